This is an optimization exercise on Yosys and OpenROAD, whose aim is small area and a short achievable clock period, not a production implementation.
At most, simulation tests tie the RTL to the original design; equivalence was not proved.
Order is by start time. A run may have started before the one above it ended, and the first run may already hold edits.
The series may have gaps, and a smaller design here may also do less where the tests do not look.
Function not checked in runs 2 to 6 and 9: the RTL went through the layout flow alone.

==> design.v <==
module fifo (
    clk      ,  
    rst      ,  
    data_in  ,  
    rd_en    ,  
    wr_en    ,  
    data_out ,  
    empty    ,  
    full        
);
parameter DATA_WIDTH = 8;
parameter ADDR_WIDTH = 8;
parameter FIFO_DEPTH = (1 << ADDR_WIDTH);
input clk;
input rst;
input rd_en;
input wr_en;
input [DATA_WIDTH-1:0] data_in;
output full;
output empty;
output [DATA_WIDTH-1:0] data_out;
reg [DATA_WIDTH-1:0] mem [0:FIFO_DEPTH-1];
reg [ADDR_WIDTH-1:0] wr_pointer;
reg [ADDR_WIDTH-1:0] rd_pointer;
reg [ADDR_WIDTH:0] status_cnt;
reg [DATA_WIDTH-1:0] data_out;
assign full = (status_cnt == FIFO_DEPTH);
assign empty = (status_cnt == 0);
always @ (posedge clk)
begin : WRITE_POINTER
  if (rst) begin
    wr_pointer <= 0;
  end
  else if (wr_en & ~full) begin
    mem[wr_pointer] <= data_in;
    wr_pointer <= wr_pointer + 1;
  end
end
always @ (posedge clk)
begin : READ_POINTER
  if (rst) begin
    data_out <= 0;
    rd_pointer <= 0;
  end
  else if (rd_en & ~empty) begin
    data_out <= mem[rd_pointer];
    rd_pointer <= rd_pointer + 1;
  end
end
always @ (posedge clk)
begin : STATUS_COUNTER
  if (rst)
    status_cnt <= 0;
  else if (rd_en && !(wr_en && ~full) && (status_cnt != 0))
    status_cnt <= status_cnt - 1;
  else if (wr_en && !(rd_en && !empty) && (status_cnt != FIFO_DEPTH))
    status_cnt <= status_cnt + 1;
end
endmodule
==> run.sh <==
#!/bin/bash
# synth_recipe.tcl (not shown) runs the flow's synth.tcl, then flattens the netlist and writes it again
# the make line also repeats each setting of config.mk as NAME=value (left out here)
make -C /OpenROAD-flow-scripts/flow DESIGN_CONFIG=/design/flow/config.mk WORK_HOME=/design/flow/orfs CLKGATE_MAP_FILE= SYNTH_SCRIPT=/design/flow/synth_recipe.tcl finish
==> config.mk <==
export PLATFORM = sky130hd
export DESIGN_NAME = fifo
export DESIGN_NICKNAME = fifo
export VERILOG_FILES = /design/flow/design.v
export SDC_FILE = /design/flow/constraint.sdc
export NUM_CORES = 4
export LEC_CHECK = 0
export CAP_MARGIN = 20
export CORE_MARGIN = 2
export CORE_UTILIZATION = 50
export PLACE_DENSITY = 0.6
export SLEW_MARGIN = 20
==> constraint.sdc <==
create_clock -name core_clock -period 5.0 [get_ports {clk}]
set_input_delay 1.0000 -clock core_clock [delete_from_list [all_inputs] [get_ports {clk}]]
set_output_delay 1.0000 -clock core_clock [all_outputs]
set_load 0.01 [all_outputs]
==> results of run 1 <==
-- critical path: cells and delay by family, from the launching register on --
kind / cells / cell delay [ns]
simple gates: 1 / 0.12
buf+inv: 1 / 0.50
mux: 2 / 0.91
flops: 1 / 0.76
compound gates: 4 / 1.38
-- registers in the layout, summed over array words and instances (netlist names) --
register / count
data_out: 8
status_cnt: 9
mem: 2048
rd_pointer: 8
wr_pointer: 8
-- cells in the mapped netlist (4+ instances only) --
library cell / number / area [sq um]
xnor2_1: 12 / 105
a211o_1: 10 / 87.6
nand2b_1: 8 / 50.1
buf_6: 38 / 428
a22oi_1: 31 / 233
nor3_1: 16 / 80.1
a211oi_1: 13 / 97.6
ha_1: 12 / 150
o211ai_1: 5 / 37.5
mux2_2: 8 / 90.1
o22ai_1: 30 / 188
buf_2: 56 / 280
a221o_1: 4 / 40.0
mux2i_1: 149 / 1490
dfxtp_1: 33 / 661
inv_1: 10 / 37.5
nor2_1: 319 / 1200
o21ai_1: 10 / 50.1
nor2b_1: 19 / 119
and2_1: 7 / 43.8
a221oi_1: 28 / 245
a21oi_1: 56 / 280
buf_8: 4 / 60.1
edfxtp_1: 2048 / 61500
o2111ai_1: 4 / 35.0
a222oi_1: 5 / 50.1
a2111oi_0: 8 / 70.1
nand2_1: 73 / 274
nor4_1: 5 / 31.3
buf_1: 7 / 26.3
xor2_1: 8 / 70.1
and3_1: 4 / 25.0
a31oi_1: 8 / 50.1
nand3_1: 21 / 105
o21ai_0: 28 / 140
clkbuf_1: 91 / 342
o221ai_1: 13 / 114
mux4_2: 516 / 11600
a22o_1: 10 / 87.6
a21o_1: 8 / 60.1
buf_4: 28 / 210
-- path summary, 6_finish.rpt --
| path | endpoint | slack [ns] | from |
|---|---|---|---|
| hold reg to reg | status_cnt[5] | 0.50 | status_cnt[5] |
| setup / recovery | data_out[7] | 1.08 | rd_pointer[0] |
| setup reg to reg | data_out[7] | 1.08 | rd_pointer[0] |
| hold / removal | status_cnt[5] | 0.50 | status_cnt[5] |
-- stage by stage --
stage	area, sq um	setup slack, ns	cells	hold slack [ns]
after floorplan	81300	1.42	3805	0.456
after global placement	84200	-1.55	5890	0.482
after detailed placement	84200	0.429	5892	0.498
after CTS	91100	1.06	6277	0.505
after global routing	91100	0.886	6280	0.519
final	91100	1.08	6283	0.501
-- cell type report --
cell class | instances | area, sq um
clock buffer | 241 | 5290
clock inverter | 144 | 1530
timing repair buffer | 155 | 1600
tap | 2160 | 2700
sequential | 2081 | 62200
antenna | 4 | 10.0
inverter | 11 | 41.3
multi-input combinational | 1487 | 17800
fill | 11800 | 69800
-- cell usage in the layout (no fill, tap or decap), types with 16 or more instances in the layout --
cell type and count:
clkbuf_1 35, clkinv_2 41, mux4_2 516, clkinv_1 49
a221oi_1 28, dfxtp_1 28, nor3_1 16, buf_12 25
mux2i_1 149, a22oi_1 31, nand3_1 17, clkbuf_16 206
nand2_1 61, edfxtp_1 2048, o22ai_1 30, buf_4 106
o21ai_0 28, a21oi_1 56, bufinv_16 21, nor2b_1 16
nor2_1 317
-- cells by family after synthesis --
logic type      after synthesis
compound gates              291
xor+xnor                     20
fa+ha+maj                    13
buf+inv                     237
flops                      2081
mux                         673
simple gates                490
-- layer usage --
metal	track usage	share of wire	vias up
li1	-	-	16200
met1	0.385	0.42	21200
met2	0.381	0.46	1944
met3	0.0604	0.095	355
met4	0.0807	0.030	8
met5	0	0.00023	-
==> impl_metrics.yaml, run 1 <==
worst_setup_path:
  cp_slowest_stage_delay_ns: 0.76
  rr_worst_depth: 8
  arrival_ns: 4.64
  cp_max_fo: 67
  startpoint_type: "flip-flop"
  cp_slowest_cell: "dfxtp_4"
  path_cells: "buf_12 -> mux4_2 -> mux2i_1 -> o22ai_1 -> a31oi_1 -> nand2_1 -> a221oi_1 -> o311ai_1"
  worstSetupEndpointType: "flip-flop"
  critPathRequiredTime_ns: 5.72
  crit_type: "flip-flop to flip-flop"
global_route:
  grt_pass1_vias: 39600
  grt_util_all_layers: 0.258
  grt_max_degree: 142
  grt_pass1_wl_um: 304000
  gr-total-overflow: 0
  antenna_found_initial: 9
finish:
  fin_nets: 3967
  utilization: 0.566
  drive_above_1_share: 0.244
  areaGrowthSynthToFinish_pct: 12.1
clocking:
  ctsHoldBuffers: 0
  cts_buffer_depth: 3
  cts_tree: "yes"
  clk_pin_slew_ns: 0.06
  cts_made_buffers: 206
  htree_levels: 4
  cts_setup_buffers: 0
  clk_latency_ns: 0.87
  clockRootBuffer: "clkbuf_16"
  cts.sinks: 2081
  ctsResizeCount: 0
synth:
  synth_edf_count: 2048
  postSynthCellCount: 3805
  yosys.area_share.simple: 0.0255
  synth_flop_cell: "edfxtp_1"
  synthesis.nets: 3830
  synth_fa_ha_area_frac: 0.00209
  synth_compound_area_frac: 0.0253
  muxShareOfSynthArea: 0.162
  synth_top_family_by_area: "multiplexers"
  async_reset_ff_frac: 0
  syn_area_per_cell_sq_um: 21.4
  synthesis.area_sq_mm: 0.0813
  ys_warn_count: 1
  yosysSeqAreaShare: 0.765
  ys_seq_elements: 2081
  ys_types: 70
  synth-xor-area-share: 0.00216
timing:
  tightest_slew_ns: 1.11
  tns_ns: 0
  clock_skew_ns: 0.0459
  fmax_mhz: 255
  hold_viol: 0
  rsz0062_at_grt: "false"
  slew_violations: 0
  period_needed_ns: 3.92
  post-route-period-util: 0.784
  slew_headroom: 0.254
  finalSetupViolCount: 0
detailed_routing:
  wire_per_inst_um: 33.9
  drt.antenna.violating_nets: 0
  viasPerCell: 6.32
  drt_iter0_drc: 5656
  route.vias.total: 39700
  wl_um: 213000
  drc_errors: 0
  first_pass_iters: 6
floorplanning:
  ios: 22
  die_x_um: 407
  start_util: 0.505
  placementRows: 147
  die_h_um: 407
  core_area_sq_mm: 0.161
  die_area_sq_mm: 0.166
placement:
  io_buffers: 21
  gp_congestion: 0.930
  hpwlAfterDp_um: 129000
min_path:
  whs_path_depth: 2
  hp-class: "flip-flop to flip-flop"
job:
  max-cap-violations: 0
outcome:
  status: "finished clean"
Power of run 1 is not shown: the default activity estimate is doubtful for this run.
==> run 2: changes to the inputs <==
==> design.v (replaced) <==
module fifo (
    clk      ,  
    rst      ,  
    data_in  ,  
    rd_en    ,  
    wr_en    ,  
    data_out ,  
    empty    ,  
    full        
);
input clk;
input rst;
input rd_en;
input wr_en;
input [7:0] data_in;
output full;
output empty;
output [7:0] data_out;
reg [7:0] data_out;
reg       full;
reg       empty;
reg [7:0] wr_ptr;
reg [7:0] rd_ptr;
reg       phase;
reg [7:0] q [0:255];
wire wr_acc = wr_en & ~full & ~rst;
wire rd_acc = rd_en & ~empty;
wire [7:0] wr_ptr_p1 = wr_ptr + 8'd1;
wire [7:0] rd_ptr_p1 = rd_ptr + 8'd1;
wire almost_full  = (wr_ptr_p1 == rd_ptr);    
wire almost_empty = (rd_ptr_p1 == wr_ptr);    
wire sel_cur  = ~full | rd_en;
wire sel_next = wr_acc & (~almost_full | rd_en);
wire [7:0] col_even = (wr_acc & ~wr_ptr[0]) ? (data_in ^ {8{phase}}) : 8'hff;
wire [7:0] col_odd  = (wr_acc &  wr_ptr[0]) ? (data_in ^ {8{phase}}) : 8'hff;
wire [15:0] wr_hi = 16'd1 << wr_ptr[7:4];
wire [15:0] wr_lo = 16'd1 << wr_ptr[3:0];
wire [15:0] wn_hi = 16'd1 << wr_ptr_p1[7:4];
wire [15:0] wn_lo = 16'd1 << wr_ptr_p1[3:0];
genvar k;
generate
  for (k = 0; k < 256; k = k + 1) begin : row
    wire r = (wr_hi[k >> 4] & wr_lo[k & 15] & sel_cur) |
             (wn_hi[k >> 4] & wn_lo[k & 15] & sel_next) |
             ((k == 0) & rst);
    wire [7:0] c = (k & 1) ? col_odd : col_even;
    always @(posedge clk)
      q[k] <= ~(({8{r}} & c) | q[k]);
  end
endgenerate
wire [15:0] rd_hi = 16'd1 << rd_ptr[7:4];
wire [15:0] rd_lo = 16'd1 << rd_ptr[3:0];
reg  [7:0] rd_data;
integer i;
always @* begin
  rd_data = 8'd0;
  for (i = 0; i < 256; i = i + 1)
    rd_data = rd_data | ({8{rd_hi[i >> 4] & rd_lo[i & 15]}} & q[i]);
end
always @(posedge clk) begin
  phase <= ~phase & ~rst;
  if (rst) begin
    wr_ptr   <= 8'd0;
    rd_ptr   <= 8'd0;
    data_out <= 8'd0;
    full     <= 1'b0;
    empty    <= 1'b1;
  end else begin
    if (wr_acc) wr_ptr <= wr_ptr_p1;
    if (rd_acc) begin
      rd_ptr   <= rd_ptr_p1;
      data_out <= rd_data ^ {8{phase}};
    end
    if (full)  full  <= ~rd_en;
    else       full  <= wr_acc & ~rd_acc & almost_full;
    if (empty) empty <= ~wr_en;
    else       empty <= rd_acc & ~wr_acc & almost_empty;
  end
end
endmodule
--- a/config.mk
+++ b/config.mk
@@ -8,5 +8,6 @@
 export CAP_MARGIN = 20
 export CORE_MARGIN = 2
-export CORE_UTILIZATION = 50
-export PLACE_DENSITY = 0.6
+export CORE_UTILIZATION = 60
+export PLACE_DENSITY = 0.7
+export SETUP_SLACK_MARGIN = 2.6
 export SLEW_MARGIN = 20
==> run 2 against run 1 <==
Effect of this change:
- the run now fails in global routing
- synthesized cell count is 94% higher
- area after synthesis down 11%
==> impl_metrics.yaml, run 2 <==
placement:
  hpwlAfterDp_um: 314000
  gp_congestion: 1.33
  placed_area_sq_mm: 0.0794
  io_buffers: 21
synth:
  synth_compound_area_frac: 0.286
  synth_edf_count: 0
  yosysSeqAreaShare: 0.575
  yosys-top-cells-area: "dfxtp_1, a21oi_1, a22oi_1, nand3_1, clkbuf_1"
  synth-xor-area-share: 0.00532
  yosys.area_share.simple: 0.0883
  synthesis.area_sq_mm: 0.0723
  synth_fa_ha_area_frac: 0.00225
  syn_area_per_cell_sq_um: 9.78
  synth_top_area_frac: 0.575
  muxShareOfSynthArea: 0.00532
  synthesis.nets: 7410
  ys_top_cells_by_count: "a21oi_1, dfxtp_1, clkbuf_1, a22oi_1, nand3_1"
  synth.most_common_cell: "a21oi_1"
  ys_seq_elements: 2075
  ys_warn_count: 2
  synth_flop_cell: "dfxtp_1"
  yosysTopAreaCell: "dfxtp_1"
  ys_types: 87
  async_reset_ff_frac: 0
  synth_top_family_by_area: "compound AO/OA/AOI/OAI gates"
  postSynthCellCount: 7385
global_route:
  grt_pass1_vias: 96900
  gr-total-overflow: 6082
  grt_util_all_layers: 0.989
  grt_max_degree: 129
  grt_pass1_wl_um: 856000
floorplanning:
  die_x_um: 351
  die_h_um: 351
  start_util: 0.604
  placementRows: 127
  ios: 22
clocking:
  cts.sinks: 2075
  htree_levels: 4
  ctsHoldBuffers: 0
  cts_made_buffers: 197
  cts_buffer_depth: 3
  clockRootBuffer: "clkbuf_16"
outcome:
  status: "stopped before the end"
  failing_step: "global routing"
  error_line: "[ERROR GRT-0116] Global routing finished with congestion. Check the congestion regions in the DRC Viewer."
run 2: cell count changes after synthesis, moves of 125 or more:
| cell | before | now |
|---|---|---|
| a21oi_1 | 56 | 2172 |
| edfxtp_1 | 2048 | 0 |
| dfxtp_1 | 33 | 2075 |
| mux4_2 | 516 | 0 |
| a22oi_1 | 31 | 439 |
| nand3_1 | 21 | 420 |
| clkbuf_1 | 91 | 467 |
| o22ai_1 | 30 | 275 |
| nor2_1 | 319 | 117 |
| nand4_1 | 3 | 147 |
| mux2i_1 | 149 | 20 |
| a32oi_1 | 0 | 125 |
run 2: layer usage:
layer / track usage / GRT overflow
met5: 0.810 / 66
met4: 1.01 / 1328
met3: 0.908 / 668
met2: 1.10 / 3252
met1: 0.953 / 768
run 2: logic make-up after synthesis:
family                     Yosys count
adders and majority gates           13
DFF                               2075
muxes                               36
and+or+nand+nor                   1155
xor gates and xnor gates            39
AOI/OAI and AO/OA                 3403
buffers and inverters              664
run 2: how the worst max path moves through the flow:
stage | slack, ns | endpoint | start
after floorplan | 1.73 | data_out[5] | rd_ptr[2]
after global placement | 0.20 | data_out[0] | rd_ptr[7]
after detailed placement | 0.24 | data_out[0] | rd_ptr[7]
after CTS | 1.46 | data_out[5] | rd_ptr[5]
run 2: stage by stage:
step / util / instances / hold WS (ns) / setup slack (ns)
CTS: 0.872 / 9800 / 0.402 / 1.46
detailed placement: 0.663 / 8792 / 0.390 / 0.239
global placement: 0.663 / 8792 / 0.389 / 0.203
floorplan: - / 7385 / 0.380 / 1.73
run 2: what timing repair did:
action,CTS
gates resized for setup,2293
buffers inserted,601
setup endpoints to repair,2068
gates cloned,50
pin swaps,398
==> run 3: changes to the inputs <==
--- a/design.v
+++ b/design.v
@@ -17,10 +17,12 @@
 output empty;
 output [7:0] data_out;
-reg [7:0] data_out;
-reg       full;
-reg       empty;
-reg [7:0] wr_ptr;
-reg [7:0] rd_ptr;
-reg       phase;
+reg [7:0]  data_out;
+reg        full;
+reg        empty;
+reg [7:0]  wr_ptr;
+reg [7:0]  rd_ptr;
+reg [15:0] rd_hi_n;    
+reg [15:0] rd_lo_n;    
+reg        phase;
 reg [7:0] q [0:255];
 wire wr_acc = wr_en & ~full & ~rst;
@@ -36,26 +38,56 @@
 wire [15:0] wr_hi = 16'd1 << wr_ptr[7:4];
 wire [15:0] wr_lo = 16'd1 << wr_ptr[3:0];
-wire [15:0] wn_hi = 16'd1 << wr_ptr_p1[7:4];
-wire [15:0] wn_lo = 16'd1 << wr_ptr_p1[3:0];
-genvar k;
+wire [15:0] z_cur  = wr_lo & {16{sel_cur}};
+wire [15:0] z_next = {wr_lo[14:0], 1'b0} & {16{sel_next}};
+wire        z_wrap = wr_lo[15] & sel_next;
+wire [15:0] z = z_cur | z_next;
+genvar k, b, j;
 generate
   for (k = 0; k < 256; k = k + 1) begin : row
-    wire r = (wr_hi[k >> 4] & wr_lo[k & 15] & sel_cur) |
-             (wn_hi[k >> 4] & wn_lo[k & 15] & sel_next) |
-             ((k == 0) & rst);
+    wire r;
+    if ((k & 15) != 0) begin : mid
+      g_and2 u_r (.a(wr_hi[k >> 4]), .b(z[k & 15]), .y(r));
+    end else begin : first
+      assign r = (wr_hi[k >> 4] & z[0]) |
+                 (wr_hi[((k >> 4) + 15) & 15] & z_wrap) |
+                 ((k == 0) & rst);
+    end
     wire [7:0] c = (k & 1) ? col_odd : col_even;
+    wire [7:0] d;
+    for (b = 0; b < 8; b = b + 1) begin : cb
+      g_a21oi u_c (.a1(r), .a2(c[b]), .b1(q[k][b]), .y(d[b]));
+    end
     always @(posedge clk)
-      q[k] <= ~(({8{r}} & c) | q[k]);
+      q[k] <= d;
   end
 endgenerate
-wire [15:0] rd_hi = 16'd1 << rd_ptr[7:4];
-wire [15:0] rd_lo = 16'd1 << rd_ptr[3:0];
-reg  [7:0] rd_data;
-integer i;
-always @* begin
-  rd_data = 8'd0;
-  for (i = 0; i < 256; i = i + 1)
-    rd_data = rd_data | ({8{rd_hi[i >> 4] & rd_lo[i & 15]}} & q[i]);
-end
+wire [255:0] rsel;
+generate
+  for (k = 0; k < 256; k = k + 1) begin : rs
+    g_nor2 u_s (.a(rd_hi_n[k >> 4]), .b(rd_lo_n[k & 15]), .y(rsel[k]));
+  end
+endgenerate
+wire [7:0] rd_data;
+generate
+  for (b = 0; b < 8; b = b + 1) begin : rt
+    wire [127:0] l1;   
+    wire [31:0]  l2;   
+    wire [7:0]   l3;   
+    wire [1:0]   l4;   
+    for (j = 0; j < 128; j = j + 1) begin : a
+      g_a22oi u (.a1(rsel[2*j]), .a2(q[2*j][b]), .b1(rsel[2*j+1]), .b2(q[2*j+1][b]), .y(l1[j]));
+    end
+    for (j = 0; j < 32; j = j + 1) begin : n2
+      g_nand4 u (.a(l1[4*j]), .b(l1[4*j+1]), .c(l1[4*j+2]), .d(l1[4*j+3]), .y(l2[j]));
+    end
+    for (j = 0; j < 8; j = j + 1) begin : n3
+      g_nor4 u (.a(l2[4*j]), .b(l2[4*j+1]), .c(l2[4*j+2]), .d(l2[4*j+3]), .y(l3[j]));
+    end
+    for (j = 0; j < 2; j = j + 1) begin : n4
+      g_nand4 u (.a(l3[4*j]), .b(l3[4*j+1]), .c(l3[4*j+2]), .d(l3[4*j+3]), .y(l4[j]));
+    end
+    assign rd_data[b] = l4[0] | l4[1];
+  end
+endgenerate
 always @(posedge clk) begin
   phase <= ~phase & ~rst;
@@ -63,4 +95,6 @@
     wr_ptr   <= 8'd0;
     rd_ptr   <= 8'd0;
+    rd_hi_n  <= 16'hfffe;
+    rd_lo_n  <= 16'hfffe;
     data_out <= 8'd0;
     full     <= 1'b0;
@@ -70,4 +104,6 @@
     if (rd_acc) begin
       rd_ptr   <= rd_ptr_p1;
+      rd_lo_n  <= {rd_lo_n[14:0], rd_lo_n[15]};
+      if (~rd_lo_n[15]) rd_hi_n <= {rd_hi_n[14:0], rd_hi_n[15]};
       data_out <= rd_data ^ {8{phase}};
     end
@@ -79,2 +115,20 @@
 end
 endmodule
+module g_and2 (input a, input b, output y);
+  assign y = a & b;
+endmodule
+module g_nor2 (input a, input b, output y);
+  assign y = ~(a | b);
+endmodule
+module g_a21oi (input a1, input a2, input b1, output y);
+  assign y = ~((a1 & a2) | b1);
+endmodule
+module g_a22oi (input a1, input a2, input b1, input b2, output y);
+  assign y = ~((a1 & a2) | (b1 & b2));
+endmodule
+module g_nand4 (input a, input b, input c, input d, output y);
+  assign y = ~(a & b & c & d);
+endmodule
+module g_nor4 (input a, input b, input c, input d, output y);
+  assign y = ~(a | b | c | d);
+endmodule
==> flow/run.sh (new file) <==
#!/bin/bash
# Standard flow, with one step added after synthesis: the single-gate cells
# that synthesis mapped to drive strength 2 are set back to drive strength 1
# (timing repair later upsizes the ones that need it).
set -euo pipefail
R=orfs/results/sky130hd/fifo/base
bash standard.sh synth > log_synth.txt 2>&1
cat > downsize.tcl <<TCL
read_db $R/1_synth.odb
set db [ord::get_db]
set block [ord::get_db_block]
set n 0
foreach pair {{a21oi_2 a21oi_1} {a22oi_2 a22oi_1}} {
  set from sky130_fd_sc_hd__[lindex \$pair 0]
  set to [\$db findMaster sky130_fd_sc_hd__[lindex \$pair 1]]
  foreach inst [\$block getInsts] {
    if {[[\$inst getMaster] getName] eq \$from} {
      \$inst swapMaster \$to
      incr n
    }
  }
}
puts "downsized \$n instances"
write_db $R/1_synth.odb
TCL
openroad -no_init -exit downsize.tcl > log_downsize.txt 2>&1
touch $R/1_synth.sdc
bash standard.sh finish > log_finish.txt 2>&1
==> standard.sh (new file) <==
#!/bin/bash
# synth_recipe.tcl (not shown) runs the flow's synth.tcl, then flattens the netlist and writes it again
# the make line also repeats each setting of config.mk as NAME=value (left out here)
make -C /OpenROAD-flow-scripts/flow DESIGN_CONFIG=/design/flow/config.mk WORK_HOME=/design/flow/orfs CLKGATE_MAP_FILE= SYNTH_SCRIPT=/design/flow/synth_recipe.tcl "${@:-finish}"
--- a/config.mk
+++ b/config.mk
@@ -8,6 +8,7 @@
 export CAP_MARGIN = 20
 export CORE_MARGIN = 2
-export CORE_UTILIZATION = 60
-export PLACE_DENSITY = 0.7
-export SETUP_SLACK_MARGIN = 2.6
+export CORE_UTILIZATION = 50
+export PLACE_DENSITY = 0.6
 export SLEW_MARGIN = 20
+export SYNTH_HIERARCHICAL = 1
+export SYNTH_MINIMUM_KEEP_SIZE = 0
removed: run.sh
==> run 3 against run 2 <==
Effect of this change:
- now clean on timing, DRC and antenna
- area after synthesis decreased by 6.7%
- synthesized cell count decreased by 13%
==> impl_metrics.yaml, run 3 <==
min_path:
  hold_path.startpoint: "q[218][1]"
  hp-class: "flip-flop to flip-flop"
  whs_path_depth: 1
detailed_routing:
  drt.antenna.violating_nets: 0
  wire_per_inst_um: 29.6
  route.vias.total: 58200
  viasPerCell: 6.68
  first_pass_iters: 8
  drc_errors: 0
  wl_um: 258000
  drt_iter0_drc: 8335
synth:
  ys_warn_count: 9
  synthesis.area_sq_mm: 0.0674
  synthesis.nets: 6454
  postSynthCellCount: 6435
  syn_area_per_cell_sq_um: 10.5
timing:
  tns_ns: 0
  slew_headroom: 0.178
  tightest_slew_ns: 1.23
  fin_ws_ns: 0.616
  slew_violations: 0
  rsz0062_at_grt: "false"
  clock_skew_ns: 0.0309
  period_needed_ns: 4.38
  post-route-period-util: 0.877
  hold_viol: 0
  fmax_mhz: 228
  finalSetupViolCount: 0
floorplanning:
  start_util: 0.504
  placementRows: 134
  ios: 22
  die_x_um: 371
  die_area_sq_mm: 0.138
  core_area_sq_mm: 0.134
  die_h_um: 371
clocking:
  clk_pin_slew_ns: 0.06
  ctsResizeCount: 0
  htree_levels: 4
  cts.sinks: 2107
  cts_buffer_depth: 3
  cts_setup_buffers: 0
  cts_tree: "yes"
  clockRootBuffer: "clkbuf_16"
  ctsHoldBuffers: 0
  cts_made_buffers: 203
  clk_latency_ns: 0.85
finish:
  regMostFlops: "q"
  multi_input_area_sq_mm: 0.0255
  fin_nets: 6785
  nFillCells: 11400
  areaGrowthSynthToFinish_pct: 16.5
  final_cell_mix: "dfxtp_1, a21oi_1, a22oi_1"
  regArea_sq_mm: 0.0422
  final_cells: 8707
  drive_above_1_share: 0.0864
  top_regs: "q x2048, rd_hi_n x16, rd_lo_n x16"
  fin_area_sq_mm: 0.0785
  final_common_cell: "dfxtp_1"
  largest_reg_flops: 2048
placement:
  placed_area_sq_mm: 0.0717
  hpwlAfterDp_um: 160000
  gp_congestion: 0.935
  io_buffers: 21
  pre_cts_ws_ns: 0.555
  placedCellCount: 8329
worst_setup_path:
  worstSetupEndpointType: "flip-flop"
  cp_slowest_stage_delay_ns: 0.97
  startpoint: "rd_hi_n[14]"
  cp_max_fo: 18
  rr_worst_depth: 9
  arrival_ns: 5.16
  critPathRequiredTime_ns: 5.78
  path_buf_inv: 0
  path_cells: "nor2_1 -> a22oi_1 -> nand4_1 -> nor4_2 -> nand4_1 -> nor2_1 -> xnor2_1 -> nand2_1 -> a21oi_1"
  cp.depth: 9
  startpoint_type: "flip-flop"
  crit_family: "simple AND/OR/NAND/NOR gates"
  crit-reg2reg-launch: "rd_hi_n[14]"
  cp_slowest_cell: "dfxtp_1"
  crit_type: "flip-flop to flip-flop"
outcome:
  status: "finished clean"
global_route:
  grt_max_degree: 69
  grt_util_all_layers: 0.362
  gr-total-overflow: 0
  grt_pass1_wl_um: 369000
  antenna_found_initial: 13
  grt_pass1_vias: 54000
job:
  max-cap-violations: 0
-- run 3: final cells by class --
| cell class | instances | area share |
|---|---|---|
| repair buffers | 165 | 0.0231 |
| flip-flops and latches | 2107 | 0.537 |
| multi-input cells | 4284 | 0.324 |
| clock buffers | 303 | 0.0772 |
| clock inverters | 67 | 0.00956 |
| well taps | 1768 | 0.0282 |
| inverters | 5 | 0.000239 |
| diodes | 8 | 0.000255 |
-- run 3: final timing paths --
| path | end | slack (ns) |
|---|---|---|
| min | q[218][1] | 0.41 |
| min reg2reg | q[218][1] | 0.41 |
| max reg2reg | data_out[1] | 0.62 |
| max | data_out[1] | 0.62 |
-- run 3: through the flow --
stage	hold WS, ns	util
4_1_cts	0.407	0.588
3_5_place_dp	0.399	0.537
2_1_floorplan	0.389	-
3_3_place_gp	0.396	0.537
6_report	0.405	0.588
5_1_grt	0.414	0.588
-- run 3: metal layers --
layer	GRT usage	vias up	wire, um	share of wire
met5	0	-	15	0.000058
met4	0.147	2	10900	0.042
met3	0.0781	579	27600	0.11
met2	0.527	3566	109000	0.42
met1	0.519	28600	110000	0.43
li1	-	25400	-	-
Power of run 3 is not shown: the default activity estimate is doubtful for this run.
==> run 4: changes to the inputs <==
==> run.sh (new file) <==
#!/bin/bash
# synth_recipe.tcl (not shown) runs the flow's synth.tcl, then flattens the netlist and writes it again
# the make line also repeats each setting of config.mk as NAME=value (left out here)
make -C /OpenROAD-flow-scripts/flow DESIGN_CONFIG=/design/flow/config.mk WORK_HOME=/design/flow/orfs CLKGATE_MAP_FILE= SYNTH_SCRIPT=/design/flow/synth_recipe.tcl finish
removed: flow/run.sh
removed: standard.sh
==> run 4 against run 3 <==
Effect of this change:
- wire length is 9.6% higher
- count of clock-buffer cells in the layout is 26 higher
- cell count is 4.2% higher
- largest cell class unchanged
- non-clock buffer count is 40 higher
- register-to-register slack better by 0.42 ns
- critical endpoint is now data_out[6]
==> impl_metrics.yaml, run 4 <==
clocking:
  ctsResizeCount: 0
  ctsHoldBuffers: 0
  clk_latency_ns: 0.87
  cts_buffer_depth: 3
  htree_levels: 4
  clockRootBuffer: "clkbuf_16"
  cts_tree: "yes"
  clk_pin_slew_ns: 0.06
  cts_made_buffers: 213
  cts.sinks: 2107
  cts_setup_buffers: 0
finish:
  final_common_cell: "dfxtp_1"
  drive_above_1_share: 0.534
  largest_reg_flops: 2048
  fin_nets: 6835
  final_cell_mix: "dfxtp_1, a21oi_2, a22oi_2"
  top_regs: "q x2048, rd_hi_n x16, rd_lo_n x16"
  areaGrowthSynthToFinish_pct: 15.5
  final_cells: 9077
  regMostFlops: "q"
timing:
  slew_violations: 0
  finalSetupViolCount: 0
  rsz0062_at_grt: "false"
  clock_skew_ns: 0.0278
  fmax_mhz: 252
  period_needed_ns: 3.97
  slew_headroom: 0.246
  tightest_slew_ns: 1.13
  post-route-period-util: 0.793
  hold_viol: 0
synth:
  synth_flop_cell: "dfxtp_1"
  synth.most_common_cell: "dfxtp_1"
  ys_top_cells_by_count: "dfxtp_1, a21oi_2, a22oi_2, nor2_1, nand4_1"
  synthesis.nets: 6454
  postSynthCellCount: 6435
  ys_warn_count: 9
  async_reset_ff_frac: 0
  ys_seq_elements: 2107
  yosysTopAreaCell: "dfxtp_1"
  yosys-top-cells-area: "dfxtp_1, a21oi_2, a22oi_2, nand4_1, and2_1"
  syn_area_per_cell_sq_um: 12.5
  yosysSeqAreaShare: 0.526
  synth_edf_count: 0
  synthesis.area_sq_mm: 0.0802
  synth_top_area_frac: 0.526
  ys_types: 44
worst_setup_path:
  startpoint_type: "flip-flop"
  cp-endpoint: "data_out[6]"
  critPathRequiredTime_ns: 5.79
  worstSetupEndpointType: "flip-flop"
  arrival_ns: 4.76
  regToRegSetupSlack_ns: 1.03
  cp_max_fo: 11
  rr_worst_depth: 11
  crit_family: "simple AND/OR/NAND/NOR gates"
  startpoint: "rd_lo_n[10]"
  cp_slowest_stage_delay_ns: 1.03
  path_buf_inv: 2
  crit_type: "flip-flop to flip-flop"
  r2r-end: "data_out[6]"
  path_cells: "buf_4 -> nor2_1 -> a22oi_2 -> nand4_1 -> nor4_2 -> nand4_1 -> buf_4 -> nor2_1 -> xnor2_1 -> nand2_1 -> a21oi_1"
  crit-reg2reg-launch: "rd_lo_n[10]"
  cp.depth: 11
  cp_slowest_cell: "dfxtp_2"
global_route:
  grt_util_all_layers: 0.339
  gr-total-overflow: 0
  grt_pass1_vias: 56400
  grt_max_degree: 75
  antenna_found_initial: 24
  grt_pass1_wl_um: 407000
detailed_routing:
  viasPerCell: 6.35
  drt.antenna.violating_nets: 0
  first_pass_iters: 6
  wire_per_inst_um: 31.1
  drc_errors: 0
  drt_iter0_drc: 4890
  route.vias.total: 57700
  wl_um: 283000
floorplanning:
  ios: 22
  die_area_sq_mm: 0.164
  placementRows: 146
  die_h_um: 405
  core_area_sq_mm: 0.159
  die_x_um: 405
  start_util: 0.505
job:
  max-cap-violations: 0
placement:
  placedCellCount: 8673
  hpwlAfterDp_um: 182000
  io_buffers: 21
  gp_congestion: 0.889
outcome:
  status: "finished clean"
min_path:
  hold_path.startpoint: "q[14][6]"
  hp-class: "flip-flop to flip-flop"
run 4: metal layers:
layer / GRT usage / vias to the layer above / routed length, um
met4: 0.117 / 8 / 9650
met3: 0.0509 / 466 / 17100
met1: 0.472 / 29800 / 127000
met5: 0 / - / 47
met2: 0.535 / 1945 / 128000
li1: - / 25500 / -
run 4: final cells by class:
class                      instances  area (sq um)
antenna                            6          15.0
clock buffer                     329          6490
clock inverter                    69           788
fill                           13200         66300
inverter                           5          18.8
multi-input combinational       4284         38300
sequential                      2107         42200
tap                             2072          2590
timing repair buffer             205          2220
run 4: cells by family after synthesis:
family          Yosys count  share of synthesized area
flops                  2107                      0.526
buf+inv                  44                    0.00211
fa+ha+maj                 7                    0.00109
compound gates         3152                      0.390
simple gates           1086                     0.0771
mux                       2                   0.000250
xor+xnor                 37                    0.00404
run 4: how the worst min path moves through the flow:
stage                     to  slack, ns  cells past startpoint
detailed placement  q[24][2]       0.43                      1
CTS                 q[83][1]       0.43                      1
global route         q[4][7]       0.44                      1
floorplan            q[0][0]       0.42                      1
finish              q[14][6]       0.43                      1
global placement    q[62][0]       0.42                      1
run 4: per-module statistics from Yosys (local to each module, per instance):
module   cells  cell area [sq um]  times used
g_and2       1               6.26         240
g_a21oi      1               8.76        2048
g_nor4       1               12.5          64
g_nor2       1               3.75         256
fifo      2531              44500           1
g_nand4      1               6.26         272
g_a22oi      1               12.5        1024
run 4: metrics by stage:
stage	area [sq um]	TNS (ns)	setup slack (ns)	utilization	hold slack (ns)
floorplan	80200	-1114.73	-0.555	-	0.416
global placement	85300	0	0.462	0.537	0.421
detailed placement	85300	0	0.418	0.537	0.425
CTS	92600	0	1.24	0.583	0.434
global route	92600	0	1.11	0.583	0.438
finish	92600	0	1.03	0.583	0.431
Power of run 4 is not shown: the default activity estimate is doubtful for this run.
==> run 5: changes to the inputs <==
==> flow/run.sh (new file) <==
#!/bin/bash
# Standard flow, with one step added after synthesis: the single-gate cells
# that synthesis mapped to drive strength 2 are set back to drive strength 1
# (timing repair later upsizes the ones that need it).
set -euo pipefail
R=orfs/results/sky130hd/fifo/base
bash standard.sh synth > log_synth.txt 2>&1
cat > downsize.tcl <<TCL
read_db $R/1_synth.odb
set db [ord::get_db]
set block [ord::get_db_block]
set n 0
foreach pair {{a21oi_2 a21oi_1} {a22oi_2 a22oi_1}} {
  set from sky130_fd_sc_hd__[lindex \$pair 0]
  set to [\$db findMaster sky130_fd_sc_hd__[lindex \$pair 1]]
  foreach inst [\$block getInsts] {
    if {[[\$inst getMaster] getName] eq \$from} {
      \$inst swapMaster \$to
      incr n
    }
  }
}
puts "downsized \$n instances"
write_db $R/1_synth.odb
TCL
openroad -no_init -exit downsize.tcl > log_downsize.txt 2>&1
touch $R/1_synth.sdc
bash standard.sh finish > log_finish.txt 2>&1
==> standard.sh (new file) <==
#!/bin/bash
# synth_recipe.tcl (not shown) runs the flow's synth.tcl, then flattens the netlist and writes it again
# the make line also repeats each setting of config.mk as NAME=value (left out here)
make -C /OpenROAD-flow-scripts/flow DESIGN_CONFIG=/design/flow/config.mk WORK_HOME=/design/flow/orfs CLKGATE_MAP_FILE= SYNTH_SCRIPT=/design/flow/synth_recipe.tcl "${@:-finish}"
--- a/config.mk
+++ b/config.mk
@@ -8,6 +8,9 @@
 export CAP_MARGIN = 20
 export CORE_MARGIN = 2
-export CORE_UTILIZATION = 50
-export PLACE_DENSITY = 0.6
+export CORE_UTILIZATION = 55
+export CTS_BUF_LIST = sky130_fd_sc_hd__clkbuf_8
+export CTS_CLUSTER_SIZE = 30
+export PLACE_DENSITY = 0.65
+export SETUP_SLACK_MARGIN = 2.6
 export SLEW_MARGIN = 20
 export SYNTH_HIERARCHICAL = 1
removed: run.sh
==> run 5 against run 4 <==
Effect of this change:
- still clean
- utilization grew 17 points
- synthesized cell count is the same
- clock skew grew 0.027 ns
- critical path type unchanged
- critical endpoint is now data_out[5]
- largest cell class unchanged
- highest routed layer unchanged
==> impl_metrics.yaml, run 5 <==
outcome:
  status: "finished clean"
timing:
  hold_viol: 0
  period_needed_ns: 3.32
  slew_headroom: 0.172
  post-route-period-util: 0.665
  tightest_slew_ns: 1.24
  finalSetupViolCount: 0
  clock_skew_ns: 0.0544
  fmax_mhz: 301
  slew_violations: 0
  rsz0062_at_grt: "true"
  tns_ns: 0
finish:
  nFillCells: 8201
  areaGrowthSynthToFinish_pct: 35.7
  regMostFlops: "q"
  final_cell_mix: "dfxtp_1, a21oi_2, a22oi_1"
  largest_reg_flops: 2048
  top_regs: "q x2048, rd_hi_n x16, rd_lo_n x16"
  fin_nets: 7110
  final_common_cell: "dfxtp_1"
  drive_above_1_share: 0.477
synth:
  ys_warn_count: 9
  postSynthCellCount: 6435
  synthesis.area_sq_mm: 0.0674
  syn_area_per_cell_sq_um: 10.5
  synthesis.nets: 6454
detailed_routing:
  m1WireLength_um: 108000
  first_pass_iters: 9
  dr.max_layer_used: "met5"
  drt_iter0_drc: 8426
  route.vias.total: 61900
  viasPerCell: 6.92
  drc_errors: 0
  wire_per_inst_um: 31.8
  wl_met2_um: 121000
  dr_wl_met3_um: 33800
  drt.antenna.violating_nets: 0
  wl_um: 284000
floorplanning:
  die_area_sq_mm: 0.125
  start_util: 0.554
  ios: 22
  die_x_um: 354
  die_h_um: 354
  placementRows: 128
  core_area_sq_mm: 0.122
clocking:
  cts.sinks: 2107
  cts_buffer_depth: 4
  clk_latency_ns: 1.04
  htree_levels: 5
  clockRootBuffer: "clkbuf_8"
  ctsHoldBuffers: 0
  cts_made_buffers: 337
  cts_tree: "yes"
  clk_pin_slew_ns: 0.06
global_route:
  grt_max_degree: 81
  grt_pass1_vias: 60100
  grt_pass1_wl_um: 403000
  gr-total-overflow: 0
  grt_util_all_layers: 0.432
  antenna_found_initial: 7
min_path:
  hp-class: "flip-flop to flip-flop"
worst_setup_path:
  startpoint_type: "flip-flop"
  crit_type: "flip-flop to flip-flop"
  cp_max_fo: 8
  critPathRequiredTime_ns: 5.93
  worstSetupEndpointType: "flip-flop"
  arrival_ns: 4.25
placement:
  hpwlAfterDp_um: 156000
  io_buffers: 21
  gp_congestion: 0.901
job:
  max-cap-violations: 0
## run 5: what timing repair did
item | CTS | global route
setup buffers | 141 | 44
pin swaps | 1890 | 418
cloned | 25 | 2
endpoints found under the setup margin | 2067 | 2066
resized for setup | 2631 | 401
## run 5: critical path, stage by stage, from the launching register on
cell and delay [ns]:
dfxtp_4 0.47, buf_6 0.15, nor2_4 0.07, a22oi_1 0.26, nand4_1 0.28, nor4_4 0.61
nand4_1 0.65, nor2_2 0.29, xnor2_1 0.14, nand2_1 0.11, a21oi_1 0.18
## run 5: final cells by class
cell class	instances	area, sq um	share of cell area
Antenna cell	8	20.0	0.000219
Sequential cell	2107	42300	0.463
Multi-Input combinational cell	4297	35800	0.391
Inverter	5	33.8	0.000369
Timing Repair Buffer	343	4660	0.0510
Tap cell	1625	2030	0.0222
Clock buffer	421	5790	0.0634
Clock inverter	139	793	0.00867
## run 5: worst paths after layout
check	endpoint	cells past startpoint	slack [ns]	start
worst max-delay path	data_out[5]	10	1.68	rd_hi_n[10]
worst min register to register	q[145][4]	1	0.41	q[145][4]
worst min-delay path	q[145][4]	1	0.41	q[145][4]
worst max register to register	data_out[5]	10	1.68	rd_hi_n[10]
## run 5: per-stage QoR
step	hold slack [ns]	cell area [sq um]	std cells	util	setup WS, ns
floorplan	0.389	68300	6435	-	2.11
global placement	0.396	71700	8157	0.589	0.549
detailed placement	0.399	71900	8165	0.591	0.602
CTS	0.408	89400	8891	0.735	2.14
global route	0.422	91400	8940	0.751	1.86
finish	0.414	91400	8945	0.751	1.68
## run 5: metal layers
| layer | vias to the layer above | GRT usage |
|---|---|---|
| li1 | 26100 | - |
| met1 | 30300 | 0.552 |
| met2 | 4299 | 0.631 |
| met3 | 1245 | 0.125 |
| met4 | 14 | 0.300 |
| met5 | - | 0.00226 |
Power of run 5 is not shown: the default activity estimate is doubtful for this run.
==> run 6: changes to the inputs <==
--- a/design.v
+++ b/design.v
@@ -20,22 +20,28 @@
 reg        full;
 reg        empty;
-reg [7:0]  wr_ptr;
+reg [7:0]  wr_ptr;     
+reg [7:0]  arr_ptr;    
 reg [7:0]  rd_ptr;
 reg [15:0] rd_hi_n;    
 reg [15:0] rd_lo_n;    
 reg        phase;
+reg        pend_v;
+reg [7:0]  pend_d;
 reg [7:0] q [0:255];
-wire wr_acc = wr_en & ~full & ~rst;
+wire wr_acc = wr_en & ~full;
 wire rd_acc = rd_en & ~empty;
-wire [7:0] wr_ptr_p1 = wr_ptr + 8'd1;
-wire [7:0] rd_ptr_p1 = rd_ptr + 8'd1;
+wire [7:0] wr_ptr_p1  = wr_ptr + 8'd1;
+wire [7:0] rd_ptr_p1  = rd_ptr + 8'd1;
+wire [7:0] arr_ptr_p1 = arr_ptr + 8'd1;
 wire almost_full  = (wr_ptr_p1 == rd_ptr);    
 wire almost_empty = (rd_ptr_p1 == wr_ptr);    
-wire sel_cur  = ~full | rd_en;
-wire sel_next = wr_acc & (~almost_full | rd_en);
-wire [7:0] col_even = (wr_acc & ~wr_ptr[0]) ? (data_in ^ {8{phase}}) : 8'hff;
-wire [7:0] col_odd  = (wr_acc &  wr_ptr[0]) ? (data_in ^ {8{phase}}) : 8'hff;
-wire [15:0] wr_hi = 16'd1 << wr_ptr[7:4];
-wire [15:0] wr_lo = 16'd1 << wr_ptr[3:0];
+wire rd_pend      = pend_v & (arr_ptr == rd_ptr);
+wire sel_cur  = pend_v | ~full;
+wire sel_next = pend_v & ~full;
+wire [7:0] col_data = pend_d ^ {8{phase}};
+wire [7:0] col_even = (pend_v & ~arr_ptr[0]) ? col_data : 8'hff;
+wire [7:0] col_odd  = (pend_v &  arr_ptr[0]) ? col_data : 8'hff;
+wire [15:0] wr_hi = 16'd1 << arr_ptr[7:4];
+wire [15:0] wr_lo = 16'd1 << arr_ptr[3:0];
 wire [15:0] z_cur  = wr_lo & {16{sel_cur}};
 wire [15:0] z_next = {wr_lo[14:0], 1'b0} & {16{sel_next}};
@@ -50,6 +56,5 @@
     end else begin : first
       assign r = (wr_hi[k >> 4] & z[0]) |
-                 (wr_hi[((k >> 4) + 15) & 15] & z_wrap) |
-                 ((k == 0) & rst);
+                 (wr_hi[((k >> 4) + 15) & 15] & z_wrap);
     end
     wire [7:0] c = (k & 1) ? col_odd : col_even;
@@ -90,8 +95,10 @@
   end
 endgenerate
+wire [7:0] rd_val = rd_pend ? pend_d : (rd_data ^ {8{phase}});
 always @(posedge clk) begin
   phase <= ~phase & ~rst;
   if (rst) begin
     wr_ptr   <= 8'd0;
+    arr_ptr  <= 8'd0;
     rd_ptr   <= 8'd0;
     rd_hi_n  <= 16'hfffe;
@@ -100,11 +107,17 @@
     full     <= 1'b0;
     empty    <= 1'b1;
+    pend_v   <= 1'b0;
   end else begin
-    if (wr_acc) wr_ptr <= wr_ptr_p1;
+    pend_v <= wr_acc;
+    if (wr_acc) begin
+      pend_d <= data_in;
+      wr_ptr <= wr_ptr_p1;
+    end
+    if (pend_v) arr_ptr <= arr_ptr_p1;
     if (rd_acc) begin
       rd_ptr   <= rd_ptr_p1;
       rd_lo_n  <= {rd_lo_n[14:0], rd_lo_n[15]};
       if (~rd_lo_n[15]) rd_hi_n <= {rd_hi_n[14:0], rd_hi_n[15]};
-      data_out <= rd_data ^ {8{phase}};
+      data_out <= rd_val;
     end
     if (full)  full  <= ~rd_en;
--- a/config.mk
+++ b/config.mk
@@ -8,8 +8,6 @@
 export CAP_MARGIN = 20
 export CORE_MARGIN = 2
-export CORE_UTILIZATION = 55
-export CTS_BUF_LIST = sky130_fd_sc_hd__clkbuf_8
-export CTS_CLUSTER_SIZE = 30
-export PLACE_DENSITY = 0.65
+export CORE_UTILIZATION = 50
+export PLACE_DENSITY = 0.6
 export SETUP_SLACK_MARGIN = 2.6
 export SLEW_MARGIN = 20
==> run 6 against run 5 <==
Effect of this change:
- critical path depth unchanged
- via count down 4.6%
- still clean
- sequential cell count up 17
- worst hold slack worse by 0.010 ns
- area after synthesis up 1.2%
- worst setup slack better by 0.31 ns
- cell count down 1.4%
- cell area down 11%
==> impl_metrics.yaml, run 6 <==
floorplanning:
  die_x_um: 373
  placementRows: 135
  ios: 22
  start_util: 0.504
  die_area_sq_mm: 0.139
  core_area_sq_mm: 0.135
  die_h_um: 373
synth:
  synthesis.area_sq_mm: 0.0682
  postSynthCellCount: 6474
  synthesis.nets: 6494
  ys_warn_count: 9
  syn_area_per_cell_sq_um: 10.5
detailed_routing:
  drt_iter0_drc: 8069
  first_pass_iters: 7
  route.vias.total: 59100
  viasPerCell: 6.70
  drt.antenna.violating_nets: 0
  wire_per_inst_um: 30.0
  drc_errors: 0
  wl_um: 264000
worst_setup_path:
  cp_slowest_cell: "nor4_4"
  cp_slowest_stage_delay_ns: 0.50
  path_buf_inv: 1
  worstSetupEndpointType: "flip-flop"
  arrival_ns: 3.74
  startpoint_type: "flip-flop"
  path_cells: "buf_12 -> nor2_1 -> a22oi_1 -> nand4_1 -> nor4_4 -> nand4_1 -> nor2_2 -> xnor2_1 -> mux2i_1 -> a211oi_1"
  crit_top_cell: "nand4_1"
  cp_max_fo: 8
  crit_family: "simple AND/OR/NAND/NOR gates"
  critPathRequiredTime_ns: 5.73
  crit_type: "flip-flop to flip-flop"
global_route:
  grt_max_degree: 99
  grt_pass1_wl_um: 380000
  grt_util_all_layers: 0.363
  gr-total-overflow: 0
  antenna_found_initial: 17
  grt_pass1_vias: 55700
min_path:
  hp-class: "flip-flop to flip-flop"
timing:
  slew_headroom: 0.302
  slew_violations: 0
  rsz0062_at_grt: "true"
  holdWs_ns: 0.404
  fmax_mhz: 332
  tightest_slew_ns: 1.05
  clock_skew_ns: 0.0327
  period_needed_ns: 3.01
  post-route-period-util: 0.602
  finalSetupViolCount: 0
  hold_viol: 0
  tns_ns: 0
placement:
  io_buffers: 21
  hpwlAfterDp_um: 157000
  gp_congestion: 0.935
  placedCellCount: 8306
  placed_area_sq_mm: 0.0714
clocking:
  htree_levels: 4
  clockRootBuffer: "clkbuf_16"
  ctsHoldBuffers: 0
  cts_tree: "yes"
  cts_made_buffers: 204
  clk_pin_slew_ns: 0.07
  cts.sinks: 2124
  cts_buffer_depth: 3
  clk_latency_ns: 0.84
finish:
  regMostFlops: "q"
  final_cells: 8816
  largest_reg_flops: 2048
  fin_area_sq_mm: 0.0814
  top_regs: "q x2048, rd_hi_n x16, rd_lo_n x16"
  final_common_cell: "dfxtp_1"
  fin_nets: 6878
  areaGrowthSynthToFinish_pct: 19.4
  final_cell_mix: "dfxtp_1, a21oi_1, a22oi_1"
  drive_above_1_share: 0.141
job:
  max-cap-violations: 0
outcome:
  status: "finished clean"
[run 6: final timing paths]
kind                             startpoint          end  slack, ns  cells past startpoint
worst min register to register     q[41][2]     q[41][2]       0.40                      1
worst max register to register  rd_lo_n[12]  data_out[7]       1.99                     10
worst max-delay path            rd_lo_n[12]  data_out[7]       1.99                     10
worst min-delay path               q[41][2]     q[41][2]       0.40                      1
[run 6: layer usage]
layer / up-vias / part of all wire / GRT usage / wire (um)
met3: 803 / 0.097 / 0.0679 / 25600
met2: 3551 / 0.44 / 0.555 / 116000
met4: 20 / 0.054 / 0.179 / 14400
met1: 29000 / 0.41 / 0.493 / 109000
met5: - / 0.00048 / 0 / 127
li1: 25700 / - / - / -
[run 6: layout make-up]
type                       instances  area [sq um]
fill                           11300         54000
sequential                      2124         42800
multi-input combinational       4289         26900
clock buffer                     302          6020
timing repair buffer             216          2660
tap                             1781          2230
clock inverter                    62           637
inverter                          23           135
antenna                           19          47.5
[run 6: timing repair]
action | CTS | global route
resized for setup | 440 | 133
endpoints found under the setup margin | 2066 | 1885
buffers inserted | 122 | 0
endpoints found under the hold margin | 0 | 0
pin swaps | 160 | 38
gates cloned | 4 | 1
[run 6: worst reg2reg max path: stages, from the launching register on]
cell and delay [ns]:
dfxtp_4 0.41, buf_12 0.17, nor2_1 0.18, a22oi_1 0.24, nand4_1 0.37, nor4_4 0.50
nand4_1 0.33, nor2_2 0.23, xnor2_1 0.14, mux2i_1 0.09, a211oi_1 0.24
[run 6: through the flow]
stage | utilization | setup slack [ns]
2_1_floorplan | - | 1.95
4_1_cts | 0.598 | 2.16
3_3_place_gp | 0.527 | 1.04
3_5_place_dp | 0.527 | 1.04
5_1_grt | 0.601 | 2.03
6_report | 0.601 | 1.99
Power of run 6 is not shown: the default activity estimate is doubtful for this run.
==> run 7: changes to the inputs <==
--- a/design.v
+++ b/design.v
@@ -78,6 +78,7 @@
     wire [127:0] l1;   
     wire [31:0]  l2;   
-    wire [7:0]   l3;   
-    wire [1:0]   l4;   
+    wire [15:0]  l3;   
+    wire [3:0]   l4;   
+    wire [1:0]   l5;   
     for (j = 0; j < 128; j = j + 1) begin : a
       g_a22oi u (.a1(rsel[2*j]), .a2(q[2*j][b]), .b1(rsel[2*j+1]), .b2(q[2*j+1][b]), .y(l1[j]));
@@ -86,11 +87,14 @@
       g_nand4 u (.a(l1[4*j]), .b(l1[4*j+1]), .c(l1[4*j+2]), .d(l1[4*j+3]), .y(l2[j]));
     end
-    for (j = 0; j < 8; j = j + 1) begin : n3
-      g_nor4 u (.a(l2[4*j]), .b(l2[4*j+1]), .c(l2[4*j+2]), .d(l2[4*j+3]), .y(l3[j]));
+    for (j = 0; j < 16; j = j + 1) begin : n3
+      g_nor2 u (.a(l2[2*j]), .b(l2[2*j+1]), .y(l3[j]));
     end
-    for (j = 0; j < 2; j = j + 1) begin : n4
+    for (j = 0; j < 4; j = j + 1) begin : n4
       g_nand4 u (.a(l3[4*j]), .b(l3[4*j+1]), .c(l3[4*j+2]), .d(l3[4*j+3]), .y(l4[j]));
     end
-    assign rd_data[b] = l4[0] | l4[1];
+    for (j = 0; j < 2; j = j + 1) begin : n5
+      g_nor2 u (.a(l4[2*j]), .b(l4[2*j+1]), .y(l5[j]));
+    end
+    g_nand2 u6 (.a(l5[0]), .b(l5[1]), .y(rd_data[b]));
   end
 endgenerate
@@ -143,5 +147,5 @@
   assign y = ~(a & b & c & d);
 endmodule
-module g_nor4 (input a, input b, input c, input d, output y);
-  assign y = ~(a | b | c | d);
+module g_nand2 (input a, input b, output y);
+  assign y = ~(a & b);
 endmodule
==> run 7 against run 6 <==
Effect of this change:
- still clean
- cell count rose by 1.7%
- worst hold slack gained 0.0017 ns
- utilization increased by 0.85 points
- non-clock buffer count rose by 18
- maximum frequency increased by 3.2%
- worst setup slack better by 0.093 ns
- count of clock-buffer cells in the layout is 6 higher
- wire length up 6.5%
- critical path type unchanged
==> impl_metrics.yaml, run 7 <==
outcome:
  status: "finished clean"
floorplanning:
  placementRows: 135
  ios: 22
  core_area_sq_mm: 0.135
  die_area_sq_mm: 0.139
  die_x_um: 373
  start_util: 0.503
  die_h_um: 373
timing:
  tns_ns: 0
  post-route-period-util: 0.584
  slew_violations: 0
  clock_skew_ns: 0.0265
  hold_viol: 0
  rsz0062_at_grt: "true"
  finalSetupViolCount: 0
  holdWs_ns: 0.406
  fin_ws_ns: 2.08
  period_needed_ns: 2.92
  tightest_slew_ns: 1.13
  slew_headroom: 0.249
  fmax_mhz: 343
worst_setup_path:
  startpoint: "rd_lo_n[14]"
  crit-reg2reg-launch: "rd_lo_n[14]"
  crit_type: "flip-flop to flip-flop"
  critPathRequiredTime_ns: 5.72
  startpoint_type: "flip-flop"
  arrival_ns: 3.64
  cp_max_fo: 8
  worstSetupEndpointType: "flip-flop"
synth:
  ys_warn_count: 9
  synthesis.nets: 6593
  postSynthCellCount: 6573
  syn_area_per_cell_sq_um: 10.3
  synthesis.area_sq_mm: 0.0680
finish:
  top_regs: "q x2048, rd_hi_n x16, rd_lo_n x16"
  fin_nets: 7006
  regMostFlops: "q"
  nFillCells: 11200
  multi_input_area_sq_mm: 0.0273
  final_common_cell: "dfxtp_1"
  final_cell_mix: "dfxtp_1, a21oi_1, a22oi_1"
  final_cells: 8962
  regArea_sq_mm: 0.0428
  areaGrowthSynthToFinish_pct: 21.2
  largest_reg_flops: 2048
  drive_above_1_share: 0.153
placement:
  io_buffers: 21
  hpwlAfterDp_um: 160000
  gp_congestion: 0.926
  pre_cts_ws_ns: 1.17
  placedCellCount: 8410
clocking:
  clk_pin_slew_ns: 0.06
  clockRootBuffer: "clkbuf_16"
  clk_latency_ns: 0.85
  cts_tree: "yes"
  htree_levels: 4
  cts_made_buffers: 205
  cts_buffer_depth: 3
  ctsHoldBuffers: 0
  cts.sinks: 2124
detailed_routing:
  route.vias.total: 60200
  viasPerCell: 6.72
  drt.antenna.violating_nets: 0
  wl_um: 282000
  drc_errors: 0
  first_pass_iters: 6
  wire_per_inst_um: 31.4
  drt_iter0_drc: 8287
min_path:
  hold_path.startpoint: "q[70][2]"
  hp-class: "flip-flop to flip-flop"
global_route:
  gr-total-overflow: 0
  grt_max_degree: 91
  antenna_found_initial: 23
  grt_pass1_vias: 56000
  grt_pass1_wl_um: 397000
  grt_util_all_layers: 0.386
job:
  max-cap-violations: 0
run 7: metal layers:
metal	part of all wire	up-vias	track usage
li1	-	26000	-
met1	0.40	29400	0.519
met2	0.43	3918	0.580
met3	0.11	819	0.0842
met4	0.062	12	0.213
met5	0.00028	-	0
run 7: metrics by stage:
step	area, sq um	utilization
CTS	81700	0.604
global route	82300	0.609
detailed placement	71300	0.528
floorplan	68000	-
global placement	71300	0.528
finish	82400	0.610
run 7: path summary, 6_finish.rpt:
path,end,slack [ns],cells after the start
setup reg to reg,data_out[2],2.08,11
hold / removal,q[70][2],0.41,1
setup / recovery,data_out[2],2.08,11
hold reg to reg,q[70][2],0.41,1
run 7: cell type report:
type,count,share of cell area
Sequential cell,2124,0.519
Multi-Input combinational cell,4397,0.331
Clock buffer,308,0.0749
Timing Repair Buffer,234,0.0345
Tap cell,1781,0.0271
Clock inverter,67,0.0104
Inverter,23,0.00169
Antenna cell,27,0.000820
Timing Repair inverter,1,0.0000608
run 7: timing repair:
item / 4_1_cts / 5_1_grt
buffers inserted: 125 / 8
endpoints found under the setup margin: 2066 / 1821
cloned: 13 / 4
pin swaps: 158 / 88
gates resized for setup: 550 / 159
run 7: worst max-delay path, cell delays in order, from the launching register on:
cell	delay [ns]
dfxtp_4	0.41
buf_12	0.18
nor2_1	0.14
a22oi_1	0.28
nand4_1	0.23
nor2_2	0.23
nand4_1	0.44
nor2_1	0.25
nand2_1	0.12
xnor2_2	0.15
nor3_1	0.06
a211o_1	0.28
Power of run 7 is not shown: the default activity estimate is doubtful for this run.
==> run 8: changes to the inputs <==
--- a/design.v
+++ b/design.v
@@ -67,4 +67,8 @@
   end
 endgenerate
+wire       take_arr = rd_acc & ~rst & ~rd_pend;
+wire [7:0] d_early  = take_arr ? {8{phase}} :
+                      rst      ? 8'd0 :
+                      rd_acc   ? pend_d : data_out;
 wire [255:0] rsel;
 generate
@@ -73,5 +77,6 @@
   end
 endgenerate
-wire [7:0] rd_data;
+wire [7:0] rd_hit;
+wire [7:0] data_out_d;
 generate
   for (b = 0; b < 8; b = b + 1) begin : rt
@@ -96,8 +101,10 @@
       g_nor2 u (.a(l4[2*j]), .b(l4[2*j+1]), .y(l5[j]));
     end
-    g_nand2 u6 (.a(l5[0]), .b(l5[1]), .y(rd_data[b]));
+    g_a21oi u6 (.a1(l5[0]), .a2(l5[1]), .b1(~take_arr), .y(rd_hit[b]));
+    g_xor2 u7 (.a(rd_hit[b]), .b(d_early[b]), .y(data_out_d[b]));
   end
 endgenerate
-wire [7:0] rd_val = rd_pend ? pend_d : (rd_data ^ {8{phase}});
+always @(posedge clk)
+  data_out <= data_out_d;
 always @(posedge clk) begin
   phase <= ~phase & ~rst;
@@ -108,5 +115,4 @@
     rd_hi_n  <= 16'hfffe;
     rd_lo_n  <= 16'hfffe;
-    data_out <= 8'd0;
     full     <= 1'b0;
     empty    <= 1'b1;
@@ -123,5 +129,4 @@
       rd_lo_n  <= {rd_lo_n[14:0], rd_lo_n[15]};
       if (~rd_lo_n[15]) rd_hi_n <= {rd_hi_n[14:0], rd_hi_n[15]};
-      data_out <= rd_val;
     end
     if (full)  full  <= ~rd_en;
@@ -150,2 +155,5 @@
   assign y = ~(a & b);
 endmodule
+module g_xor2 (input a, input b, output y);
+  assign y = a ^ b;
+endmodule
--- a/flow/run.sh
+++ b/flow/run.sh
@@ -26,3 +26,5 @@
 openroad -no_init -exit downsize.tcl > log_downsize.txt 2>&1
 touch $R/1_synth.sdc
+# input and output ports get a buf_4 rather than the smallest buffer
+export BUFFER_PORTS_ARGS="-buffer_cell sky130_fd_sc_hd__buf_4"
 bash standard.sh finish > log_finish.txt 2>&1
==> run 8 against run 7 <==
Effect of this change:
- still clean
- register-to-register slack improved by 0.24 ns
- critical path depth fell by 1
- sequential cell count did not move
- clock skew rose by 0.0081 ns
- critical endpoint is now data_out[0]
==> impl_metrics.yaml, run 8 <==
clocking:
  cts_buffer_depth: 3
  clk_pin_slew_ns: 0.06
  clk_latency_ns: 0.85
  clockRootBuffer: "clkbuf_16"
  cts.sinks: 2124
  htree_levels: 4
  cts_made_buffers: 208
  cts_tree: "yes"
  ctsHoldBuffers: 0
worst_setup_path:
  cp_max_fo: 8
  crit-reg2reg-launch: "rd_hi_n[2]"
  worstSetupEndpointType: "flip-flop"
  critPathRequiredTime_ns: 5.71
  regToRegSetupSlack_ns: 2.32
  crit_top_cell: "nor2_4"
  cp_slowest_cell: "nand4_1"
  rr_worst_depth: 10
  crit_type: "flip-flop to flip-flop"
  r2r-end: "data_out[0]"
  arrival_ns: 3.39
  cp_slowest_stage_delay_ns: 0.46
  startpoint_type: "flip-flop"
  path_cells: "buf_12 -> buf_16 -> nor2_4 -> a22oi_1 -> nand4_1 -> nor2_4 -> nand4_1 -> nor2_4 -> a21oi_1 -> xor2_1"
  startpoint: "rd_hi_n[2]"
detailed_routing:
  wire_per_inst_um: 30.8
  drt_iter0_drc: 8739
  wl_um: 275000
  drc_errors: 0
  first_pass_iters: 6
  drt.antenna.violating_nets: 0
  viasPerCell: 6.72
  route.vias.total: 60100
finish:
  nFillCells: 11100
  largest_reg_flops: 2048
  drive_above_1_share: 0.158
  top_regs: "q x2048, rd_hi_n x16, rd_lo_n x16"
  areaGrowthSynthToFinish_pct: 21.1
  final_common_cell: "dfxtp_1"
  regMostFlops: "q"
  fin_nets: 6995
  final_cell_mix: "dfxtp_1, a21oi_1, a22oi_1"
job:
  max-cap-violations: 0
min_path:
  whs_path_depth: 1
  whs_endpoint: "pend_d[2]"
  hp-class: "input pin to flip-flop"
  hold_path.startpoint: "data_in[2]"
timing:
  slew_violations: 0
  slew_headroom: 0.422
  rsz0062_at_grt: "true"
  clock_skew_ns: 0.0346
  tightest_slew_ns: 0.863
  period_needed_ns: 2.68
  tns_ns: 0
  post-route-period-util: 0.536
  hold_viol: 0
  fmax_mhz: 373
  finalSetupViolCount: 0
synth:
  synthesis.nets: 6604
  synthesis.area_sq_mm: 0.0679
  ys_warn_count: 9
  postSynthCellCount: 6584
  syn_area_per_cell_sq_um: 10.3
global_route:
  grt_util_met1: 0.509
  use_met2: 0.550
  grt_max_degree: 97
  grt_pass1_wl_um: 384000
  gr-total-overflow: 0
  busiest_layer: "met2"
  grt_pass1_vias: 56200
  grtUsageMet3: 0.0958
  antenna_found_initial: 16
  grt_util_all_layers: 0.374
floorplanning:
  core_area_sq_mm: 0.135
  start_util: 0.503
  die_area_sq_mm: 0.139
  placementRows: 135
  ios: 22
  die_h_um: 373
  die_x_um: 373
placement:
  gp_congestion: 0.950
  hpwlAfterDp_um: 155000
  io_buffers: 21
outcome:
  status: "finished clean"
[run 8: worst max path at each step]
stage / slack, ns / cells after the start / to
5_1_grt: 2.37 / 10 / data_out[4]
6_report: 2.32 / 10 / data_out[0]
2_1_floorplan: 1.86 / 4 / q[0][0]
4_1_cts: 2.36 / 4 / q[190][1]
3_5_place_dp: 1.30 / 9 / data_out[0]
3_3_place_gp: 1.26 / 9 / data_out[7]
[run 8: layer usage]
metal | wire length (um) | up-vias | part of all wire
met5 | 29 | - | 0.00011
met2 | 116000 | 3891 | 0.42
met3 | 31700 | 875 | 0.12
li1 | - | 26000 | -
met1 | 112000 | 29400 | 0.41
met4 | 15100 | 4 | 0.055
[run 8: stage by stage]
| step | area [sq um] | setup WS (ns) | util | hold slack (ns) | cells |
|---|---|---|---|---|---|
| after floorplan | 67900 | 1.86 | - | 0.389 | 6584 |
| after global placement | 71100 | 1.26 | 0.526 | 0.396 | 8418 |
| after detailed placement | 71100 | 1.30 | 0.526 | 0.399 | 8418 |
| after CTS | 81300 | 2.36 | 0.601 | 0.310 | 8900 |
| after global routing | 82200 | 2.37 | 0.608 | 0.331 | 8931 |
| final | 82200 | 2.32 | 0.608 | 0.345 | 8947 |
[run 8: area by class of cell]
type / instances / area [sq um] / area share
Sequential cell: 2124 / 42700 / 0.520
Multi-Input combinational cell: 4403 / 27300 / 0.332
Clock buffer: 301 / 6130 / 0.0746
Timing Repair Buffer: 213 / 2750 / 0.0335
Tap cell: 1781 / 2230 / 0.0271
Clock inverter: 80 / 903 / 0.0110
Inverter: 24 / 143 / 0.00174
Antenna cell: 20 / 50.0 / 0.000609
Timing Repair inverter: 1 / 5.00 / 0.0000609
[run 8: timing repair]
item                                    in CTS  in global routing
setup buffers                               92                 16
pin swaps                                  161                 65
resized for setup                          547                193
endpoints found under the setup margin    2008               1874
gates cloned                                 9                 11
[run 8: worst max-delay path, delay by kind of cell (launching register included)]
| family | cells | cell delay [ns] |
|---|---|---|
| flops | 1 | 0.37 |
| xor+xnor | 1 | 0.16 |
| compound gates | 2 | 0.42 |
| buf+inv | 2 | 0.35 |
| simple gates | 5 | 1.22 |
Power of run 8 is not shown: the default activity estimate is doubtful for this run.
==> run 9: changes to the inputs <==
--- a/design.v
+++ b/design.v
@@ -48,4 +48,6 @@
 wire        z_wrap = wr_lo[15] & sel_next;
 wire [15:0] z = z_cur | z_next;
+wire [15:0] z_n = ~z;
+wire [15:0] wr_hi_n = ~wr_hi;
 genvar k, b, j;
 generate
@@ -53,5 +55,5 @@
     wire r;
     if ((k & 15) != 0) begin : mid
-      g_and2 u_r (.a(wr_hi[k >> 4]), .b(z[k & 15]), .y(r));
+      g_nor2 u_r (.a(wr_hi_n[k >> 4]), .b(z_n[k & 15]), .y(r));
     end else begin : first
       assign r = (wr_hi[k >> 4] & z[0]) |
@@ -137,7 +139,4 @@
 end
 endmodule
-module g_and2 (input a, input b, output y);
-  assign y = a & b;
-endmodule
 module g_nor2 (input a, input b, output y);
   assign y = ~(a | b);
@@ -152,7 +151,4 @@
   assign y = ~(a & b & c & d);
 endmodule
-module g_nand2 (input a, input b, output y);
-  assign y = ~(a & b);
-endmodule
 module g_xor2 (input a, input b, output y);
   assign y = a ^ b;
--- a/flow/run.sh
+++ b/flow/run.sh
@@ -1,6 +1,8 @@
 #!/bin/bash
-# Standard flow, with one step added after synthesis: the single-gate cells
-# that synthesis mapped to drive strength 2 are set back to drive strength 1
-# (timing repair later upsizes the ones that need it).
+# Standard flow, with one step added after synthesis:
+# - the single-gate cells that synthesis mapped to drive strength 2 are set
+#   back to drive strength 1 (timing repair later upsizes the ones that need it);
+# - the last two levels of the read tree, which drive long wires, are given
+#   stronger cells (upsize_tree.tcl).
 set -euo pipefail
 R=orfs/results/sky130hd/fifo/base
@@ -25,4 +27,5 @@
 TCL
 openroad -no_init -exit downsize.tcl > log_downsize.txt 2>&1
+ODB_IN=$R/1_synth.odb L5=nor2_4 L4=nand4_2 openroad -no_init -exit flow/upsize_tree.tcl > log_upsize.txt 2>&1
 touch $R/1_synth.sdc
 # input and output ports get a buf_4 rather than the smallest buffer
==> flow/upsize_tree.tcl (new file) <==
# walk back from each data_out flop through the read tree and set drive strengths
read_db $::env(ODB_IN)
set db [ord::get_db]
set block [ord::get_db_block]
proc driver_inst {iterm} {
  set net [$iterm getNet]
  if {$net eq "NULL"} { return "" }
  foreach it [$net getITerms] {
    if {[$it isOutputSignal]} { return [$it getInst] }
  }
  return ""
}
proc mtype {inst} { return [regsub {^sky130_fd_sc_hd__} [[$inst getMaster] getName] ""] }
set n 0
proc setm {inst new} {
  global db n
  set m [$db findMaster sky130_fd_sc_hd__$new]
  if {[[$inst getMaster] getName] ne [$m getName]} { $inst swapMaster $m; incr n }
}
foreach inst [$block getInsts] {
  if {![string match "data_out*" [$inst getName]]} continue
  set x [driver_inst [$inst findITerm D]]
  if {$x eq "" || ![string match "xor2*" [mtype $x]]} continue
  foreach xi [$x getITerms] {
    if {![$xi isInputSignal]} continue
    set a [driver_inst $xi]
    if {$a eq "" || ![string match "a21oi*" [mtype $a]]} continue
    foreach ai {A1 A2} {
      set l5 [driver_inst [$a findITerm $ai]]
      if {$l5 eq "" || ![string match "nor2*" [mtype $l5]]} continue
      setm $l5 $::env(L5)
      foreach li {A B} {
        set l4 [driver_inst [$l5 findITerm $li]]
        if {$l4 eq "" || ![string match "nand4*" [mtype $l4]]} continue
        setm $l4 $::env(L4)
      }
    }
  }
}
puts "upsized $n instances"
write_db $::env(ODB_IN)
--- a/config.mk
+++ b/config.mk
@@ -9,4 +9,6 @@
 export CORE_MARGIN = 2
 export CORE_UTILIZATION = 50
+export CTS_CLUSTER_DIAMETER = 80
+export CTS_CLUSTER_SIZE = 25
 export PLACE_DENSITY = 0.6
 export SETUP_SLACK_MARGIN = 2.6
==> run 9 against run 8 <==
Effect of this change:
- worst setup slack improved by 0.11 ns
- cell count decreased by 3.9%
- cell area decreased by 5.6%
- area after synthesis decreased by 0.47%
- clock skew increased by 0.0013 ns
- wire length decreased by 6.0%
- non-clock buffer count decreased by 48
- via count decreased by 3.2%
- sequential share of layout area increased by 3.1 points
- worst hold slack improved by 0.063 ns
- first-iteration DRC count decreased by 15%
- register-to-register slack improved by 0.11 ns
==> impl_metrics.yaml, run 9 <==
detailed_routing:
  drc_errors: 0
  drt_iter0_drc: 7401
  wl_um: 259000
  wire_per_inst_um: 30.1
  drt.antenna.violating_nets: 0
  viasPerCell: 6.77
  first_pass_iters: 8
  route.vias.total: 58200
timing:
  fmax_mhz: 390
  slew_headroom: 0.354
  tns_ns: 0
  finalSetupViolCount: 0
  rsz0062_at_grt: "true"
  slew_violations: 0
  tightest_slew_ns: 0.966
  clock_skew_ns: 0.0359
  period_needed_ns: 2.56
  hold_viol: 0
  post-route-period-util: 0.513
global_route:
  grt_util_all_layers: 0.363
  gr-total-overflow: 0
  grt_pass1_vias: 54800
  grt_max_degree: 107
  grt_pass1_wl_um: 374000
  antenna_found_initial: 9
clocking:
  htree_levels: 3
  cts_buffer_depth: 3
  cts_tree: "yes"
  clk_latency_ns: 0.76
  cts_made_buffers: 99
  cts.sinks: 2124
  clockRootBuffer: "clkbuf_16"
  ctsHoldBuffers: 0
  clk_pin_slew_ns: 0.10
synth:
  synthesis.area_sq_mm: 0.0676
  synthesis.nets: 6590
  ys_warn_count: 9
  postSynthCellCount: 6570
  syn_area_per_cell_sq_um: 10.3
worst_setup_path:
  r2r-end: "data_out[5]"
  rr_worst_depth: 10
  worstSetupEndpointType: "flip-flop"
  regToRegSetupSlack_ns: 2.44
  startpoint_type: "flip-flop"
  crit-reg2reg-launch: "rd_lo_n[4]"
  crit_type: "flip-flop to flip-flop"
  cp_max_fo: 8
  critPathRequiredTime_ns: 5.64
  arrival_ns: 3.20
finish:
  regMostFlops: "q"
  final_cell_mix: "a21oi_1, dfxtp_1, a22oi_1"
  final_common_cell: "a21oi_1"
  nFillCells: 11300
  multi_input_area_sq_mm: 0.0277
  areaGrowthSynthToFinish_pct: 14.8
  drive_above_1_share: 0.130
  largest_reg_flops: 2048
  num_antenna_cells: 0
  regArea_sq_mm: 0.0428
  fin_nets: 6815
  top_regs: "q x2048, rd_hi_n x16, rd_lo_n x16"
min_path:
  hold_path.startpoint: "q[196][0]"
  whs_endpoint: "q[196][0]"
  whs_path_depth: 1
  hp-class: "flip-flop to flip-flop"
floorplanning:
  core_area_sq_mm: 0.134
  placementRows: 134
  die_h_um: 372
  ios: 22
  die_x_um: 372
  start_util: 0.505
  die_area_sq_mm: 0.138
job:
  max-cap-violations: 0
placement:
  io_buffers: 21
  hpwlAfterDp_um: 154000
  gp_congestion: 0.914
outcome:
  status: "finished clean"
run 9: cell types whose count changed in the layout (fill, tap and decap cells not counted), sizes merged, moves of 13 or more:
cell	previous run	this run
and2	243	2
buf	203	163
clkbuf	306	113
clkinvlp	18	2
clkinv	54	14
diode	20	0
nor2	447	680
bufinv	16	3
run 9: stage by stage:
stage	area [sq um]	hold WS, ns	std cells	worst slack (ns)	util
finish	77600	0.409	8600	2.44	0.580
global route	77600	0.417	8600	2.43	0.580
CTS	76500	0.412	8574	2.45	0.572
detailed placement	70600	0.399	8381	1.69	0.528
global placement	70600	0.396	8380	1.53	0.528
floorplan	67600	0.389	6570	1.86	-
run 9: metal layers:
layer	GRT usage	routed length, um
met1	0.507	107000
met4	0.180	14700
met5	0	94
met2	0.531	110000
met3	0.0797	27000
run 9: cell type report:
cell class / instances / share of cell area
inverters: 7 / 0.000339
well taps: 1768 / 0.0285
flip-flops and latches: 2124 / 0.551
repair buffers: 165 / 0.0252
clock buffers: 112 / 0.0337
multi-input cells: 4398 / 0.357
clock inverters: 26 / 0.00376
run 9: critical path, stage by stage, from the launching register on:
cell     delay (ns)
dfxtp_4        0.41
buf_4          0.22
buf_4          0.21
nor2_1         0.16
a22oi_1        0.29
nand4_1        0.12
nor2_1         0.33
nand4_2        0.17
nor2_4         0.23
a21oi_1        0.13
xor2_1         0.16
run 9: repair_timing:
action	in CTS	in global routing
endpoints found under the setup margin	2063	1907
resized for setup	641	205
pin swaps	17	40
buffers inserted	52	25
cloned	3	1
run 9: worst max-delay path by stage:
| stage | from | endpoint | depth (start not counted) |
|---|---|---|---|
| 5_1_grt | rd_lo_n[10] | data_out[5] | 9 |
| 3_5_place_dp | rd_lo_n[15] | data_out[5] | 9 |
| 6_report | rd_lo_n[4] | data_out[5] | 10 |
| 3_3_place_gp | rd_en | rd_hi_n[8] | 5 |
| 2_1_floorplan | phase | q[0][0] | 4 |
| 4_1_cts | phase | q[96][0] | 4 |
Power of run 9 is not shown: the default activity estimate is doubtful for this run.
==> run 10: changes to the inputs <==
--- a/design.v
+++ b/design.v
@@ -25,4 +25,6 @@
 reg [15:0] rd_hi_n;    
 reg [15:0] rd_lo_n;    
+reg [15:0] rd_hi_n1, rd_hi_n2, rd_hi_n3;
+reg [15:0] rd_lo_n1, rd_lo_n2, rd_lo_n3;
 reg        phase;
 reg        pend_v;
@@ -76,5 +78,9 @@
 generate
   for (k = 0; k < 256; k = k + 1) begin : rs
-    g_nor2 u_s (.a(rd_hi_n[k >> 4]), .b(rd_lo_n[k & 15]), .y(rsel[k]));
+    wire hn = (((k & 15) >> 2) == 0) ? rd_hi_n[k >> 4]  : (((k & 15) >> 2) == 1) ? rd_hi_n1[k >> 4] :
+              (((k & 15) >> 2) == 2) ? rd_hi_n2[k >> 4] : rd_hi_n3[k >> 4];
+    wire ln = ((k >> 6) == 0) ? rd_lo_n[k & 15]  : ((k >> 6) == 1) ? rd_lo_n1[k & 15] :
+              ((k >> 6) == 2) ? rd_lo_n2[k & 15] : rd_lo_n3[k & 15];
+    g_nor2 u_s (.a(hn), .b(ln), .y(rsel[k]));
   end
 endgenerate
@@ -109,4 +115,23 @@
 always @(posedge clk)
   data_out <= data_out_d;
+wire [15:0] rd_lo_n_d = rst ? 16'hfffe : rd_acc ? {rd_lo_n[14:0], rd_lo_n[15]} : rd_lo_n;
+wire [15:0] rd_hi_n_d = rst ? 16'hfffe : (rd_acc & ~rd_lo_n[15]) ? {rd_hi_n[14:0], rd_hi_n[15]} : rd_hi_n;
+wire [15:0] rd_lo_n_d1, rd_lo_n_d2, rd_lo_n_d3, rd_hi_n_d1, rd_hi_n_d2, rd_hi_n_d3;
+g_buf16 u_bl1 (.a(rd_lo_n_d), .y(rd_lo_n_d1));
+g_buf16 u_bl2 (.a(rd_lo_n_d), .y(rd_lo_n_d2));
+g_buf16 u_bl3 (.a(rd_lo_n_d), .y(rd_lo_n_d3));
+g_buf16 u_bh1 (.a(rd_hi_n_d), .y(rd_hi_n_d1));
+g_buf16 u_bh2 (.a(rd_hi_n_d), .y(rd_hi_n_d2));
+g_buf16 u_bh3 (.a(rd_hi_n_d), .y(rd_hi_n_d3));
+always @(posedge clk) begin
+  rd_lo_n  <= rd_lo_n_d;
+  rd_hi_n  <= rd_hi_n_d;
+  rd_lo_n1 <= rd_lo_n_d1;
+  rd_lo_n2 <= rd_lo_n_d2;
+  rd_lo_n3 <= rd_lo_n_d3;
+  rd_hi_n1 <= rd_hi_n_d1;
+  rd_hi_n2 <= rd_hi_n_d2;
+  rd_hi_n3 <= rd_hi_n_d3;
+end
 always @(posedge clk) begin
   phase <= ~phase & ~rst;
@@ -115,6 +140,4 @@
     arr_ptr  <= 8'd0;
     rd_ptr   <= 8'd0;
-    rd_hi_n  <= 16'hfffe;
-    rd_lo_n  <= 16'hfffe;
     full     <= 1'b0;
     empty    <= 1'b1;
@@ -129,6 +152,4 @@
     if (rd_acc) begin
       rd_ptr   <= rd_ptr_p1;
-      rd_lo_n  <= {rd_lo_n[14:0], rd_lo_n[15]};
-      if (~rd_lo_n[15]) rd_hi_n <= {rd_hi_n[14:0], rd_hi_n[15]};
     end
     if (full)  full  <= ~rd_en;
@@ -154,2 +175,5 @@
   assign y = a ^ b;
 endmodule
+module g_buf16 (input [15:0] a, output [15:0] y);
+  assign y = a;
+endmodule
--- a/flow/run.sh
+++ b/flow/run.sh
@@ -1,8 +1,6 @@
 #!/bin/bash
-# Standard flow, with one step added after synthesis:
-# - the single-gate cells that synthesis mapped to drive strength 2 are set
-#   back to drive strength 1 (timing repair later upsizes the ones that need it);
-# - the last two levels of the read tree, which drive long wires, are given
-#   stronger cells (upsize_tree.tcl).
+# Standard flow, with one step added after synthesis: the single-gate cells
+# that synthesis mapped to drive strength 2 are set back to drive strength 1
+# (timing repair later upsizes the ones that need it).
 set -euo pipefail
 R=orfs/results/sky130hd/fifo/base
@@ -27,5 +25,4 @@
 TCL
 openroad -no_init -exit downsize.tcl > log_downsize.txt 2>&1
-ODB_IN=$R/1_synth.odb L5=nor2_4 L4=nand4_2 openroad -no_init -exit flow/upsize_tree.tcl > log_upsize.txt 2>&1
 touch $R/1_synth.sdc
 # input and output ports get a buf_4 rather than the smallest buffer
removed: flow/upsize_tree.tcl
==> run 10 against run 9 <==
Effect of this change:
- still clean on timing, DRC and antenna
- utilization is 1.2 points lower
- worst setup slack better by 0.0018 ns
- die area is 3.3% higher
- first-iteration DRC count is 2.5% higher
- wire length hardly changed
- non-clock buffer count is 54 lower
- cell area is 1.7% higher
- area after synthesis is 3.3% higher
- sequential share of layout area is 1.6 points higher
- global-route usage is 1.2 points lower
- critical path type unchanged
- largest cell class unchanged
- highest routed layer unchanged
==> impl_metrics.yaml, run 10 <==
outcome:
  status: "finished clean"
clocking:
  cts_made_buffers: 104
  clockRootBuffer: "clkbuf_16"
  ctsHoldBuffers: 0
  clk_pin_slew_ns: 0.10
  cts_buffer_depth: 3
  htree_levels: 3
  cts_tree: "yes"
  clk_latency_ns: 0.76
  cts.sinks: 2220
detailed_routing:
  wl_um: 259000
  route.vias.total: 57900
  first_pass_iters: 8
  drt_iter0_drc: 7585
  viasPerCell: 6.62
  drt.antenna.violating_nets: 0
  wire_per_inst_um: 29.6
  drc_errors: 0
global_route:
  gr-total-overflow: 0
  grt_pass1_wl_um: 371000
  antenna_found_initial: 9
  grt_util_all_layers: 0.351
  grt_max_degree: 129
  grt_pass1_vias: 53800
floorplanning:
  die_area_sq_mm: 0.143
  start_util: 0.502
  placementRows: 137
  core_area_sq_mm: 0.139
  die_h_um: 378
  die_x_um: 378
  ios: 22
min_path:
  hp-class: "flip-flop to flip-flop"
finish:
  fin_nets: 6858
  nFillCells: 11800
  final_cell_mix: "dfxtp_1, a21oi_1, a22oi_1"
  largest_reg_flops: 2048
  final_common_cell: "dfxtp_1"
  areaGrowthSynthToFinish_pct: 13.0
  drive_above_1_share: 0.125
  regMostFlops: "q"
worst_setup_path:
  critPathRequiredTime_ns: 5.62
  cp_max_fo: 8
  crit_type: "flip-flop to flip-flop"
  arrival_ns: 3.18
  worstSetupEndpointType: "flip-flop"
  startpoint_type: "flip-flop"
timing:
  tightest_slew_ns: 1.01
  finalSetupViolCount: 0
  post-route-period-util: 0.512
  hold_viol: 0
  rsz0062_at_grt: "true"
  slew_headroom: 0.328
  tns_ns: 0
  slew_violations: 0
  clock_skew_ns: 0.0329
  fmax_mhz: 390
  period_needed_ns: 2.56
synth:
  ys_warn_count: 9
  synthesis.nets: 6773
  synthesis.area_sq_mm: 0.0698
  postSynthCellCount: 6753
  syn_area_per_cell_sq_um: 10.3
placement:
  gp_congestion: 0.918
  hpwlAfterDp_um: 156000
  io_buffers: 21
job:
  max-cap-violations: 0
## run 10: timing repair
action	in CTS	in global routing
endpoints found under the setup margin	2070	1665
resized for setup	614	254
endpoints found under the hold margin	0	0
buffers inserted	32	9
pin swaps	51	68
gates cloned	8	2
## run 10: layout make-up
type                    count  area [sq um]  area share
diodes                      2          5.00   0.0000634
clock buffers             119          2820      0.0357
flip-flops and latches   2220         44800       0.567
multi-input cells        4395         27100       0.344
well taps                1876          2350      0.0297
clock inverters            24           327     0.00414
inverters                   5          22.5    0.000285
repair inverters            1          5.00   0.0000634
repair buffers            111          1510      0.0192
## run 10: worst paths after layout
check	start	to	slack, ns	cells past startpoint
max	rd_lo_n[4]	data_out[5]	2.44	8
min reg2reg	q[142][1]	q[142][1]	0.41	1
max reg2reg	rd_lo_n[4]	data_out[5]	2.44	8
min	q[142][1]	q[142][1]	0.41	1
## run 10: routing by layer
metal | GRT usage | share of wire | up-vias
met5 | 0 | 0.00025 | -
met4 | 0.146 | 0.045 | 10
met3 | 0.0764 | 0.11 | 557
met2 | 0.515 | 0.42 | 3148
met1 | 0.498 | 0.42 | 28600
li1 | - | - | 25600
## run 10: worst max-delay path: stages, from the launching register on
cell	delay (ns)
dfxtp_4	0.44
nor2_2	0.12
a22oi_1	0.29
nand4_1	0.24
nor2_2	0.27
nand4_1	0.43
nor2_4	0.35
a21oi_1	0.12
xor2_1	0.16
## run 10: metrics by stage
stage	std cells	hold slack, ns	area [sq um]	setup slack (ns)	utilization
CTS	8740	0.374	77800	2.52	0.560
finish	8753	0.411	78900	2.44	0.568
global placement	8557	0.396	72100	1.50	0.519
floorplan	6753	0.389	69800	1.98	-
global route	8751	0.397	78900	2.44	0.568
detailed placement	8557	0.399	72100	1.58	0.519
Power of run 10 is not shown: the default activity estimate is doubtful for this run.
==> run 11: changes to the inputs <==
--- a/design.v
+++ b/design.v
@@ -22,4 +22,6 @@
 reg [7:0]  wr_ptr;     
 reg [7:0]  arr_ptr;    
+reg [15:0] arr_hi_n;   
+reg [15:0] arr_lo;     
 reg [7:0]  rd_ptr;
 reg [15:0] rd_hi_n;    
@@ -44,12 +46,8 @@
 wire [7:0] col_even = (pend_v & ~arr_ptr[0]) ? col_data : 8'hff;
 wire [7:0] col_odd  = (pend_v &  arr_ptr[0]) ? col_data : 8'hff;
-wire [15:0] wr_hi = 16'd1 << arr_ptr[7:4];
-wire [15:0] wr_lo = 16'd1 << arr_ptr[3:0];
-wire [15:0] z_cur  = wr_lo & {16{sel_cur}};
-wire [15:0] z_next = {wr_lo[14:0], 1'b0} & {16{sel_next}};
-wire        z_wrap = wr_lo[15] & sel_next;
-wire [15:0] z = z_cur | z_next;
-wire [15:0] z_n = ~z;
-wire [15:0] wr_hi_n = ~wr_hi;
+wire [15:0] z_cur  = arr_lo & {16{sel_cur}};
+wire [15:0] z_next = {arr_lo[14:0], 1'b0} & {16{sel_next}};
+wire        zw_n   = ~(arr_lo[15] & sel_next);
+wire [15:0] z_n    = ~(z_cur | z_next);
 genvar k, b, j;
 generate
@@ -57,8 +55,8 @@
     wire r;
     if ((k & 15) != 0) begin : mid
-      g_nor2 u_r (.a(wr_hi_n[k >> 4]), .b(z_n[k & 15]), .y(r));
+      g_nor2 u_r (.a(arr_hi_n[k >> 4]), .b(z_n[k & 15]), .y(r));
     end else begin : first
-      assign r = (wr_hi[k >> 4] & z[0]) |
-                 (wr_hi[((k >> 4) + 15) & 15] & z_wrap);
+      g_o22ai u_r (.a1(arr_hi_n[k >> 4]), .a2(z_n[0]),
+                   .b1(arr_hi_n[((k >> 4) + 15) & 15]), .b2(zw_n), .y(r));
     end
     wire [7:0] c = (k & 1) ? col_odd : col_even;
@@ -139,4 +137,6 @@
     wr_ptr   <= 8'd0;
     arr_ptr  <= 8'd0;
+    arr_hi_n <= 16'hfffe;
+    arr_lo   <= 16'h0001;
     rd_ptr   <= 8'd0;
     full     <= 1'b0;
@@ -149,5 +149,9 @@
       wr_ptr <= wr_ptr_p1;
     end
-    if (pend_v) arr_ptr <= arr_ptr_p1;
+    if (pend_v) begin
+      arr_ptr <= arr_ptr_p1;
+      arr_lo  <= {arr_lo[14:0], arr_lo[15]};
+      if (arr_lo[15]) arr_hi_n <= {arr_hi_n[14:0], arr_hi_n[15]};
+    end
     if (rd_acc) begin
       rd_ptr   <= rd_ptr_p1;
@@ -178,2 +182,5 @@
   assign y = a;
 endmodule
+module g_o22ai (input a1, input a2, input b1, input b2, output y);
+  assign y = ~((a1 | a2) & (b1 | b2));
+endmodule
--- a/flow/run.sh
+++ b/flow/run.sh
@@ -1,6 +1,8 @@
 #!/bin/bash
-# Standard flow, with one step added after synthesis: the single-gate cells
-# that synthesis mapped to drive strength 2 are set back to drive strength 1
-# (timing repair later upsizes the ones that need it).
+# Standard flow, with one step added after synthesis:
+# - the single-gate cells that synthesis mapped to drive strength 2 are set
+#   back to drive strength 1 (timing repair later upsizes the ones that need it);
+# - the last two levels of the read tree, which drive long wires, are given
+#   stronger cells (upsize_tree.tcl).
 set -euo pipefail
 R=orfs/results/sky130hd/fifo/base
@@ -25,4 +27,5 @@
 TCL
 openroad -no_init -exit downsize.tcl > log_downsize.txt 2>&1
+ODB_IN=$R/1_synth.odb L5=nor2_4 L4=nand4_2 openroad -no_init -exit flow/upsize_tree.tcl > log_upsize.txt 2>&1
 touch $R/1_synth.sdc
 # input and output ports get a buf_4 rather than the smallest buffer
==> flow/upsize_tree.tcl (new file) <==
# walk back from each data_out flop through the read tree and set drive strengths
read_db $::env(ODB_IN)
set db [ord::get_db]
set block [ord::get_db_block]
proc driver_inst {iterm} {
  set net [$iterm getNet]
  if {$net eq "NULL"} { return "" }
  foreach it [$net getITerms] {
    if {[$it isOutputSignal]} { return [$it getInst] }
  }
  return ""
}
proc mtype {inst} { return [regsub {^sky130_fd_sc_hd__} [[$inst getMaster] getName] ""] }
set n 0
proc setm {inst new} {
  global db n
  set m [$db findMaster sky130_fd_sc_hd__$new]
  if {[[$inst getMaster] getName] ne [$m getName]} { $inst swapMaster $m; incr n }
}
foreach inst [$block getInsts] {
  if {![string match "data_out*" [$inst getName]]} continue
  set x [driver_inst [$inst findITerm D]]
  if {$x eq "" || ![string match "xor2*" [mtype $x]]} continue
  foreach xi [$x getITerms] {
    if {![$xi isInputSignal]} continue
    set a [driver_inst $xi]
    if {$a eq "" || ![string match "a21oi*" [mtype $a]]} continue
    foreach ai {A1 A2} {
      set l5 [driver_inst [$a findITerm $ai]]
      if {$l5 eq "" || ![string match "nor2*" [mtype $l5]]} continue
      setm $l5 $::env(L5)
      foreach li {A B} {
        set l4 [driver_inst [$l5 findITerm $li]]
        if {$l4 eq "" || ![string match "nand4*" [mtype $l4]]} continue
        setm $l4 $::env(L4)
      }
    }
  }
}
puts "upsized $n instances"
write_db $::env(ODB_IN)
==> run 11 against run 10 <==
Effect of this change:
- still clean
- count of clock-buffer cells in the layout increased by 1
- wire length down 1.0%
- sequential share of layout area rose by 0.79 points
- first-iteration DRC count is 3.4% lower
- area after synthesis rose by 2.0%
- critical path depth is the same
- largest cell class unchanged
- highest routed layer unchanged
==> impl_metrics.yaml, run 11 <==
outcome:
  status: "finished clean"
worst_setup_path:
  arrival_ns: 3.17
  crit_top_cell: "nor2_1"
  cp.depth: 8
  path_buf_inv: 0
  cp_slowest_cell: "dfxtp_1"
  worstSetupEndpointType: "flip-flop"
  rr_worst_depth: 8
  startpoint_type: "flip-flop"
  cp_slowest_stage_delay_ns: 0.53
  crit_family: "simple AND/OR/NAND/NOR gates"
  critPathRequiredTime_ns: 5.65
  cp_max_fo: 8
  path_cells: "nor2_1 -> a22oi_1 -> nand4_1 -> nor2_1 -> nand4_4 -> nor2_4 -> a21oi_1 -> xor2_1"
  crit_type: "flip-flop to flip-flop"
global_route:
  antenna_found_initial: 6
  gr-total-overflow: 0
  grt_pass1_vias: 54000
  grt_pass1_wl_um: 362000
  grt_max_degree: 109
  grt_util_all_layers: 0.330
placement:
  io_buffers: 21
  hpwlAfterDp_um: 154000
  gp_congestion: 0.937
  pre_cts_ws_ns: 1.75
finish:
  fin_nets: 6937
  regMostFlops: "q"
  largest_reg_flops: 2048
  drive_above_1_share: 0.0851
  areaGrowthSynthToFinish_pct: 10.5
  final_cell_mix: "dfxtp_1, a21oi_1, a22oi_1"
  final_common_cell: "dfxtp_1"
floorplanning:
  die_area_sq_mm: 0.145
  core_area_sq_mm: 0.141
  start_util: 0.504
  die_h_um: 381
  ios: 22
  placementRows: 138
  die_x_um: 381
synth:
  postSynthCellCount: 6838
  synthesis.nets: 6853
  syn_area_per_cell_sq_um: 10.4
  synthesis.area_sq_mm: 0.0712
  ys_warn_count: 9
clocking:
  htree_levels: 3
  clk_pin_slew_ns: 0.10
  cts_tree: "yes"
  cts_made_buffers: 107
  cts_buffer_depth: 3
  clockRootBuffer: "clkbuf_16"
  cts.sinks: 2252
  clk_latency_ns: 0.78
min_path:
  hp-class: "input pin to flip-flop"
  whs_path_depth: 1
timing:
  rsz0062_at_grt: "true"
  fmax_mhz: 396
  finalSetupViolCount: 0
  tightest_slew_ns: 1.30
  clock_skew_ns: 0.0396
  period_needed_ns: 2.52
  slew_headroom: 0.131
  fin_ws_ns: 2.48
  slew_violations: 0
  hold_viol: 0
  post-route-period-util: 0.505
  tns_ns: 0
job:
  max-cap-violations: 0
detailed_routing:
  viasPerCell: 6.56
  drt_iter0_drc: 7325
  route.vias.total: 58100
  drt.antenna.violating_nets: 0
  wire_per_inst_um: 28.9
  first_pass_iters: 6
  wl_um: 256000
  drc_errors: 0
-- run 11: changes by cell type in the layout (fill, tap and decap cells not counted), moves of 17 or more --
cell,previous run,this run
o21ai_0,26,4
nor2_1,316,536
nor2b_1,6,28
nor2_2,218,147
a211o_1,0,30
a22oi_1,970,1034
nand4_1,296,265
a22oi_2,55,2
nand3_1,43,11
nand4_2,0,17
dfxtp_1,2120,2186
dfxtp_4,52,15
nor2_4,152,51
-- run 11: routing by layer --
metal  wire, um  global-route usage  up-vias
li1           -                   -    25900
met1     109000               0.473    28600
met2     108000               0.483     3118
met3      26800              0.0656      545
met4      12400               0.139        4
met5         22                   0        -
-- run 11: final timing paths --
check        slack (ns)     endpoint        start
min                0.40    pend_d[7]   data_in[7]
max                2.48  data_out[1]  rd_lo_n2[0]
min reg2reg        0.41    q[252][6]    q[252][6]
max reg2reg        2.48  data_out[1]  rd_lo_n2[0]
-- run 11: cell type report --
cell class	count	area [sq um]
Tap cell	1890	2360
Clock buffer	120	2810
Antenna cell	9	22.5
Multi-Input combinational cell	4448	26300
Inverter	5	22.5
Sequential cell	2252	45300
Clock inverter	34	475
Fill cell	12200	62700
Timing Repair Buffer	108	1420
-- run 11: per-stage QoR --
step | area [sq um] | instances | util | hold WS, ns
after floorplan | 71200 | 6838 | - | 0.389
after global placement | 73600 | 8658 | 0.521 | 0.396
after detailed placement | 73600 | 8660 | 0.521 | 0.399
after CTS | 77700 | 8838 | 0.550 | 0.361
after global routing | 78700 | 8857 | 0.556 | 0.385
final | 78700 | 8866 | 0.557 | 0.401
-- run 11: worst reg2reg max path: cells and delay by family, from the launching register on --
kind	cells	cell delay (ns)
AOI/OAI and AO/OA	2	0.48
and+or+nand+nor	5	1.22
xor gates and xnor gates	1	0.18
DFF	1	0.53
-- run 11: repair_timing --
action	in CTS	in global routing
buffers inserted	20	8
hold buffers	0	0
setup endpoints to repair	2018	1202
pin swaps	7	7
cloned	4	10
resized for setup	141	197
Power of run 11 is not shown: the default activity estimate is doubtful for this run.
==> run 12: changes to the inputs <==
--- a/config.mk
+++ b/config.mk
@@ -12,5 +12,5 @@
 export CTS_CLUSTER_SIZE = 25
 export PLACE_DENSITY = 0.6
-export SETUP_SLACK_MARGIN = 2.6
+export SETUP_SLACK_MARGIN = 3.0
 export SLEW_MARGIN = 20
 export SYNTH_HIERARCHICAL = 1
==> run 12 against run 11 <==
Effect of this change:
- worst setup slack gained 0.11 ns
- sequential cell count unchanged
- maximum frequency increased by 4.7%
- via count grew 5.8%
- global-route usage grew 5.0 points
- synthesized cell count is the same
- cell count increased by 1.6%
- worst hold slack barely moved
- critical endpoint is now full
- highest routed layer unchanged
- first-iteration DRC count up 21%
- non-clock buffer count up 90
- still clean
==> impl_metrics.yaml, run 12 <==
outcome:
  status: "finished clean"
min_path:
  hp-class: "input pin to flip-flop"
  whs_endpoint: "pend_d[4]"
  hold_path.startpoint: "data_in[4]"
  whs_path_depth: 1
global_route:
  grt_max_degree: 55
  grt_pass1_vias: 56400
  grt_pass1_wl_um: 405000
  gr-total-overflow: 0
  grt_util_all_layers: 0.380
  antenna_found_initial: 14
finish:
  multi_input_area_sq_mm: 0.0302
  final_cell_mix: "dfxtp_1, a21oi_1, a22oi_1"
  nFillCells: 11700
  areaGrowthSynthToFinish_pct: 17.4
  regMostFlops: "q"
  fin_nets: 7077
  drive_above_1_share: 0.177
  final_common_cell: "dfxtp_1"
  regArea_sq_mm: 0.0455
  largest_reg_flops: 2048
worst_setup_path:
  crit_type: "flip-flop to primary output"
  startpoint_type: "flip-flop"
  arrival_ns: 1.41
  critPathRequiredTime_ns: 4.00
  worstSetupEndpointType: "primary output"
  cp_max_fo: 2
  crit-reg2reg-launch: "rd_lo_n[12]"
  r2r-end: "data_out[4]"
  rr_worst_depth: 8
  regToRegSetupSlack_ns: 2.76
placement:
  hpwlAfterDp_um: 154000
  gp_congestion: 0.912
  io_buffers: 21
timing:
  post-route-period-util: 0.482
  tightest_slew_ns: 1.11
  rsz0062_at_grt: "true"
  fmax_mhz: 415
  hold_viol: 0
  finalSetupViolCount: 0
  slew_violations: 0
  clock_skew_ns: 0.0410
  tns_ns: 0
  slew_headroom: 0.257
  period_needed_ns: 2.41
detailed_routing:
  drt_iter0_drc: 8894
  drc_errors: 0
  drt.antenna.violating_nets: 0
  wire_per_inst_um: 32.5
  first_pass_iters: 7
  wl_um: 293000
  viasPerCell: 6.83
  route.vias.total: 61500
clocking:
  clk_latency_ns: 0.78
  clk_pin_slew_ns: 0.10
  clockRootBuffer: "clkbuf_16"
  cts_tree: "yes"
  cts_buffer_depth: 3
  cts.sinks: 2252
  htree_levels: 3
  cts_made_buffers: 105
floorplanning:
  core_area_sq_mm: 0.141
  die_x_um: 381
  placementRows: 138
  start_util: 0.504
  die_area_sq_mm: 0.145
  ios: 22
  die_h_um: 381
synth:
  postSynthCellCount: 6838
  ys_warn_count: 9
  synthesis.area_sq_mm: 0.0712
  syn_area_per_cell_sq_um: 10.4
  synthesis.nets: 6853
job:
  max-cap-violations: 0
[run 12: cell types whose count changed in the layout (fill, tap and decap cells not counted), moves of 59 or more]
cell / delta
dfxtp_1: -72
nor2_4: +253
a22oi_1: -119
nor2_2: +59
a22oi_2: +119
nor2_1: -313
[run 12: area by class of cell]
cell class / count / share of cell area
sequential: 2252 / 0.544
antenna: 16 / 0.000479
clock buffer: 117 / 0.0332
multi-input combinational: 4500 / 0.362
inverter: 5 / 0.000269
clock inverter: 27 / 0.00344
tap: 1890 / 0.0283
timing repair buffer: 198 / 0.0282
[run 12: critical path, stage by stage (launching register included)]
cell     delay (ns)
dfxtp_4        0.37
buf_8          0.13
buf_8          0.14
[run 12: how the worst max path moves through the flow]
stage	cells after the start	start	slack, ns	endpoint
floorplan	4	phase	2.66	q[101][7]
global placement	5	pend_v	1.84	q[11][6]
detailed placement	5	pend_v	1.81	q[83][6]
CTS	2	full	2.56	full
global route	2	full	2.57	full
finish	2	full	2.59	full
[run 12: what timing repair did]
| item | 4_1_cts | 5_1_grt |
|---|---|---|
| gates resized for setup | 883 | 384 |
| gates cloned | 49 | 11 |
| setup endpoints to repair | 2117 | 1762 |
| pin swaps | 192 | 137 |
| setup buffers | 89 | 35 |
| hold buffers | 0 | 0 |
[run 12: stage by stage]
step                std cells   util  hold slack (ns)  worst slack (ns)  cell area, sq um
detailed placement       8661  0.521            0.399              1.81             73700
global placement         8661  0.521            0.397              1.84             73700
floorplan                6838      -            0.389              2.66             71400
CTS                      8943  0.575            0.370              2.56             81300
finish                   9005  0.591            0.401              2.59             83600
global route             8990  0.591            0.397              2.57             83500
[run 12: metal layers]
| metal | track usage | share of wire |
|---|---|---|
| met1 | 0.525 | 0.39 |
| met2 | 0.554 | 0.42 |
| met3 | 0.0800 | 0.12 |
| met4 | 0.208 | 0.060 |
| met5 | 0 | 0.00034 |
Power of run 12 is not shown: the default activity estimate is doubtful for this run.
==> run 13: changes to the inputs <==
--- a/config.mk
+++ b/config.mk
@@ -8,9 +8,9 @@
 export CAP_MARGIN = 20
 export CORE_MARGIN = 2
-export CORE_UTILIZATION = 50
+export CORE_UTILIZATION = 58
 export CTS_CLUSTER_DIAMETER = 80
 export CTS_CLUSTER_SIZE = 25
-export PLACE_DENSITY = 0.6
-export SETUP_SLACK_MARGIN = 3.0
+export PLACE_DENSITY = 0.68
+export SETUP_SLACK_MARGIN = 2.6
 export SLEW_MARGIN = 20
 export SYNTH_HIERARCHICAL = 1
==> run 13 against run 12 <==
Effect of this change:
- utilization rose by 4.3 points
- die area fell by 14%
- area after synthesis did not move
- via count fell by 4.3%
- critical path type is now flip-flop to flip-flop
- largest cell class unchanged
==> impl_metrics.yaml, run 13 <==
finish:
  final_common_cell: "dfxtp_1"
  nFillCells: 9933
  final_cell_mix: "dfxtp_1, a21oi_1, a22oi_1"
  regMostFlops: "q"
  largest_reg_flops: 2048
  fin_nets: 6922
  drive_above_1_share: 0.0680
  areaGrowthSynthToFinish_pct: 8.47
global_route:
  use_met2: 0.552
  gr-total-overflow: 0
  busiest_layer: "met2"
  grt_pass1_vias: 55000
  grt_util_all_layers: 0.367
  grt_max_degree: 120
  grt_util_met1: 0.518
  antenna_found_initial: 8
  grtUsageMet3: 0.0672
  grt_pass1_wl_um: 352000
detailed_routing:
  drt_iter0_drc: 8355
  route.vias.total: 58800
  first_pass_iters: 9
  wire_per_inst_um: 28.6
  wl_um: 244000
  drc_errors: 0
  viasPerCell: 6.87
  drt.antenna.violating_nets: 0
timing:
  post-route-period-util: 0.497
  period_needed_ns: 2.49
  slew_violations: 0
  rsz0062_at_grt: "true"
  tns_ns: 0
  slew_headroom: 0.225
  tightest_slew_ns: 1.16
  clock_skew_ns: 0.0417
  hold_viol: 0
  fmax_mhz: 402
  finalSetupViolCount: 0
min_path:
  whs_endpoint: "q[49][1]"
  hold_path.startpoint: "q[49][1]"
  whs_path_depth: 1
  hp-class: "flip-flop to flip-flop"
clocking:
  cts_made_buffers: 102
  cts_buffer_depth: 3
  clk_latency_ns: 0.75
  clockRootBuffer: "clkbuf_16"
  clk_pin_slew_ns: 0.11
  htree_levels: 3
  cts.sinks: 2252
  cts_tree: "yes"
  ctsHoldBuffers: 0
floorplanning:
  die_x_um: 354
  core_area_sq_mm: 0.122
  die_area_sq_mm: 0.126
  placementRows: 128
  start_util: 0.584
  ios: 22
  die_h_um: 354
job:
  max-cap-violations: 0
worst_setup_path:
  startpoint_type: "flip-flop"
  crit-reg2reg-launch: "rd_lo_n2[1]"
  rr_worst_depth: 8
  regToRegSetupSlack_ns: 2.51
  cp_max_fo: 8
  arrival_ns: 3.14
  r2r-end: "data_out[5]"
  critPathRequiredTime_ns: 5.65
  worstSetupEndpointType: "flip-flop"
  crit_type: "flip-flop to flip-flop"
synth:
  syn_area_per_cell_sq_um: 10.4
  ys_warn_count: 9
  postSynthCellCount: 6838
  synthesis.area_sq_mm: 0.0712
  synthesis.nets: 6853
placement:
  hpwlAfterDp_um: 150000
  io_buffers: 21
  gp_congestion: 0.954
outcome:
  status: "finished clean"
run 13: per-stage QoR:
step                      setup slack [ns]  std cells  instance area [sq um]  hold WS, ns   util
after floorplan                       1.87       6838                  71200        0.389      -
after global placement                1.74       8398                  73300        0.396  0.601
after detailed placement              1.61       8399                  73300        0.399  0.601
after CTS                             2.48       8543                  76700        0.399  0.629
after global routing                  2.57       8556                  77200        0.417  0.634
final                                 2.51       8559                  77300        0.410  0.634
run 13: layout make-up:
class                           count  area [sq um]  share of cell area
Inverter                            5          22.5            0.000292
Antenna cell                        4          10.0            0.000130
Sequential cell                  2252         45300               0.586
Multi-Input combinational cell   4449         26000               0.336
Clock buffer                      114          2700              0.0350
Clock inverter                     13           170             0.00220
Tap cell                         1625          2030              0.0263
Timing Repair Buffer               97          1090              0.0141
run 13: how the worst max path moves through the flow:
stage	start	end	slack, ns	cells past startpoint
4_1_cts	pend_d[0]	q[28][0]	2.48	4
3_3_place_gp	pend_v	q[88][4]	1.74	5
6_report	rd_lo_n2[1]	data_out[5]	2.51	8
2_1_floorplan	phase	q[0][0]	1.87	4
5_1_grt	full	q[70][7]	2.57	8
3_5_place_dp	pend_v	q[92][4]	1.61	5
run 13: routing by layer:
| metal | vias to the layer above | routed length [um] |
|---|---|---|
| li1 | 25800 | - |
| met1 | 28800 | 99700 |
| met2 | 3641 | 105000 |
| met3 | 623 | 27500 |
| met4 | 8 | 12000 |
| met5 | - | 45 |
run 13: worst max-delay path, stage by stage, from the launching register on:
cell and delay [ns]:
dfxtp_1 0.52, nor2_1 0.23, a22oi_1 0.33, nand4_1 0.13, nor2_1 0.40, nand4_2 0.33
nor2_4 0.21, a21oi_1 0.09, xor2_1 0.14
run 13: repair_timing:
item / in CTS / in global routing
setup buffers: 17 / 5
pin swaps: 5 / 5
endpoints found under the setup margin: 2059 / 1271
resized for setup: 90 / 123
gates cloned: 0 / 7
Power of run 13 is not shown: the default activity estimate is doubtful for this run.
==> run 14: changes to the inputs <==
--- a/config.mk
+++ b/config.mk
@@ -8,9 +8,9 @@
 export CAP_MARGIN = 20
 export CORE_MARGIN = 2
-export CORE_UTILIZATION = 58
+export CORE_UTILIZATION = 62
 export CTS_CLUSTER_DIAMETER = 80
 export CTS_CLUSTER_SIZE = 25
-export PLACE_DENSITY = 0.68
-export SETUP_SLACK_MARGIN = 2.6
+export PLACE_DENSITY = 0.72
+export SETUP_SLACK_MARGIN = 2.7
 export SLEW_MARGIN = 20
 export SYNTH_HIERARCHICAL = 1
==> run 14 against run 13 <==
Effect of this change:
- still clean
- synthesized cell count unchanged
- sequential share of layout area fell by 0.16 points
- sequential cell count did not move
- critical path type unchanged
==> impl_metrics.yaml, run 14 <==
worst_setup_path:
  r2r-end: "q[132][0]"
  crit_type: "flip-flop to flip-flop"
  regToRegSetupSlack_ns: 2.55
  arrival_ns: 3.11
  worstSetupEndpointType: "flip-flop"
  startpoint_type: "flip-flop"
  rr_worst_depth: 7
  crit-reg2reg-launch: "pend_v"
  critPathRequiredTime_ns: 5.66
  cp_max_fo: 65
clocking:
  htree_levels: 3
  ctsHoldBuffers: 0
  cts_tree: "yes"
  cts.sinks: 2252
  clk_pin_slew_ns: 0.10
  clk_latency_ns: 0.75
  cts_made_buffers: 100
  clockRootBuffer: "clkbuf_16"
  cts_buffer_depth: 3
placement:
  pre_cts_ws_ns: 1.98
  hpwlAfterDp_um: 147000
  gp_congestion: 0.952
  io_buffers: 21
detailed_routing:
  wl_um: 247000
  viasPerCell: 7.10
  drc_errors: 0
  drt_iter0_drc: 9585
  route.vias.total: 60000
  drt.antenna.violating_nets: 0
  wire_per_inst_um: 29.2
  first_pass_iters: 8
finish:
  fin_nets: 6931
  final_cell_mix: "dfxtp_1, a21oi_1, a22oi_1"
  regArea_sq_mm: 0.0453
  areaGrowthSynthToFinish_pct: 8.88
  largest_reg_flops: 2048
  multi_input_area_sq_mm: 0.0264
  final_common_cell: "dfxtp_1"
  drive_above_1_share: 0.0836
  regMostFlops: "q"
  nFillCells: 8924
synth:
  ys_warn_count: 9
  synthesis.nets: 6853
  syn_area_per_cell_sq_um: 10.4
  synthesis.area_sq_mm: 0.0712
  postSynthCellCount: 6838
timing:
  slew_violations: 0
  finalSetupViolCount: 0
  fin_ws_ns: 2.55
  clock_skew_ns: 0.0263
  hold_viol: 0
  tns_ns: 0
  rsz0062_at_grt: "true"
  period_needed_ns: 2.45
  post-route-period-util: 0.490
  tightest_slew_ns: 1.35
  fmax_mhz: 408
  slew_headroom: 0.0999
global_route:
  gr-total-overflow: 0
  grt_max_degree: 129
  antenna_found_initial: 7
  grt_util_all_layers: 0.399
  grt_pass1_wl_um: 355000
  grt_pass1_vias: 55400
job:
  max-cap-violations: 0
floorplanning:
  ios: 22
  placementRows: 124
  core_area_sq_mm: 0.114
  die_x_um: 343
  start_util: 0.624
  die_h_um: 343
  die_area_sq_mm: 0.118
outcome:
  status: "finished clean"
min_path:
  hp-class: "flip-flop to flip-flop"
  whs_path_depth: 1
  hold_path.startpoint: "q[251][6]"
  whs_endpoint: "q[251][6]"
-- run 14: critical path, cell delays in order (launching register included) --
cell	delay (ns)
dfxtp_2	0.38
clkinvlp_4	0.18
buf_12	0.19
nor2_1	0.13
clkbuf_8	0.33
nand2_8	0.31
buf_12	0.33
a21oi_1	0.27
-- run 14: area by class of cell --
type | instances | area share
flip-flops and latches | 2252 | 0.584
multi-input cells | 4449 | 0.340
clock buffers | 108 | 0.0336
well taps | 1512 | 0.0244
repair buffers | 108 | 0.0162
clock inverters | 5 | 0.000775
diodes | 10 | 0.000323
inverters | 5 | 0.000290
-- run 14: per-layer routing --
layer,global-route usage,share of wire
met5,0,0.00037
met4,0.186,0.054
met3,0.104,0.13
met2,0.583,0.42
met1,0.556,0.39
-- run 14: what timing repair did --
| action | 4_1_cts | 5_1_grt |
|---|---|---|
| gates resized for setup | 177 | 202 |
| gates cloned | 4 | 3 |
| pin swaps | 12 | 6 |
| buffers inserted | 26 | 7 |
| setup endpoints to repair | 2075 | 1361 |
-- run 14: per-stage QoR --
stage,utilization,cell area [sq um],std cells,hold slack (ns)
2_1_floorplan,-,71200,6838,0.389
3_3_place_gp,0.640,73100,8286,0.397
3_5_place_dp,0.640,73100,8286,0.399
4_1_cts,0.672,76800,8429,0.409
5_1_grt,0.679,77500,8440,0.413
6_report,0.679,77500,8449,0.411
-- run 14: worst max-delay path by stage --
stage               startpoint   endpoint  slack [ns]  depth (start not counted)
floorplan                phase    q[0][0]        1.87                          4
global placement         rd_en       full        2.00                          7
detailed placement      pend_v  q[133][2]        1.98                          5
CTS                       full       full        2.62                          1
global route            pend_v  q[132][0]        2.58                          7
finish                  pend_v  q[132][0]        2.55                          7
Power of run 14 is not shown: the default activity estimate is doubtful for this run.

-- what the ideal ports hide --
No port has a modelled driver above. Below, the same layouts with a new extraction and two added sets of constraints. Step 1: set_driving_cell puts a clkbuf_16 on clk and a buf_2 on each other input, an assumption about the parent block. Step 2 moves the port delays by t, midway between the first and last clock arrival at a register: inputs arrive t later, outputs are due t later. That takes back most of the time a late clock gives input paths. a / b / c = ideal ports / drivers / drivers and shift; a / b = the first two.
run	t, ns	setup slack, ns	clock arrival spread, ns	slew at the worst register clock pin (ns)
run 1	0.935	1.082 / 1.082 / 0.393	0.054 / 0.054	0.07 / 0.07
run 3	0.907	0.616 / 0.616 / 0.490	0.036 / 0.035	0.07 / 0.07
run 4	0.946	1.035 / 1.035 / 0.371	0.028 / 0.028	0.07 / 0.07
run 5	1.103	1.677 / 1.677 / 1.061	0.061 / 0.061	0.07 / 0.07
run 6	0.897	1.988 / 1.988 / 1.988	0.034 / 0.034	0.07 / 0.07
run 7	0.922	2.081 / 2.081 / 1.760	0.036 / 0.037	0.07 / 0.07
run 8	0.907	2.322 / 2.322 / 2.059	0.036 / 0.037	0.07 / 0.07
run 9	0.826	2.436 / 2.436 / 2.076	0.039 / 0.039	0.10 / 0.10
run 10	0.837	2.438 / 2.438 / 1.890	0.039 / 0.039	0.10 / 0.10
run 11	0.849	2.475 / 2.475 / 1.858	0.044 / 0.043	0.10 / 0.10
run 12	0.843	2.589 / 2.505 / 2.100	0.041 / 0.041	0.11 / 0.11
run 13	0.816	2.513 / 2.513 / 1.810	0.043 / 0.043	0.11 / 0.11
run 14	0.818	2.548 / 2.534 / 2.105	0.028 / 0.027	0.10 / 0.10
After both steps every run listed still meets setup and hold. The setup slack of run 13, which loses most, moves by 0.000 ns with the drivers and by -0.703 ns with both steps.
